This design comes from an exercise in tuning for small area on the open sky130 flow, not from production work. At most, simulation tests tie the RTL to the original design; equivalence was not proved. The runs stand in the order in which they began. Some may have run side by side, so a run need not build on the results above it, and the first need not be the original design. The series may have gaps, and a smaller design here may also do less where the tests do not look. For run 6, only the layout was checked, not whether the RTL still works. No activity file was given, so power comes from the tool's default toggle rates. The flow treats the clock pin as an ideal source, which a real chip does not have.

### flow/constraint.sdc
create_clock -name core_clock -period 5.0 [get_ports {clk}]
set_input_delay 1.0000 -clock core_clock [delete_from_list [all_inputs] [get_ports {clk}]]
set_output_delay 1.0000 -clock core_clock [all_outputs]
set_load 0.01 [all_outputs]
### flow/config.mk
export PLATFORM = sky130hd
export DESIGN_NAME = cardinal_ring
export DESIGN_NICKNAME = cardinal_ring
export VERILOG_FILES = /design/flow/design.v
export SDC_FILE = /design/flow/constraint.sdc
export NUM_CORES = 4
export LEC_CHECK = 0
export CAP_MARGIN = 20
export CORE_MARGIN = 2
export CORE_UTILIZATION = 45
export PLACE_DENSITY = 0.6
export SLEW_MARGIN = 20
### flow/design.v
module cardinal_router (cwsi, cwri, cwdi, ccwsi, ccwri, ccwdi, pesi, peri, pedi,
               cwso, cwro, cwdo, ccwso, ccwro, ccwdo, peso, pero, pedo,
               polarity, clk, reset);
    input cwsi, cwro, ccwsi, ccwro, pesi, pero, clk, reset, polarity;
    input [60:0] cwdi, ccwdi;        
    input [63:0] pedi;
    output cwri, cwso, ccwri, ccwso, peri, peso;
    output [60:0] cwdo, ccwdo;       
    output [63:0] pedo;
    reg [60:0] cwi_e, cwi_w, ccwi_e, ccwi_w;    
    reg [62:0] pei_e, pei_w;                    
    reg cwi_fe, cwi_fw, ccwi_fe, ccwi_fw, pei_fe, pei_fw;
    reg [60:0] cwo_o, cwo_w, ccwo_o, ccwo_w;    
    reg [60:0] peo_o, peo_w;                    
    reg cwo_fo, cwo_fw, ccwo_fo, ccwo_fw, peo_fo, peo_fw;
    reg cwo_g, ccwo_g, peo_g;
    wire cwo_ri  = ~cwo_fw;
    wire ccwo_ri = ~ccwo_fw;
    wire peo_ri  = ~peo_fw;
    wire cwi_so_cw   = cwi_fe & cwo_ri & cwi_e[48];
    wire cwi_so_pe   = cwi_fe & peo_ri & ~cwi_e[48];
    wire ccwi_so_ccw = ccwi_fe & ccwo_ri & ccwi_e[48];
    wire ccwi_so_pe  = ccwi_fe & peo_ri & ~ccwi_e[48];
    wire pei_so_cw   = pei_fe & cwo_ri & ~pei_e[62];
    wire pei_so_ccw  = pei_fe & ccwo_ri & pei_e[62];
    wire cwo_g1 = cwi_so_cw & ~(pei_so_cw & cwo_g);
    wire cwo_g2 = pei_so_cw & ~(cwi_so_cw & ~cwo_g);
    wire cwo_si = cwi_so_cw | pei_so_cw;
    wire ccwo_g1 = ccwi_so_ccw & ~(pei_so_ccw & ccwo_g);
    wire ccwo_g2 = pei_so_ccw & ~(ccwi_so_ccw & ~ccwo_g);
    wire ccwo_si = ccwi_so_ccw | pei_so_ccw;
    wire peo_g1 = cwi_so_pe & ~(ccwi_so_pe & peo_g);
    wire peo_g2 = ccwi_so_pe & ~(cwi_so_pe & ~peo_g);
    wire peo_si = cwi_so_pe | ccwi_so_pe;
    assign cwri  = ~cwi_fw;
    assign ccwri = ~ccwi_fw;
    assign peri  = ~pei_fw;
    assign cwso  = cwo_fo & cwro;
    assign ccwso = ccwo_fo & ccwro;
    assign peso  = peo_fo & pero;
    wire pe_take = pesi & (pedi[63] ^ polarity);
    wire [60:0] cwo_l1  = {cwi_e[60:55], 1'b0, cwi_e[54:49], cwi_e[47:0]};
    wire [60:0] cwo_l2  = {pei_e[61:56], pei_e[55:49], pei_e[47:0]};
    wire [60:0] ccwo_l1 = {ccwi_e[60:55], 1'b0, ccwi_e[54:49], ccwi_e[47:0]};
    wire [60:0] ccwo_l2 = cwo_l2;
    wire [60:0] peo_l1  = {1'b0, cwi_e[60:55], cwi_e[54:49], cwi_e[47:0]};
    wire [60:0] peo_l2  = {1'b1, ccwi_e[60:55], ccwi_e[54:49], ccwi_e[47:0]};
    reg cwi_fwn, ccwi_fwn, pei_fwn;
    function [60:0] sel3;
        input s1; input [60:0] a;
        input s2; input [60:0] b;
        input s3; input [60:0] c;
        sel3 = ({61{s1}} & a) | ({61{s2}} & b) | ({61{s3}} & c);
    endfunction
    always @(posedge clk) begin
        cwi_e  <= ({61{cwi_fw}} & cwi_w) | ({61{cwi_fwn}} & cwdi);
        cwi_w  <= cwi_e;
        ccwi_e <= ({61{ccwi_fw}} & ccwi_w) | ({61{ccwi_fwn}} & ccwdi);
        ccwi_w <= ccwi_e;
        pei_e  <= ({63{pei_fw}} & pei_w) | ({63{pei_fwn}} & pedi[62:0]);
        pei_w  <= pei_e;
        cwo_o  <= sel3(cwo_g1, cwo_l1, cwo_g2, cwo_l2, cwo_fw, cwo_w);
        cwo_w  <= cwo_o;
        ccwo_o <= sel3(ccwo_g1, ccwo_l1, ccwo_g2, ccwo_l2, ccwo_fw, ccwo_w);
        ccwo_w <= ccwo_o;
        peo_o  <= sel3(peo_g1, peo_l1, peo_g2, peo_l2, peo_fw, peo_w);
        peo_w  <= peo_o;
    end
    wire cwi_fw_nx  = cwi_fe & ~(cwo_g1 | peo_g1);
    wire ccwi_fw_nx = ccwi_fe & ~(ccwo_g1 | peo_g2);
    wire pei_fw_nx  = pei_fe & ~(cwo_g2 | ccwo_g2);
    wire cwo_fw_nx  = cwo_fo & ~cwro;
    wire ccwo_fw_nx = ccwo_fo & ~ccwro;
    wire peo_fw_nx  = peo_fo & ~pero;
    always @(posedge clk) begin
        if (reset) begin
            cwi_fwn <= 1; ccwi_fwn <= 1; pei_fwn <= 1;
        end else begin
            cwi_fwn <= ~cwi_fw_nx;
            ccwi_fwn <= ~ccwi_fw_nx;
            pei_fwn <= ~pei_fw_nx;
        end
    end
    always @(posedge clk) begin
        if (reset) begin
            cwi_fe <= 0; cwi_fw <= 0;
            ccwi_fe <= 0; ccwi_fw <= 0;
            pei_fe <= 0; pei_fw <= 0;
            cwo_fo <= 0; cwo_fw <= 0;
            ccwo_fo <= 0; ccwo_fw <= 0;
            peo_fo <= 0; peo_fw <= 0;
            cwo_g <= 0; ccwo_g <= 0; peo_g <= 0;
        end else begin
            cwi_fe  <= cwi_fw | cwsi;
            cwi_fw  <= cwi_fw_nx;
            ccwi_fe <= ccwi_fw | ccwsi;
            ccwi_fw <= ccwi_fw_nx;
            pei_fe  <= pei_fw | pe_take;
            pei_fw  <= pei_fw_nx;
            cwo_fo  <= cwo_fw | cwo_si;
            cwo_fw  <= cwo_fw_nx;
            ccwo_fo <= ccwo_fw | ccwo_si;
            ccwo_fw <= ccwo_fw_nx;
            peo_fo  <= peo_fw | peo_si;
            peo_fw  <= peo_fw_nx;
            cwo_g  <= cwo_g  ^ (cwi_so_cw & pei_so_cw);
            ccwo_g <= ccwo_g ^ (ccwi_so_ccw & pei_so_ccw);
            peo_g  <= peo_g  ^ (cwi_so_pe & ccwi_so_pe);
        end
    end
    assign pedo = {~polarity, peo_o[60:54], 2'b00, peo_o[53:0]};
    assign cwdo  = cwo_o;
    assign ccwdo = ccwo_o;
endmodule
module cardinal_ring (node0_pesi, node0_peri, node0_pedi, node0_peso, node0_pero, node0_pedo, node0_polarity,
                  node1_pesi, node1_peri, node1_pedi, node1_peso, node1_pero, node1_pedo, node1_polarity,
                  node2_pesi, node2_peri, node2_pedi, node2_peso, node2_pero, node2_pedo, node2_polarity,
                  node3_pesi, node3_peri, node3_pedi, node3_peso, node3_pero, node3_pedo, node3_polarity,
                  clk, reset);
    input clk, reset;
    input node0_pesi, node0_pero;
    input [63:0] node0_pedi;
    output node0_peri, node0_peso, node0_polarity;
    output [63:0] node0_pedo;
    input node1_pesi, node1_pero;
    input [63:0] node1_pedi;
    output node1_peri, node1_peso, node1_polarity;
    output [63:0] node1_pedo;
    input node2_pesi, node2_pero;
    input [63:0] node2_pedi;
    output node2_peri, node2_peso, node2_polarity;
    output [63:0] node2_pedo;
    input node3_pesi, node3_pero;
    input [63:0] node3_pedi;
    output node3_peri, node3_peso, node3_polarity;
    output [63:0] node3_pedo;
    reg polarity;
    always @(posedge clk) begin
        if (reset) polarity <= 0;
        else polarity <= ~polarity;
    end
    assign node0_polarity = polarity;
    assign node1_polarity = polarity;
    assign node2_polarity = polarity;
    assign node3_polarity = polarity;
    wire cwso_0, cwso_1, cwso_2, cwso_3;
    wire ccwso_0, ccwso_1, ccwso_2, ccwso_3;
    wire cwri_0, cwri_1, cwri_2, cwri_3;
    wire ccwri_0, ccwri_1, ccwri_2, ccwri_3;
    wire [60:0] cwdo_0, cwdo_1, cwdo_2, cwdo_3;
    wire [60:0] ccwdo_0, ccwdo_1, ccwdo_2, ccwdo_3;
    cardinal_router router_0 (cwso_3, cwri_0, cwdo_3, ccwso_1, ccwri_0, ccwdo_1, node0_pesi, node0_peri, node0_pedi,
                          cwso_0, cwri_1, cwdo_0, ccwso_0, ccwri_3, ccwdo_0, node0_peso, node0_pero, node0_pedo,
                          polarity, clk, reset);
    cardinal_router router_1 (cwso_0, cwri_1, cwdo_0, ccwso_2, ccwri_1, ccwdo_2, node1_pesi, node1_peri, node1_pedi,
                          cwso_1, cwri_2, cwdo_1, ccwso_1, ccwri_0, ccwdo_1, node1_peso, node1_pero, node1_pedo,
                          polarity, clk, reset);
    cardinal_router router_2 (cwso_1, cwri_2, cwdo_1, ccwso_3, ccwri_2, ccwdo_3, node2_pesi, node2_peri, node2_pedi,
                          cwso_2, cwri_3, cwdo_2, ccwso_2, ccwri_1, ccwdo_2, node2_peso, node2_pero, node2_pedo,
                          polarity, clk, reset);
    cardinal_router router_3 (cwso_2, cwri_3, cwdo_2, ccwso_0, ccwri_3, ccwdo_0, node3_pesi, node3_peri, node3_pedi,
                          cwso_3, cwri_0, cwdo_3, ccwso_3, ccwri_2, ccwdo_3, node3_peso, node3_pero, node3_pedo,
                          polarity, clk, reset);
endmodule
### flow/run.sh
#!/bin/bash
# synth_recipe.tcl (not shown) runs the flow's synth.tcl, then flattens the netlist and writes it again
# the make line also repeats each setting of config.mk as NAME=value (left out here)
make -C /OpenROAD-flow-scripts/flow DESIGN_CONFIG=/design/flow/config.mk WORK_HOME=/design/flow/orfs CLKGATE_MAP_FILE= SYNTH_SCRIPT=/design/flow/synth_recipe.tcl finish
==> metrics.md, run 1 <==
| Metric | Value |
|---|---|
| Status | `timing/DRC/antenna clean` |
| Area Growth Syn to Fin | `21.20%` |
| Chip height | `430.8 um` |
| Crit start category | `register` |
| Fin cells | `8936` |
| Initial antenna violation count | `24` |
| Worst-Margin Slew | `1250 ps` |
| #FFs+latches synth | `3009` |
| Synth Warn # | `2` |
| CTS clk-pin slew, worst paths | `60 ps` |
| Initial drt markers | `4664` |
| Max VDD drop | `0.2539 mV` |
| Top_reg_cell synth | `dfxtp_1` |
| Critical path's top delay family | `flip-flops` |
| Crit path time final | `3328 ps` |
| Post-Syn Area | `81970 um2` |
| Synth cell count leaders | `3009 x dfxtp_1, 744 x a22o_1, 724 x and2_1` |
| Worst Path Buf+Inv | `2` |
| Post-cts resize count | `0` |
| Relative slew slack | `0.1670` |
| CTS Sinks | `3009` |
| # placed instances | `8393` |
| Most frequent cell after synthesis | `dfxtp_1` |
| Critical Path AT | `2330 ps` |
| Reg2reg start | `router_1.ccwi_fe$_SDFF_PP0_` |
| Area contributors post-synth | `dfxtp_1 73%, a221o_1 8.8%, a22o_1 7.9%` |
| ANT nets after route | `0` |
| Clock buffer depth | `4` |
| Pin count of the biggest net entering global routing | `67` |
| Final Hold Vio Count | `0` |
| DRC Markers | `0` |
| Slew Limit Fails | `0` |
| Vias per Instance | `5.706` |
| Die ar. | `185600 um2` |
| Port buffer count | `521` |
| Initial core utilization | `0.4530` |
| CP startpoint | `polarity$_SDFF_PP0_` |
| Vias | `50990` |
| Horiz. Die Dim | `430.8 um` |
| Max frequency | `0.3005 GHz` |
| Drt first pass iters | `6` |
| CP max FO | `10` |
| Final setup violating endpoints | `0` |
| Post-synth EDFFs | `0` |
| Detailed Place HPWL | `161200 um` |
| Max-cap violation count | `0` |
| Cts-stage hold buffer count | `0` |
| FP Rows | `156` |
| Total negative setup slack | `0 ps` |
| Critical path capture point type | `output port` |
| Htree depth | `5` |
| Hold_sp | `router_0.cwo_o[49]$_DFF_P_` |
| DRT Wirelength | `274500 um` |
| Seq/Total Area, Yosys | `0.7349` |
| CTS buffer count | `307` |
| P_leak | `39.88 nW` |
| Core ar. | `180900 um2` |
| CTS tree | `yes` |
| First-pass GRT wire length | `384900 um` |
| Crit-path max cell delay | `720 ps` |
| Nets@finish | `6598` |
| GR Overflow Total | `0` |
| Unrepaired setup endpoints after global routing | `no` |
| Tcrit/Tclk final | `0.6656` |
| Fraction of registers with async set or reset after synthesis | `0` |
| Setup Buffers After CTS | `0` |
| Worst path cell trace | `inv_1 > clkdlybuf4s50_1` |
| GPL Wtd Cong | `0.8280` |
| WP data required | `4000 ps` |
| Crit-path slowest cell | `dfxtp_1` |
| PwrDens | `500.0 nW/um2` |
| Synthesized instance count | `5830` |
| Vias in the first global route | `50700` |
| Gr usage total | `0.2890` |
| Worst skew pair latency | `930 ps` |
| Clock skew | `59.21 ps` |
| CTS root buf | `clkbuf_16` |
| Wire per inst | `30.72 um` |
| Yosys top cell by area | `dfxtp_1` |
| Count of different cell masters after synthesis | `35` |
| # fillers | `14690` |
| I/O Pins | `534` |
| Mean Syn Cell Area | `14.06 um2` |
| Setup CP Type | `reg -> out` |
| Top cell type's share of synthesized area | `0.7349` |
| Min-delay worst type | `reg -> reg` |
| Share of cells above drive strength 1 | `0.09583` |
==> sequential cells by signal, indices dropped and copies added (netlist names), 62 cells and up <==
name and flops:
router_2.pei_e 62, router_2.pei_w 62, router_3.pei_w 62, router_1.pei_w 62
router_0.pei_e 62, router_1.pei_e 62, router_0.pei_w 62, router_3.pei_e 62
==> where the power goes <==
part	switching (mW)	total (mW)	leakage [nW]	internal, mW
Sequential	0.634	25.4	24.5	24.8
Clock	9.24	23.2	5.04	14.0
Combinational	0.495	1.02	10.3	0.524
Total	10.4	49.7	39.9	39.3
==> stage by stage <==
| stage | hold WS, ps | util | setup slack, ps | instance area [um2] | power, mW |
|---|---|---|---|---|---|
| after floorplan | 331.7 | - | 2854 | 82000 | 26.17 |
| after global placement | 334.3 | 0.4923 | 1834 | 89080 | 26.93 |
| after detailed placement | 335.5 | 0.4924 | 1852 | 89100 | 26.95 |
| after CTS | 317.1 | 0.5489 | 1512 | 99320 | 49.91 |
| after global routing | 314.1 | 0.5489 | 1488 | 99330 | 51.04 |
| final | 313.9 | 0.5491 | 1672 | 99350 | 49.68 |
==> kinds of logic (layout without fill, tap and decap cells) <==
kind of cell | after synthesis | count (layout) | synth area share
DFF | 3009 | 3009 | 0.7349
buffers and inverters | 431 | 1147 | 0.02552
other | 1 | 21 | 0.00004575
AOI/OAI and AO/OA | 1532 | 1532 | 0.1740
xor gates and xnor gates | 4 | 4 | 0.0004273
and+or+nand+nor | 853 | 853 | 0.06519
==> cells in the final DEF (no fill, tap or decap), types with 36 or more instances in the layout <==
master              n
and2_1            724
a21oi_1            36
clkdlybuf4s50_1   520
clkbuf_8           62
a22o_1            744
dfxtp_1          2973
clkbuf_16         313
buf_4              79
a221o_1           720
clkinv_2           53
clkbuf_1           54
==> metal layers <==
layer  global-route usage  up-vias  wire, um
li1                     -    22330         -
met1               0.3855    25900    118100
met2               0.4695     2204    126900
met3              0.04582      550     18180
met4               0.1161        4     11300
met5                    0        -        29
==> path summary, 6_finish.rpt <==
check	to	cells past startpoint	slack, ps
hold reg to reg	router_0.cwo_w[49]$_DFF_P_	0	310
setup / recovery	node2_pedo[63]	2	1670
hold / removal	router_0.cwo_w[49]$_DFF_P_	0	310
setup reg to reg	router_1.ccwo_o[4]$_DFF_P_	4	1960
==> area by class of cell <==
type / count / area (um2) / area share
clock inverter: 101 / 1329 / 0.01337
tap: 2370 / 2965 / 0.02985
multi-input combinational: 2397 / 19840 / 0.1997
clock buffer: 429 / 8889 / 0.08947
inverter: 13 / 48.80 / 0.0004912
antenna: 13 / 32.53 / 0.0003274
timing repair buffer: 604 / 5878 / 0.05917
sequential: 3009 / 60370 / 0.6076
==> inputs of run 2 (changes only) <==
--- a/flow/design.v
+++ b/flow/design.v
@@ -1,3 +1,9 @@
+module buffer_right (s1, a, s2, b, s3, c, y);
+    input s1, s2, s3;
+    input [60:0] a, b, c;
+    output [60:0] y;
+    assign y = ({61{s1}} & a) | ({61{s2}} & b) | ({61{s3}} & c);
+endmodule
 module cardinal_router (cwsi, cwri, cwdi, ccwsi, ccwri, ccwdi, pesi, peri, pedi,
                cwso, cwro, cwdo, ccwso, ccwro, ccwdo, peso, pero, pedo,
                polarity, clk, reset);
@@ -46,12 +52,10 @@
     wire [60:0] peo_l1  = {1'b0, cwi_e[60:55], cwi_e[54:49], cwi_e[47:0]};
     wire [60:0] peo_l2  = {1'b1, ccwi_e[60:55], ccwi_e[54:49], ccwi_e[47:0]};
     reg cwi_fwn, ccwi_fwn, pei_fwn;
-    function [60:0] sel3;
-        input s1; input [60:0] a;
-        input s2; input [60:0] b;
-        input s3; input [60:0] c;
-        sel3 = ({61{s1}} & a) | ({61{s2}} & b) | ({61{s3}} & c);
-    endfunction
+    wire [60:0] cwo_d, ccwo_d, peo_d;
+    buffer_right cwo_sel (cwo_g1, cwo_l1, cwo_g2, cwo_l2, cwo_fw, cwo_w, cwo_d);
+    buffer_right ccwo_sel (ccwo_g1, ccwo_l1, ccwo_g2, ccwo_l2, ccwo_fw, ccwo_w, ccwo_d);
+    buffer_right peo_sel (peo_g1, peo_l1, peo_g2, peo_l2, peo_fw, peo_w, peo_d);
     always @(posedge clk) begin
         cwi_e  <= ({61{cwi_fw}} & cwi_w) | ({61{cwi_fwn}} & cwdi);
         cwi_w  <= cwi_e;
@@ -59,11 +63,11 @@
         ccwi_w <= ccwi_e;
         pei_e  <= ({63{pei_fw}} & pei_w) | ({63{pei_fwn}} & pedi[62:0]);
         pei_w  <= pei_e;
-        cwo_o  <= sel3(cwo_g1, cwo_l1, cwo_g2, cwo_l2, cwo_fw, cwo_w);
+        cwo_o  <= cwo_d;
         cwo_w  <= cwo_o;
-        ccwo_o <= sel3(ccwo_g1, ccwo_l1, ccwo_g2, ccwo_l2, ccwo_fw, ccwo_w);
+        ccwo_o <= ccwo_d;
         ccwo_w <= ccwo_o;
-        peo_o  <= sel3(peo_g1, peo_l1, peo_g2, peo_l2, peo_fw, peo_w);
+        peo_o  <= peo_d;
         peo_w  <= peo_o;
     end
     wire cwi_fw_nx  = cwi_fe & ~(cwo_g1 | peo_g1);
--- a/flow/config.mk
+++ b/flow/config.mk
@@ -5,8 +5,10 @@
 export SDC_FILE = /design/flow/constraint.sdc
 export NUM_CORES = 4
 export LEC_CHECK = 0
-export CAP_MARGIN = 20
+export CAP_MARGIN = 0
 export CORE_MARGIN = 2
 export CORE_UTILIZATION = 45
+export CTS_BUF_LIST = sky130_fd_sc_hd__clkbuf_8
 export PLACE_DENSITY = 0.6
-export SLEW_MARGIN = 20
+export SLEW_MARGIN = 0
+export SYNTH_HIERARCHICAL = 1
==> run 2 against run 1 <==
  * Combinational power is essentially flat
  * Area after synthesis shrank 0.93%
  * Cell count grew 3.2%
  * Clock skew grew 0.95 ps
  * Count of clock-buffer cells in the layout grew 152
  * Clock power shrank 13%
  * Hold slack gained 5.9 ps
  * Synthesized cell count grew 0.67%
  * Via count grew 2.3%
  * Non-clock buffer count shrank 6
  * Die area shrank 0.92%
  * Critical path type unchanged
  * Largest cell class unchanged
  * Largest power group unchanged
  * Highest routed layer is now met4
==> metrics.md, run 2 <==
| Metric | Value |
|---|---|
| Seq/Total Area, Yosys | `0.7418 (+0.006906)` |
| Worst-Margin Slew | `1230 ps (-19.77 ps)` |
| Initial core utilization | `0.4542 (+0.001127)` |
| Comb pwr share | `0.023 (+0.002)` |
| Synth Warn # | `8 (+6)` |
| P_leak | `43.56 nW (+9.2%)` |
| Vias | `52150 (+2.3%)` |
| CP max FO | `13 (+3)` |
| Crit path time final | `3613 ps (+285.6 ps)` |
| Vias per Instance | `5.657 (-0.86%)` |
| Net Switching | `10.42 mW (+0.45%)` |
| Placed instance area | `87350 um2 (-2.0%)` |
| Net Sw Frac | `0.2238 (+0.01496)` |
| Yosys top cell by area | `dfxtp_1` |
| FF+latch area | `60370 um2 (about the same)` |
| Crit start category | `register` |
| CTS buffer count | `460 (+50%)` |
| Tcrit/Tclk final | `0.7227 (+0.05712)` |
| Max VDD drop | `0.2579 mV (+1.6%)` |
| Core ar. | `178800 um2 (-1.2%)` |
| Area contributors post-synth | `dfxtp_1 74%, a222oi_1 9.0%, a22o_1 7.9%` |
| Top_reg_cell synth | `dfxtp_1` |
| Detailed Place HPWL | `159600 um (-1.0%)` |
| Hold EP | `router_2.cwo_w[32]$_DFF_P_` |
| Clock buffer depth | `4 (unchanged)` |
| End of the worst register-to-register path | `router_0.ccwo_o[45]$_DFF_P_` |
| FP Rows | `155 (-0.64%)` |
| # placed instances | `8399 (+0.071%)` |
| Initial drt markers | `8657 (+86%)` |
| Seq pwr share | `0.547 (+0.035)` |
| Critical path's top delay family | `flip-flops` |
| Post-Syn Area | `81210 um2 (-0.93%)` |
| Post-place setup slack | `1868 ps (+16.59 ps)` |
| Post-route setup slack | `1387 ps (-285.6 ps)` |
| Port buffer count | `521 (unchanged)` |
| Design Area, Final | `96560 um2 (-2.8%)` |
| Setup CP Type | `reg -> out` |
| Setup Buffers After CTS | `0 (unchanged)` |
| Status | `timing/DRC/antenna clean` |
| Drt first pass iters | `13 (+7)` |
| Chip height | `428.8 um (-0.46%)` |
| Clock skew | `60.17 ps (+0.9516 ps)` |
| Max-cap violation count | `0 (unchanged)` |
| Final setup violating endpoints | `0 (unchanged)` |
| Share of cells above drive strength 1 | `0.1171 (+0.02131)` |
| Cts-stage hold buffer count | `0 (unchanged)` |
| Gr usage total | `0.2854 (-0.003560)` |
| Top cell type's share of synthesized area | `0.7418 (+0.006906)` |
| Hold WS | `319.8 ps (+5.916 ps)` |
| Critical Path AT | `2610 ps (+280 ps)` |
| Clk network pwr share | `0.431 (-0.036)` |
| Slew Limit Fails | `0 (unchanged)` |
| Post-cts resize count | `0 (unchanged)` |
| Hold Path Depth | `0 (unchanged)` |
| Pin count of the biggest net entering global routing | `64 (-4.5%)` |
| Max frequency | `0.2768 GHz (-7.9%)` |
| Reg2reg start | `router_0.ccwo_fw$_SDFF_PP0_` |
| Worst path cell trace | `clkdlybuf4s50_1` |
| Multi-input gate area | `15390 um2 (-22%)` |
| # fillers | `15050 (+2.4%)` |
| Worst reg2reg path depth | `5 (+1)` |
| ANT nets after route | `0 (unchanged)` |
| Htree depth | `5 (unchanged)` |
| WP data required | `4000 ps (about the same)` |
| DRC Markers | `0 (unchanged)` |
| Min-delay worst type | `reg -> reg` |
| Wire per inst | `29.47 um (-4.1%)` |
| Most frequent cell after synthesis | `dfxtp_1` |
| Die ar. | `183900 um2 (-0.92%)` |
| Worst Path Buf+Inv | `1 (-1)` |
| Commonest non-fill, non-tap cell in the layout | `dfxtp_1` |
| CTS root buf | `clkbuf_8` |
| Final core utilization | `0.5400 (-0.009058)` |
| PwrDens | `482.2 nW/um2 (-3.6%)` |
| First-pass GRT wire length | `380500 um (-1.1%)` |
| Synthesized instance count | `5869 (+0.67%)` |
| Area Growth Syn to Fin | `18.90%` |
| Power Total | `46.57 mW (-6.3%)` |
| Final Hold Vio Count | `0 (unchanged)` |
| CTS tree | `yes` |
| Crit-path slowest cell | `dfxtp_1` |
| DRT Wirelength | `271700 um (-1.0%)` |
| Critical path capture point type | `output port` |
| Mean Syn Cell Area | `13.84 um2 (-1.6%)` |
| R2r setup slk | `2120 ps (+160 ps)` |
| Count of different cell masters after synthesis | `34 (-2.9%)` |
| P_int | `36.15 mW (-8.0%)` |
| #FFs+latches synth | `3009 (unchanged)` |
| Post-synth EDFFs | `0 (unchanged)` |
| Total negative setup slack | `0 ps (unchanged)` |
| Initial antenna violation count | `23 (-4.2%)` |
| Vias in the first global route | `52030 (+2.6%)` |
| CTS clk-pin slew, worst paths | `60 ps (about the same)` |
| Synth cell count leaders | `3009 x dfxtp_1, 752 x inv_1, 736 x a22o_1` |
| Most frequent cells in the layout | `2973 x dfxtp_1, 906 x inv_1, 736 x a22o_1, 732 x a222oi_1, 581 x clkbuf_8` |
| GR Overflow Total | `0 (unchanged)` |
| Unrepaired setup endpoints after global routing | `no` |
| Horiz. Die Dim | `428.8 um (-0.46%)` |
| Hold_sp | `router_2.cwo_o[32]$_DFF_P_` |
| Fraction of registers with async set or reset after synthesis | `0 (unchanged)` |
| Nets@finish | `6772 (+2.6%)` |
| GPL Wtd Cong | `0.8266 (-0.17%)` |
| Crit-path max cell delay | `850 ps (+130 ps)` |
| Worst skew pair latency | `1110 ps (+180 ps)` |
| Relative slew slack | `0.1801 (+0.01318)` |
| I/O Pins | `534 (unchanged)` |
| CTS Sinks | `3009 (unchanged)` |
| Fin cells | `9219 (+3.2%)` |
run 2: changes by cell type after synthesis, moves of 11 or more:
cell,delta
clkbuf_1,-83
a221o_1,-720
inv_1,+739
and2_1,-712
buf_6,+126
nor2_1,-11
buf_2,-13
a222oi_1,+732
run 2: power by group through the flow:
stage | sequential (mW) | combinational [mW] | clock (mW)
after detailed placement | 25.9 | 1.04 | 0
after global routing | 25.5 | 1.11 | 21.4
after CTS | 25.4 | 1.05 | 20.3
after floorplan | 25.6 | 0.611 | 0
final | 25.5 | 1.05 | 20.1
after global placement | 25.9 | 1.02 | 0
run 2: cell families (layout without fill, tap and decap cells):
| family | Yosys count | count (layout) | synth area share |
|---|---|---|---|
| buffers and inverters | 1195 | 2165 | 0.07238 |
| AND/OR/NAND/NOR | 121 | 121 | 0.01009 |
| other | 8 | 33 | 0.0003698 |
| XOR/XNOR | 4 | 4 | 0.0004314 |
| flip-flops | 3009 | 3009 | 0.7418 |
| AO/OA/AOI/OAI | 1532 | 1532 | 0.1750 |
run 2: area by class of cell:
| cell class | instances | share of cell area |
|---|---|---|
| multi-input cells | 1681 | 0.1594 |
| flip-flops and latches | 3009 | 0.6252 |
| diodes | 9 | 0.0002332 |
| clock inverters | 230 | 0.01239 |
| well taps | 2355 | 0.03052 |
| clock buffers | 581 | 0.08281 |
| inverters | 756 | 0.02939 |
| repair buffers | 598 | 0.06007 |
run 2: worst max-delay path by stage:
stage                     cells after the start  slack, ps                 from        endpoint
after global placement                        3       1860           node2_pero      node2_peso
after CTS                                     1       1200  polarity$_SDFF_PP0_  node1_polarity
after global routing                          1       1210  polarity$_SDFF_PP0_  node1_polarity
after detailed placement                      3       1870           node3_pero      node3_peso
final                                         1       1390  polarity$_SDFF_PP0_  node1_polarity
after floorplan                               1       2850           node0_pero      node0_peso
run 2: layer usage:
layer	vias up	wire length [um]	GRT usage
li1	22790	-	-
met1	25780	114000	0.3820
met2	3022	119300	0.4334
met3	561	24460	0.06057
met4	0	13900	0.1518
met5	-	0	0
run 2: Yosys stat by module, one instance, submodules excluded:
module | cell area [um2] | flops+latches | cells
buffer_right | 1031 | 0 | 143
cardinal_ring | 46.29 | 1 | 5
cardinal_router | 17200 | 752 | 1037
==> inputs of run 3 (changes only) <==
--- a/flow/config.mk
+++ b/flow/config.mk
@@ -7,8 +7,8 @@
 export LEC_CHECK = 0
 export CAP_MARGIN = 0
 export CORE_MARGIN = 2
-export CORE_UTILIZATION = 45
-export CTS_BUF_LIST = sky130_fd_sc_hd__clkbuf_8
-export PLACE_DENSITY = 0.6
+export CORE_UTILIZATION = 60
+export CTS_BUF_LIST = sky130_fd_sc_hd__clkbuf_4
+export PLACE_DENSITY = 0.7
 export SLEW_MARGIN = 0
 export SYNTH_HIERARCHICAL = 1
==> run 3 against run 2 <==
  * Highest routed layer is now met5
  * Clock skew rose by 19 ps
  * Die area fell by 25%
  * Via count rose by 6.1%
  * Fmax fell by 4.9%
  * Wire length fell by 2.6%
  * Combinational power barely moved
  * Count of clock-buffer cells in the layout rose by 444
  * Critical path depth rose by 1
==> metrics.md, run 3 <==
| Metric | Value |
|---|---|
| Area Growth Syn to Fin | `17.31%` |
| Initial core utilization | `0.6062 (+0.1520)` |
| Detailed Place HPWL | `147600 um (-7.5%)` |
| I/O Pins | `534 (unchanged)` |
| Vias | `55330 (+6.1%)` |
| Most frequent cells in the layout | `2973 x dfxtp_1, 1025 x clkbuf_4, 752 x inv_1, 736 x a22o_1, 732 x a222oi_1` |
| Max VDD drop | `0.2148 mV (-17%)` |
| CTS clk-pin slew, worst paths | `70 ps (about the same)` |
| Setup Buffers After CTS | `0 (unchanged)` |
| Mean Syn Cell Area | `13.84 um2 (unchanged)` |
| Clock skew | `79.14 ps (+18.97 ps)` |
| Crit-path slowest cell | `dfxtp_4` |
| GR Overflow Total | `0 (unchanged)` |
| Crit-path max cell delay | `880 ps (+30 ps)` |
| Pin count of the biggest net entering global routing | `63 (-1.6%)` |
| CTS tree | `yes` |
| Max-cap violation count | `0 (unchanged)` |
| CTS Sinks | `3009 (unchanged)` |
| Vias per Instance | `6.147 (+8.7%)` |
| FP Rows | `134 (-14%)` |
| Worst-Margin Slew | `1374 ps (+143.9 ps)` |
| First-pass GRT wire length | `371300 um (-2.4%)` |
| Setup CP Type | `reg -> out` |
| Horiz. Die Dim | `371.9 um (-13%)` |
| Synth Warn # | `8 (unchanged)` |
| Post-cts resize count | `0 (unchanged)` |
| Most frequent cell after synthesis | `dfxtp_1` |
| Relative slew slack | `0.08423 (-0.09590)` |
| Max frequency | `0.2632 GHz (-4.9%)` |
| Synthesized instance count | `5869 (unchanged)` |
| WP data required | `4000 ps (about the same)` |
| Post-place setup slack | `1852 ps (-16.18 ps)` |
| Fin cells | `9002 (-2.4%)` |
| Critical Path AT | `2800 ps (+190 ps)` |
| Slew Limit Fails | `0 (unchanged)` |
| P_leak | `43.37 nW (-0.45%)` |
| Crit start category | `register` |
| Post-route setup slack | `1201 ps (-185.8 ps)` |
| Worst skew pair latency | `1380 ps (+270 ps)` |
| #FFs+latches synth | `3009 (unchanged)` |
| Initial antenna violation count | `10 (-57%)` |
| Commonest non-fill, non-tap cell in the layout | `dfxtp_1` |
| Cts-stage hold buffer count | `0 (unchanged)` |
| Clock buffer depth | `4 (unchanged)` |
| PwrDens | `479.3 nW/um2 (-0.60%)` |
| Die ar. | `138300 um2 (-25%)` |
| CTS buffer count | `701 (+52%)` |
| CP max FO | `34 (+21)` |
| Top cell type's share of synthesized area | `0.7418 (unchanged)` |
| Post-Syn Area | `81210 um2 (unchanged)` |
| Gr usage total | `0.3722 (+0.08680)` |
| Post-synth EDFFs | `0 (unchanged)` |
| Seq/Total Area, Yosys | `0.7418 (unchanged)` |
| Tcrit/Tclk final | `0.7598 (+0.03715)` |
| Drt first pass iters | `13 (unchanged)` |
| Area contributors post-synth | `dfxtp_1 74%, a222oi_1 9.0%, a22o_1 7.9%` |
| DRT Wirelength | `264600 um (-2.6%)` |
| Status | `timing/DRC/antenna clean` |
| Htree depth | `6 (+1)` |
| Top_reg_cell synth | `dfxtp_1` |
| Count of different cell masters after synthesis | `34 (unchanged)` |
| Nets@finish | `7013 (+3.6%)` |
| Fraction of registers with async set or reset after synthesis | `0 (unchanged)` |
| # placed instances | `7812 (-7.0%)` |
| Crit path time final | `3799 ps (+185.8 ps)` |
| Total negative setup slack | `0 ps (unchanged)` |
| Core ar. | `134000 um2 (-25%)` |
| Final Hold Vio Count | `0 (unchanged)` |
| Port buffer count | `521 (unchanged)` |
| DRC Markers | `0 (unchanged)` |
| Yosys top cell by area | `dfxtp_1` |
| Initial drt markers | `10150 (+17%)` |
| Critical path capture point type | `output port` |
| GPL Wtd Cong | `0.8259 (about the same)` |
| Wire per inst | `29.40 um (-0.25%)` |
| Unrepaired setup endpoints after global routing | `no` |
| Worst path cell trace | `inv_1 > clkdlybuf4s50_1` |
| Vias in the first global route | `54710 (+5.1%)` |
| CTS root buf | `clkbuf_4` |
| Final setup violating endpoints | `0 (unchanged)` |
| ANT nets after route | `0 (unchanged)` |
| Chip height | `371.9 um (-13%)` |
| Final core utilization | `0.7112 (+0.1712)` |
| Synth cell count leaders | `3009 x dfxtp_1, 752 x inv_1, 736 x a22o_1` |
| Share of cells above drive strength 1 | `0.1683 (+0.05119)` |
| Min-delay worst type | `in -> reg` |
-- run 3: cell counts after synthesis --
No cell type changed its count.
-- run 3: worst paths after layout --
| kind | start | endpoint | slack, ps | depth (start not counted) |
|---|---|---|---|---|
| setup reg to reg | router_2.ccwi_fe$_SDFF_PP0_ | router_2.ccwo_o[46]$_DFF_P_ | 2040 | 5 |
| hold / removal | node3_pero | router_3.peo_fw$_SDFF_PP0_ | 240 | 2 |
| setup / recovery | router_1.pei_fw$_SDFF_PP0_ | node1_peri | 1200 | 2 |
| hold reg to reg | router_2.ccwo_o[39]$_DFF_P_ | router_2.ccwo_w[39]$_DFF_P_ | 300 | 0 |
-- run 3: report_power, final --
part / internal, mW / total (mW) / switching, mW
registers: 24.8 / 25.4 / 0.634
clock network: 9.93 / 19.2 / 9.23
logic: 0.523 / 1.07 / 0.545
-- run 3: cell type report --
type | instances | area, um2
sequential | 3009 | 60370
fill | 9272 | 38690
multi-input combinational | 1681 | 15390
clock buffer | 1025 | 7695
timing repair buffer | 598 | 5801
inverter | 756 | 2838
tap | 1768 | 2212
clock inverter | 161 | 953.4
antenna | 4 | 10.01
-- run 3: metrics by stage --
stage / hold WS, ps / instance area (um2) / power [mW]
global placement: 334.6 / 86610 / 26.93
CTS: 136.5 / 95260 / 45.75
finish: 242.5 / 95270 / 45.67
detailed placement: 335.6 / 86610 / 26.96
floorplan: 331.7 / 81270 / 26.24
global route: 186.3 / 95270 / 47.21
-- run 3: cells by family (layout without fill, tap and decap cells) --
group | count (synthesis) | count (layout) | synth area share
AOI/OAI and AO/OA | 1532 | 1532 | 0.1750
and+or+nand+nor | 121 | 121 | 0.01009
other | 8 | 28 | 0.0003698
xor gates and xnor gates | 4 | 4 | 0.0004314
buffers and inverters | 1195 | 2540 | 0.07238
DFF | 3009 | 3009 | 0.7418
-- run 3: critical path: cells and delay by family, from the launching register on --
family	cells	cell delay [ps]
buf+inv	2	610
flops	1	880
-- run 3: Yosys stat by module (local to each module, per instance) --
module	cells	flops+latches	cell area, um2	times used
cardinal_router	1037	752	17200	4
buffer_right	143	0	1031	12
cardinal_ring	5	1	46.29	1
-- run 3: metal layers --
layer | vias up | global-route usage | routed length, um
met3 | 673 | 0.1026 | 33060
met4 | 6 | 0.1811 | 11610
met2 | 4038 | 0.5596 | 116200
li1 | 23550 | - | -
met1 | 27070 | 0.4977 | 103800
met5 | - | 0 | 34
==> inputs of run 4 (changes only) <==
==> flow/flow/run.sh (new file) <==
#!/bin/bash
# Layout flow: the standard flow (standard.sh) with three changes:
#  - port buffers use the smallest buffer (sky130_fd_sc_hd__buf_1),
#  - clock tree synthesis inserts no dummy loads and uses the buffers and
#    cluster sizes set in opts.sh,
#  - any further ORFS variables set in opts.sh.
# The standard synthesis runs unchanged. Each tool's full output is in
# the ORFS logs under orfs/logs; make's own output goes to flow.log here.
set -euo pipefail
HERE="$(cd "$(dirname "${BASH_SOURCE[0]}")" && pwd)"
WORK="$(pwd)"
export BUFFER_PORTS_ARGS="-buffer_cell sky130_fd_sc_hd__buf_1"
CTS_BUFS="sky130_fd_sc_hd__clkbuf_8"
CTS_EXTRA=""
if [[ -f "$HERE/opts.sh" ]]; then source "$HERE/opts.sh"; fi
export CTS_ARGS="-sink_clustering_enable -repair_clock_nets -dont_use_dummy_load -buf_list {$CTS_BUFS} $CTS_EXTRA"
bash "$WORK/standard.sh" > "$WORK/flow.log" 2>&1 || { tail -50 "$WORK/flow.log"; exit 1; }
tail -5 "$WORK/flow.log"
==> flow/flow/opts.sh (new file) <==
CTS_BUFS="sky130_fd_sc_hd__clkbuf_8"
==> flow/standard.sh (new file) <==
#!/bin/bash
# synth_recipe.tcl (not shown) runs the flow's synth.tcl, then flattens the netlist and writes it again
# the make line also repeats each setting of config.mk as NAME=value (left out here)
make -C /OpenROAD-flow-scripts/flow DESIGN_CONFIG=/design/flow/config.mk WORK_HOME=/design/flow/orfs CLKGATE_MAP_FILE= SYNTH_SCRIPT=/design/flow/synth_recipe.tcl "${@:-finish}"
--- a/flow/config.mk
+++ b/flow/config.mk
@@ -8,7 +8,6 @@
 export CAP_MARGIN = 0
 export CORE_MARGIN = 2
 export CORE_UTILIZATION = 60
-export CTS_BUF_LIST = sky130_fd_sc_hd__clkbuf_4
 export PLACE_DENSITY = 0.7
 export SLEW_MARGIN = 0
 export SYNTH_HIERARCHICAL = 1
removed: flow/run.sh
==> run 4 against run 3 <==
  * Synthesized cell count unchanged
  * Clock power decreased by 18%
  * Global-route usage decreased by 0.63 points
  * First-iteration DRC count is 3.8% lower
  * Sequential share of layout area grew 4.1 points
  * Power shrank 7.7%
  * Critical path depth is the same
  * Count of clock-buffer cells in the layout decreased by 586
  * Clock skew rose by 45 ps
  * Critical endpoint is now node3_pedo[63]
  * Largest cell class unchanged
==> metrics.md, run 4 <==
| Metric | Value |
|---|---|
| Hold_sp | `node2_pedi[36]` |
| CP max FO | `13 (-62%)` |
| Crit path time final | `3242 ps (-557.5 ps)` |
| Pin count of the biggest net entering global routing | `63 (unchanged)` |
| GR Overflow Total | `0 (unchanged)` |
| Chip height | `371.9 um (unchanged)` |
| Relative slew slack | `0.2057 (+0.1215)` |
| Clock buffer depth | `4 (unchanged)` |
| WP data required | `4000 ps (about the same)` |
| Top cell type's share of synthesized area | `0.7418 (unchanged)` |
| Synth Warn # | `8 (unchanged)` |
| Worst-Margin Slew | `1191 ps (-182.3 ps)` |
| Top_reg_cell synth | `dfxtp_1` |
| Post-cts resize count | `0 (unchanged)` |
| CTS clk-pin slew, worst paths | `60 ps (about the same)` |
| Core ar. | `134000 um2 (unchanged)` |
| Setup CP Type | `reg -> out` |
| Mean Syn Cell Area | `13.84 um2 (unchanged)` |
| Initial antenna violation count | `12 (+2)` |
| Synth cell count leaders | `3009 x dfxtp_1, 752 x inv_1, 736 x a22o_1` |
| Drt first pass iters | `11 (-2)` |
| Wire per inst | `31.51 um (+7.2%)` |
| Die ar. | `138300 um2 (unchanged)` |
| Post-Syn Area | `81210 um2 (unchanged)` |
| Vias per Instance | `6.416 (+4.4%)` |
| Commonest non-fill, non-tap cell in the layout | `dfxtp_1` |
| Vias in the first global route | `51750 (-5.4%)` |
| PwrDens | `471.6 nW/um2 (-1.6%)` |
| CTS buffer count | `439 (-37%)` |
| Share of cells above drive strength 1 | `0.09038 (-0.07795)` |
| Yosys top cell by area | `dfxtp_1` |
| Fraction of registers with async set or reset after synthesis | `0 (unchanged)` |
| R2r setup slk | `2060 ps (+20 ps)` |
| Final setup violating endpoints | `0 (unchanged)` |
| Vias | `53000 (-4.2%)` |
| Nets@finish | `6752 (-3.7%)` |
| Most frequent cells in the layout | `2973 x dfxtp_1, 752 x inv_1, 736 x a22o_1, 732 x a222oi_1, 520 x buf_1` |
| Synthesized instance count | `5869 (unchanged)` |
| Initial core utilization | `0.6062 (unchanged)` |
| Post-synth EDFFs | `0 (unchanged)` |
| First-pass GRT wire length | `363300 um (-2.2%)` |
| #FFs+latches synth | `3009 (unchanged)` |
| Tcrit/Tclk final | `0.6483 (-0.1115)` |
| Horiz. Die Dim | `371.9 um (unchanged)` |
| Max-cap violation count | `0 (unchanged)` |
| Seq/Total Area, Yosys | `0.7418 (unchanged)` |
| Hold EP | `router_2.pei_e[36]$_DFF_P_` |
| Slew Limit Fails | `0 (unchanged)` |
| Hold WS | `110.3 ps (-132.2 ps)` |
| Clock skew | `124.4 ps (+45.25 ps)` |
| Min-delay worst type | `in -> reg` |
| Area contributors post-synth | `dfxtp_1 74%, a222oi_1 9.0%, a22o_1 7.9%` |
| Htree depth | `5 (-1)` |
| Status | `timing/DRC/antenna clean` |
| I/O Pins | `534 (unchanged)` |
| Final Hold Vio Count | `0 (unchanged)` |
| ANT nets after route | `0 (unchanged)` |
| GPL Wtd Cong | `0.8316 (+0.69%)` |
| Max VDD drop | `0.2971 mV (+38%)` |
| Area Growth Syn to Fin | `10.11%` |
| DRC Markers | `0 (unchanged)` |
| Critical Path AT | `2240 ps (-560 ps)` |
| Reg2reg start | `router_3.cwo_fw$_SDFF_PP0_` |
| CP startpoint | `polarity$_SDFF_PP0_` |
| Gr usage total | `0.3659 (-0.006306)` |
| DRT Wirelength | `260300 um (-1.6%)` |
| P_leak | `40.07 nW (-7.6%)` |
| CTS root buf | `clkbuf_8` |
| Cts-stage hold buffer count | `0 (unchanged)` |
| Critical path capture point type | `output port` |
| Max frequency | `0.3085 GHz (+17%)` |
| Hold Path Depth | `2 (unchanged)` |
| Total negative setup slack | `0 ps (unchanged)` |
| CTS Sinks | `3009 (unchanged)` |
| Crit start category | `register` |
| Most frequent cell after synthesis | `dfxtp_1` |
| Detailed Place HPWL | `147000 um (-0.41%)` |
| CTS tree | `yes` |
| Port buffer count | `521 (unchanged)` |
| Unrepaired setup endpoints after global routing | `no` |
| FP Rows | `134 (unchanged)` |
| Count of different cell masters after synthesis | `34 (unchanged)` |
| End of the worst register-to-register path | `router_3.cwo_o[7]$_DFF_P_` |
| Worst skew pair latency | `1100 ps (-280 ps)` |
| Setup Buffers After CTS | `0 (unchanged)` |
| Initial drt markers | `9762 (-3.8%)` |
| Worst reg2reg path depth | `5 (unchanged)` |
[run 4: worst max path at each step]
stage,end,cells after the start
2_1_floorplan,node0_peso,1
3_3_place_gp,router_3.cwo_o[3]$_DFF_P_,5
3_5_place_dp,router_3.cwo_o[7]$_DFF_P_,5
4_1_cts,node2_pedo[63],2
5_1_grt,node2_pedo[63],2
6_report,node3_pedo[63],2
[run 4: area by class of cell]
class	instances	area, um2
Antenna cell	9	22.52
Clock buffer	439	6042
Fill cell	9804	44540
Inverter	756	2838
Multi-Input combinational cell	1681	15390
Sequential cell	3009	60370
Tap cell	1768	2212
Timing Repair Buffer	599	2542
[run 4: worst max-delay path, cell delays in order, from the launching register on]
cell and delay (ps):
dfxtp_1 920, inv_1 90, buf_1 160
[run 4: routing by layer]
metal | wire (um) | up-vias | GRT usage
met3 | 30200 | 637 | 0.09392
met2 | 115000 | 3798 | 0.5548
met4 | 11040 | 12 | 0.1690
met5 | 76 | - | 0
li1 | - | 22380 | -
met1 | 104000 | 26170 | 0.4933
[run 4: where the power goes]
part,switching (mW),internal (mW)
combinational,0.543,0.373
clock,8.06,7.72
sequential,0.638,24.8
total,9.24,32.9
[run 4: cells by family (layout without fill, tap and decap cells)]
logic type	Yosys count	after routing	share of synthesized area
AOI/OAI and AO/OA	1532	1532	0.1750
xor gates and xnor gates	4	4	0.0004314
buffers and inverters	1195	1794	0.07238
DFF	3009	3009	0.7418
other	8	33	0.0003698
and+or+nand+nor	121	121	0.01009
[run 4: Yosys stat by module (local to each module, per instance)]
module,times used,cells
cardinal_router,4,1037
buffer_right,12,143
cardinal_ring,1,5
[run 4: per-stage QoR]
stage               area, um2  utilization  instances  worst slack (ps)  total power [mW]
global placement        83350       0.6222       7813              2324             26.78
CTS                     89400       0.6673       8252              1723             42.19
global route            89400       0.6674       8255              1655             43.34
detailed placement      83350       0.6222       7813              2247             26.81
finish                  89420       0.6675       8261              1758             42.17
floorplan               81270            -       5885              2854             26.24
==> inputs of run 5 (changes only) <==
==> flow/flow/opts.sh (replaced) <==
CTS_BUFS="sky130_fd_sc_hd__clkbuf_16"; CTS_EXTRA="-sink_clustering_size 30 -sink_clustering_max_diameter 80"
==> run 5 against run 4 <==
  * Critical path depth grew 3
  * Register-to-register slack lost 50 ps
  * Non-clock buffer count is the same
  * Count of clock-buffer cells in the layout shrank 326
  * Critical endpoint is now router_3.cwo_o[12]$_DFF_P_
  * Cell count shrank 4.0%
  * Largest power group unchanged
  * Core utilization shrank 2.4 points
  * Combinational power is essentially flat
  * Sequential power is essentially flat
  * Still clean
  * Wire length shrank 2.2%
  * Clock skew shrank 56 ps
  * Critical path type is now reg -> reg
  * Via count shrank 3.5%
  * First-iteration DRC count shrank 3.3%
==> metrics.md, run 5 <==
| Metric | Value |
|---|---|
| Max-cap violation count | `0 (unchanged)` |
| Die ar. | `138300 um2 (unchanged)` |
| Post-cts resize count | `0 (unchanged)` |
| FP Rows | `134 (unchanged)` |
| Crit-path max cell delay | `830 ps (-90 ps)` |
| Seq/Total Area, Yosys | `0.7418 (unchanged)` |
| CTS tree | `yes` |
| Max VDD drop | `0.3361 mV (+13%)` |
| Area Growth Syn to Fin | `6.138%` |
| Clock buffer depth | `3 (-1)` |
| GPL Wtd Cong | `0.8316 (unchanged)` |
| Hold Path Depth | `0 (-2)` |
| Hold WS | `315.2 ps (+204.9 ps)` |
| Count of different cell masters after synthesis | `34 (unchanged)` |
| R2r setup slk | `2010 ps (-50 ps)` |
| Critical Path AT | `3670 ps (+1430 ps)` |
| Slew Limit Fails | `0 (unchanged)` |
| ANT nets after route | `0 (unchanged)` |
| Initial core utilization | `0.6062 (unchanged)` |
| Crit start category | `register` |
| Reg2reg start | `router_3.cwo_fw$_SDFF_PP0_` |
| Fraction of registers with async set or reset after synthesis | `0 (unchanged)` |
| Top_reg_cell synth | `dfxtp_1` |
| Total negative setup slack | `0 ps (unchanged)` |
| Power Total | `37.25 mW (-12%)` |
| Drt first pass iters | `9 (-2)` |
| Setup CP Type | `reg -> reg` |
| Yosys top cell by area | `dfxtp_1` |
| First-pass GRT wire length | `353300 um (-2.7%)` |
| Final Hold Vio Count | `0 (unchanged)` |
| Placed instance area | `83350 um2 (unchanged)` |
| # placed instances | `7813 (unchanged)` |
| Cts-stage hold buffer count | `0 (unchanged)` |
| Final core utilization | `0.6434 (-0.02407)` |
| Hold EP | `router_3.pei_w[35]$_DFF_P_` |
| Min-delay worst type | `reg -> reg` |
| End of the worst register-to-register path | `router_3.cwo_o[12]$_DFF_P_` |
| Chip height | `371.9 um (unchanged)` |
| Clock skew | `68.86 ps (-55.53 ps)` |
| Commonest non-fill, non-tap cell in the layout | `dfxtp_1` |
| Fin cells | `7931 (-4.0%)` |
| Vias per Instance | `6.447 (+0.49%)` |
| Tcrit/Tclk final | `0.5970 (-0.05132)` |
| Pin count of the biggest net entering global routing | `63 (unchanged)` |
| GR Overflow Total | `0 (unchanged)` |
| Horiz. Die Dim | `371.9 um (unchanged)` |
| Mean Syn Cell Area | `13.84 um2 (unchanged)` |
| Vias | `51130 (-3.5%)` |
| Synth Warn # | `8 (unchanged)` |
| Worst reg2reg path depth | `5 (unchanged)` |
| Initial drt markers | `9438 (-3.3%)` |
| Htree depth | `3 (-2)` |
| Setup Buffers After CTS | `0 (unchanged)` |
| #FFs+latches synth | `3009 (unchanged)` |
| Final setup violating endpoints | `0 (unchanged)` |
| Status | `timing/DRC/antenna clean` |
| Share of cells above drive strength 1 | `0.04222 (-0.04815)` |
| Synthesized instance count | `5869 (unchanged)` |
| Design Area, Final | `86190 um2 (-3.6%)` |
| CP max FO | `38 (+25)` |
| Relative slew slack | `0.2232 (+0.01749)` |
| CTS buffer count | `113 (-74%)` |
| Top cell type's share of synthesized area | `0.7418 (unchanged)` |
| Worst-Margin Slew | `1165 ps (-26.24 ps)` |
| WP data required | `5680 ps (+1680 ps)` |
| CTS root buf | `clkbuf_16` |
| Worst path cell trace | `nand3b_1 > o21ba_4 > buf_4 > a222oi_1 > inv_1` |
| Critical path capture point type | `register` |
| Area contributors post-synth | `dfxtp_1 74%, a222oi_1 9.0%, a22o_1 7.9%` |
| CTS clk-pin slew, worst paths | `110 ps (+50 ps)` |
| Post-Syn Area | `81210 um2 (unchanged)` |
| PwrDens | `432.1 nW/um2 (-8.4%)` |
| Crit-path slowest cell | `buf_4` |
| Initial antenna violation count | `10 (-2)` |
| Post-synth EDFFs | `0 (unchanged)` |
| Wire per inst | `32.10 um (+1.9%)` |
| Gr usage total | `0.3565 (-0.009422)` |
| Post-route setup slack | `2015 ps (+256.6 ps)` |
| CTS Sinks | `3009 (unchanged)` |
| Detailed Place HPWL | `147000 um (unchanged)` |
| P_leak | `38.30 nW (-4.4%)` |
| DRC Markers | `0 (unchanged)` |
| Worst skew pair latency | `770 ps (-330 ps)` |
| Vias in the first global route | `48790 (-5.7%)` |
| Hold_sp | `router_3.pei_e[35]$_DFF_P_` |
| Core ar. | `134000 um2 (unchanged)` |
| Most frequent cell after synthesis | `dfxtp_1` |
| Port buffer count | `521 (unchanged)` |
| Max frequency | `0.3350 GHz (+8.6%)` |
| Crit path time final | `2985 ps (-256.6 ps)` |
| Nets@finish | `6426 (-4.8%)` |
| Synth cell count leaders | `3009 x dfxtp_1, 752 x inv_1, 736 x a22o_1` |
| DRT Wirelength | `254600 um (-2.2%)` |
| Post-place setup slack | `2247 ps (unchanged)` |
| I/O Pins | `534 (unchanged)` |
| Unrepaired setup endpoints after global routing | `no` |
| Most frequent cells in the layout | `2973 x dfxtp_1, 752 x inv_1, 736 x a22o_1, 732 x a222oi_1, 520 x buf_1` |
==> run 5: cell counts after synthesis <==
No cell type changed its count.
==> run 5: where the power goes <==
part | switching (mW) | internal [mW] | leakage, nW | total, mW
Sequential | 0.636 | 24.8 | 24.5 | 25.4
Clock | 6.84 | 4.06 | 1.39 | 10.9
Combinational | 0.541 | 0.373 | 12.4 | 0.914
Total | 8.02 | 29.2 | 38.3 | 37.2
==> run 5: how the worst max path moves through the flow <==
| stage | startpoint | endpoint | cells past startpoint |
|---|---|---|---|
| 6_report | router_3.cwo_fw$_SDFF_PP0_ | router_3.cwo_o[12]$_DFF_P_ | 5 |
| 5_1_grt | polarity$_SDFF_PP0_ | node2_pedo[63] | 2 |
| 4_1_cts | polarity$_SDFF_PP0_ | node2_pedo[63] | 2 |
| 3_5_place_dp | router_3.cwo_fw$_SDFF_PP0_ | router_3.cwo_o[7]$_DFF_P_ | 5 |
| 3_3_place_gp | router_3.cwo_fw$_SDFF_PP0_ | router_3.cwo_o[3]$_DFF_P_ | 5 |
| 2_1_floorplan | node0_pero | node0_peso | 1 |
==> run 5: worst max-delay path: cells and delay by family (launching register included) <==
family | cells | cell delay [ps]
AOI/OAI and AO/OA | 2 | 990
buffers and inverters | 2 | 950
DFF | 1 | 600
and+or+nand+nor | 1 | 310
==> run 5: layer usage <==
layer	part of all wire	track usage	routed length, um
met4	0.042	0.1396	10730
met3	0.12	0.07589	29780
met1	0.40	0.4905	101000
met2	0.44	0.5525	113000
met5	0.00027	0	69
==> run 5: Yosys stat by module (local to each module, per instance) <==
module | cells | times used
cardinal_router | 1037 | 4
buffer_right | 143 | 12
cardinal_ring | 5 | 1
==> run 5: cell families after synthesis <==
group	after synthesis	share of synthesized area
flip-flops	3009	0.7418
AO/OA/AOI/OAI	1532	0.1750
buffers and inverters	1195	0.07238
AND/OR/NAND/NOR	121	0.01009
other	8	0.0003698
XOR/XNOR	4	0.0004314
==> run 5: final cells by class <==
| type | instances | area (um2) |
|---|---|---|
| well taps | 1768 | 2212 |
| inverters | 756 | 2838 |
| diodes | 5 | 12.51 |
| multi-input cells | 1681 | 15390 |
| repair buffers | 599 | 2542 |
| fillers | 10150 | 47770 |
| clock buffers | 113 | 2828 |
| flip-flops and latches | 3009 | 60370 |
==> inputs of run 6 (changes only) <==
--- a/flow/design.v
+++ b/flow/design.v
@@ -1,8 +1,8 @@
-module buffer_right (s1, a, s2, b, s3, c, y);
+module buffer_right #(parameter W = 61) (s1, a, s2, b, s3, c, y);
     input s1, s2, s3;
-    input [60:0] a, b, c;
-    output [60:0] y;
-    assign y = ({61{s1}} & a) | ({61{s2}} & b) | ({61{s3}} & c);
+    input [W-1:0] a, b, c;
+    output [W-1:0] y;
+    assign y = ({W{s1}} & a) | ({W{s2}} & b) | ({W{s3}} & c);
 endmodule
 module cardinal_router (cwsi, cwri, cwdi, ccwsi, ccwri, ccwdi, pesi, peri, pedi,
                cwso, cwro, cwdo, ccwso, ccwro, ccwdo, peso, pero, pedo,
@@ -53,9 +53,17 @@
     wire [60:0] peo_l2  = {1'b1, ccwi_e[60:55], ccwi_e[54:49], ccwi_e[47:0]};
     reg cwi_fwn, ccwi_fwn, pei_fwn;
     wire [60:0] cwo_d, ccwo_d, peo_d;
-    buffer_right cwo_sel (cwo_g1, cwo_l1, cwo_g2, cwo_l2, cwo_fw, cwo_w, cwo_d);
-    buffer_right ccwo_sel (ccwo_g1, ccwo_l1, ccwo_g2, ccwo_l2, ccwo_fw, ccwo_w, ccwo_d);
-    buffer_right peo_sel (peo_g1, peo_l1, peo_g2, peo_l2, peo_fw, peo_w, peo_d);
+    buffer_right #(60) cwo_sel (cwo_g1, {cwo_l1[60:55], cwo_l1[53:0]},
+        cwo_g2, {cwo_l2[60:55], cwo_l2[53:0]},
+        cwo_fw, {cwo_w[60:55], cwo_w[53:0]}, {cwo_d[60:55], cwo_d[53:0]});
+    assign cwo_d[54] = (cwo_g2 & cwo_l2[54]) | (cwo_fw & cwo_w[54]);
+    buffer_right #(60) ccwo_sel (ccwo_g1, {ccwo_l1[60:55], ccwo_l1[53:0]},
+        ccwo_g2, {ccwo_l2[60:55], ccwo_l2[53:0]},
+        ccwo_fw, {ccwo_w[60:55], ccwo_w[53:0]}, {ccwo_d[60:55], ccwo_d[53:0]});
+    assign ccwo_d[54] = (ccwo_g2 & ccwo_l2[54]) | (ccwo_fw & ccwo_w[54]);
+    buffer_right #(60) peo_sel (peo_g1, peo_l1[59:0], peo_g2, peo_l2[59:0],
+        peo_fw, peo_w[59:0], peo_d[59:0]);
+    assign peo_d[60] = peo_g2 | (peo_fw & peo_w[60]);
     always @(posedge clk) begin
         cwi_e  <= ({61{cwi_fw}} & cwi_w) | ({61{cwi_fwn}} & cwdi);
         cwi_w  <= cwi_e;
==> flow/flow/opts.sh (replaced) <==
CTS_BUFS="sky130_fd_sc_hd__clkbuf_16"; CTS_EXTRA="-sink_clustering_size 36 -sink_clustering_max_diameter 60"
==> run 6 against run 5 <==
  * Flip-flop and latch count did not move
  * Via count fell by 1.1%
  * Sequential power barely moved
  * Non-clock buffer count fell by 5
  * Synthesized cell count fell by 0.27%
  * Register-to-register slack got worse by 200 ps
  * Count of clock-buffer cells in the layout rose by 26
  * Global-route usage fell by 1.2 points
  * Worst setup slack got worse by 200 ps
==> metrics.md, run 6 <==
| Metric | Value |
|---|---|
| Status | `timing/DRC/antenna clean` |
| Crit-path max cell delay | `1020 ps (+190 ps)` |
| Worst-Margin Slew | `1290 ps (+124.5 ps)` |
| Slew Limit Fails | `0 (unchanged)` |
| Most frequent cells in the layout | `2973 x dfxtp_1, 744 x a22o_1, 740 x inv_1, 720 x a222oi_1, 520 x buf_1` |
| Die ar. | `138300 um2 (about the same)` |
| ANT nets after route | `0 (unchanged)` |
| GPL Wtd Cong | `0.8352 (+0.43%)` |
| Multi-input gate area | `15330 um2 (-0.36%)` |
| CTS root buf | `clkbuf_16` |
| Worst path cell trace | `nand2_1 > a311oi_4 > buf_4 > a222oi_1 > inv_1` |
| CTS buffer count | `139 (+23%)` |
| Vias | `50600 (-1.1%)` |
| CP max FO | `49 (+29%)` |
| Synth cell count leaders | `3009 x dfxtp_1, 744 x a22o_1, 740 x inv_1` |
| Crit path time final | `3189 ps (+204.5 ps)` |
| CTS clk-pin slew, worst paths | `100 ps (about the same)` |
| # fillers | `10140 (-0.099%)` |
| GR Overflow Total | `0 (unchanged)` |
| DRT Wirelength | `244800 um (-3.8%)` |
| Chip height | `371.8 um (about the same)` |
| Cts-stage hold buffer count | `0 (unchanged)` |
| Final setup violating endpoints | `0 (unchanged)` |
| CTS Sinks | `3009 (unchanged)` |
| Critical Path AT | `3880 ps (+210 ps)` |
| Detailed Place HPWL | `142000 um (-3.4%)` |
| Synth Warn # | `8 (unchanged)` |
| Most frequent cell after synthesis | `dfxtp_1` |
| Seq/Total Area, Yosys | `0.7421 (about the same)` |
| Setup Buffers After CTS | `0 (unchanged)` |
| Gr usage total | `0.3442 (-0.01237)` |
| Initial antenna violation count | `5 (-5)` |
| Clock skew | `74.79 ps (+5.928 ps)` |
| Tcrit/Tclk final | `0.6379 (+0.04089)` |
| Post-route setup slack | `1811 ps (-204.5 ps)` |
| Count of different cell masters after synthesis | `35 (+2.9%)` |
| Pin count of the biggest net entering global routing | `64 (+1.6%)` |
| #FFs+latches synth | `3009 (unchanged)` |
| FP Rows | `134 (unchanged)` |
| Horiz. Die Dim | `371.8 um (about the same)` |
| Fraction of registers with async set or reset after synthesis | `0 (unchanged)` |
| P_leak | `38.49 nW (+0.49%)` |
| Crit start category | `register` |
| Vias in the first global route | `48530 (-0.54%)` |
| Wire per inst | `30.91 um (-3.7%)` |
| Synthesized instance count | `5853 (-0.27%)` |
| WP data required | `5690 ps (about the same)` |
| Max-cap violation count | `0 (unchanged)` |
| Worst skew pair latency | `810 ps (+40 ps)` |
| Critical path capture point type | `register` |
| Area Growth Syn to Fin | `6.785%` |
| Total negative setup slack | `0 ps (unchanged)` |
| Max VDD drop | `0.2980 mV (-11%)` |
| Initial drt markers | `9100 (-3.6%)` |
| Top_reg_cell synth | `dfxtp_1` |
| Share of cells above drive strength 1 | `0.04568 (+0.003462)` |
| Relative slew slack | `0.1375 (-0.08575)` |
| FF+latch area | `60370 um2 (unchanged)` |
| Htree depth | `4 (+1)` |
| Post-Syn Area | `81170 um2 (about the same)` |
| Setup CP Type | `reg -> reg` |
| Post-synth EDFFs | `0 (unchanged)` |
| First-pass GRT wire length | `343400 um (-2.8%)` |
| Area contributors post-synth | `dfxtp_1 74%, a222oi_1 8.9%, a22o_1 8.0%` |
| Final Hold Vio Count | `0 (unchanged)` |
| Drt first pass iters | `12 (+3)` |
| Clock buffer depth | `3 (unchanged)` |
| Min-delay worst type | `reg -> reg` |
| CTS tree | `yes` |
| PwrDens | `441.6 nW/um2 (+2.2%)` |
| Unrepaired setup endpoints after global routing | `no` |
| Mean Syn Cell Area | `13.87 um2 (+0.23%)` |
| Post-cts resize count | `0 (unchanged)` |
| Core ar. | `133800 um2 (-0.13%)` |
| Commonest non-fill, non-tap cell in the layout | `dfxtp_1` |
| Port buffer count | `521 (unchanged)` |
| Yosys top cell by area | `dfxtp_1` |
| Nets@finish | `6419 (-0.11%)` |
| DRC Markers | `0 (unchanged)` |
| Top cell type's share of synthesized area | `0.7421 (about the same)` |
| Crit-path slowest cell | `a311oi_4` |
| Initial core utilization | `0.6067 (about the same)` |
| Vias per Instance | `6.388 (-0.91%)` |
| Post-place setup slack | `2009 ps (-238.5 ps)` |
| Max frequency | `0.3135 GHz (-6.4%)` |
| I/O Pins | `534 (unchanged)` |
run 6: logic make-up (layout without fill, tap and decap cells):
family                 after synthesis  count (layout)  synth area share
other                                4               9         0.0001849
AND/OR/NAND/NOR                    121             121           0.01016
buffers and inverters             1179            1473           0.07241
XOR/XNOR                             4               4         0.0004315
flip-flops                        3009            3009            0.7421
AO/OA/AOI/OAI                     1536            1536            0.1747
run 6: final timing paths:
| kind | from | end | slack [ps] | depth (start not counted) |
|---|---|---|---|---|
| setup / recovery | router_1.ccwi_fe$_SDFF_PP0_ | router_1.ccwo_o[1]$_DFF_P_ | 1810 | 5 |
| hold / removal | router_2.cwo_o[41]$_DFF_P_ | router_2.cwo_w[41]$_DFF_P_ | 290 | 0 |
| setup reg to reg | router_1.ccwi_fe$_SDFF_PP0_ | router_1.ccwo_o[1]$_DFF_P_ | 1810 | 5 |
| hold reg to reg | router_2.cwo_o[41]$_DFF_P_ | router_2.cwo_w[41]$_DFF_P_ | 290 | 0 |
run 6: modules after synthesis, one instance, submodules excluded, excerpt:
| module | flops+latches | copies in the design |
|---|---|---|
| cardinal_router | 752 | 4 |
| cardinal_ring | 1 | 1 |
run 6: layer usage:
metal / vias up / routed length [um] / GRT usage
li1: 21710 / - / -
met1: 25100 / 99810 / 0.4815
met2: 3247 / 107100 / 0.5196
met3: 534 / 27240 / 0.07043
met4: 4 / 10610 / 0.1499
met5: - / 32 / 0
run 6: per-stage QoR:
step	cell area, um2	utilization	power (mW)	hold WS [ps]	cells
after global placement	83200	0.6219	26.74	334.0	7780
after CTS	86680	0.6479	38.29	294.1	7919
after detailed placement	83200	0.6219	26.78	335.1	7780
final	86680	0.6479	38.28	293.6	7920
after global routing	86680	0.6479	39.29	294.0	7919
after floorplan	81190	-	26.24	331.7	5857
run 6: power by group:
group | total (mW) | internal [mW] | switching [mW] | leakage, nW
Sequential | 25.4 | 24.8 | 0.632 | 24.5
Combinational | 0.882 | 0.373 | 0.509 | 12.2
Clock | 12.0 | 4.99 | 6.99 | 1.71
run 6: layout make-up:
class / instances / share of cell area
tap: 1768 / 0.02552
sequential: 3009 / 0.6965
multi-input combinational: 1669 / 0.1769
inverter: 740 / 0.03204
timing repair buffer: 594 / 0.02890
antenna: 1 / 0.00002887
clock buffer: 139 / 0.04013
run 6: critical path: cells and delay by family, from the launching register on:
kind	cells	cell delay, ps
simple gates	1	190
compound gates	2	1300
flops	1	420
buf+inv	2	1140
==> inputs of run 7 (changes only) <==
--- a/flow/design.v
+++ b/flow/design.v
@@ -1,8 +1,20 @@
-module buffer_right #(parameter W = 61) (s1, a, s2, b, s3, c, y);
-    input s1, s2, s3;
+module left_sel #(parameter W = 61) (s, a, c, y);
+    input s;
+    input [W-1:0] a, c;
+    output [W-1:0] y;
+    assign y = ~(({W{s}} & a) | c);
+endmodule
+module hold_gate #(parameter W = 61) (a, kn, y);
+    input [W-1:0] a;
+    input kn;
+    output [W-1:0] y;
+    assign y = ~(a | {W{kn}});
+endmodule
+module sel_inv #(parameter W = 60) (s1, a, s2, b, c, y);
+    input s1, s2;
     input [W-1:0] a, b, c;
     output [W-1:0] y;
-    assign y = ({W{s1}} & a) | ({W{s2}} & b) | ({W{s3}} & c);
+    assign y = ~(({W{s1}} & a) | ({W{s2}} & b) | c);
 endmodule
 module cardinal_router (cwsi, cwri, cwdi, ccwsi, ccwri, ccwdi, pesi, peri, pedi,
                cwso, cwro, cwdo, ccwso, ccwro, ccwdo, peso, pero, pedo,
@@ -15,7 +27,8 @@
     output [63:0] pedo;
     reg [60:0] cwi_e, cwi_w, ccwi_e, ccwi_w;    
     reg [62:0] pei_e, pei_w;                    
-    reg cwi_fe, cwi_fw, ccwi_fe, ccwi_fw, pei_fe, pei_fw;
+    reg cwi_fe, ccwi_fe, pei_fe;                
+    reg cwi_en, ccwi_en, pei_en;                
     reg [60:0] cwo_o, cwo_w, ccwo_o, ccwo_w;    
     reg [60:0] peo_o, peo_w;                    
     reg cwo_fo, cwo_fw, ccwo_fo, ccwo_fw, peo_fo, peo_fw;
@@ -23,12 +36,15 @@
     wire cwo_ri  = ~cwo_fw;
     wire ccwo_ri = ~ccwo_fw;
     wire peo_ri  = ~peo_fw;
-    wire cwi_so_cw   = cwi_fe & cwo_ri & cwi_e[48];
-    wire cwi_so_pe   = cwi_fe & peo_ri & ~cwi_e[48];
-    wire ccwi_so_ccw = ccwi_fe & ccwo_ri & ccwi_e[48];
-    wire ccwi_so_pe  = ccwi_fe & peo_ri & ~ccwi_e[48];
-    wire pei_so_cw   = pei_fe & cwo_ri & ~pei_e[62];
-    wire pei_so_ccw  = pei_fe & ccwo_ri & pei_e[62];
+    wire cwi_fwd  = ~cwi_e[48];
+    wire ccwi_fwd = ~ccwi_e[48];
+    wire pei_ccw  = ~pei_e[62];
+    wire cwi_so_cw   = cwi_fe & cwo_ri & cwi_fwd;
+    wire cwi_so_pe   = cwi_fe & peo_ri & ~cwi_fwd;
+    wire ccwi_so_ccw = ccwi_fe & ccwo_ri & ccwi_fwd;
+    wire ccwi_so_pe  = ccwi_fe & peo_ri & ~ccwi_fwd;
+    wire pei_so_cw   = pei_fe & cwo_ri & ~pei_ccw;
+    wire pei_so_ccw  = pei_fe & ccwo_ri & pei_ccw;
     wire cwo_g1 = cwi_so_cw & ~(pei_so_cw & cwo_g);
     wire cwo_g2 = pei_so_cw & ~(cwi_so_cw & ~cwo_g);
     wire cwo_si = cwi_so_cw | pei_so_cw;
@@ -38,77 +54,75 @@
     wire peo_g1 = cwi_so_pe & ~(ccwi_so_pe & peo_g);
     wire peo_g2 = ccwi_so_pe & ~(cwi_so_pe & ~peo_g);
     wire peo_si = cwi_so_pe | ccwi_so_pe;
-    assign cwri  = ~cwi_fw;
-    assign ccwri = ~ccwi_fw;
-    assign peri  = ~pei_fw;
+    assign cwri  = cwi_en;
+    assign ccwri = ccwi_en;
+    assign peri  = pei_en;
     assign cwso  = cwo_fo & cwro;
     assign ccwso = ccwo_fo & ccwro;
     assign peso  = peo_fo & pero;
     wire pe_take = pesi & (pedi[63] ^ polarity);
-    wire [60:0] cwo_l1  = {cwi_e[60:55], 1'b0, cwi_e[54:49], cwi_e[47:0]};
-    wire [60:0] cwo_l2  = {pei_e[61:56], pei_e[55:49], pei_e[47:0]};
-    wire [60:0] ccwo_l1 = {ccwi_e[60:55], 1'b0, ccwi_e[54:49], ccwi_e[47:0]};
-    wire [60:0] ccwo_l2 = cwo_l2;
-    wire [60:0] peo_l1  = {1'b0, cwi_e[60:55], cwi_e[54:49], cwi_e[47:0]};
-    wire [60:0] peo_l2  = {1'b1, ccwi_e[60:55], ccwi_e[54:49], ccwi_e[47:0]};
-    reg cwi_fwn, ccwi_fwn, pei_fwn;
-    wire [60:0] cwo_d, ccwo_d, peo_d;
-    buffer_right #(60) cwo_sel (cwo_g1, {cwo_l1[60:55], cwo_l1[53:0]},
-        cwo_g2, {cwo_l2[60:55], cwo_l2[53:0]},
-        cwo_fw, {cwo_w[60:55], cwo_w[53:0]}, {cwo_d[60:55], cwo_d[53:0]});
-    assign cwo_d[54] = (cwo_g2 & cwo_l2[54]) | (cwo_fw & cwo_w[54]);
-    buffer_right #(60) ccwo_sel (ccwo_g1, {ccwo_l1[60:55], ccwo_l1[53:0]},
-        ccwo_g2, {ccwo_l2[60:55], ccwo_l2[53:0]},
-        ccwo_fw, {ccwo_w[60:55], ccwo_w[53:0]}, {ccwo_d[60:55], ccwo_d[53:0]});
-    assign ccwo_d[54] = (ccwo_g2 & ccwo_l2[54]) | (ccwo_fw & ccwo_w[54]);
-    buffer_right #(60) peo_sel (peo_g1, peo_l1[59:0], peo_g2, peo_l2[59:0],
-        peo_fw, peo_w[59:0], peo_d[59:0]);
-    assign peo_d[60] = peo_g2 | (peo_fw & peo_w[60]);
-    always @(posedge clk) begin
-        cwi_e  <= ({61{cwi_fw}} & cwi_w) | ({61{cwi_fwn}} & cwdi);
-        cwi_w  <= cwi_e;
-        ccwi_e <= ({61{ccwi_fw}} & ccwi_w) | ({61{ccwi_fwn}} & ccwdi);
-        ccwi_w <= ccwi_e;
-        pei_e  <= ({63{pei_fw}} & pei_w) | ({63{pei_fwn}} & pedi[62:0]);
-        pei_w  <= pei_e;
-        cwo_o  <= cwo_d;
-        cwo_w  <= cwo_o;
-        ccwo_o <= ccwo_d;
-        ccwo_w <= ccwo_o;
-        peo_o  <= peo_d;
-        peo_w  <= peo_o;
-    end
     wire cwi_fw_nx  = cwi_fe & ~(cwo_g1 | peo_g1);
     wire ccwi_fw_nx = ccwi_fe & ~(ccwo_g1 | peo_g2);
     wire pei_fw_nx  = pei_fe & ~(cwo_g2 | ccwo_g2);
     wire cwo_fw_nx  = cwo_fo & ~cwro;
     wire ccwo_fw_nx = ccwo_fo & ~ccwro;
     wire peo_fw_nx  = peo_fo & ~pero;
+    wire [60:0] cwi_d, ccwi_d, cwi_k, ccwi_k;
+    wire [62:0] pei_d, pei_k;
+    left_sel #(61) cwi_sel (cwi_en, cwdi, cwi_w, cwi_d);
+    left_sel #(61) ccwi_sel (ccwi_en, ccwdi, ccwi_w, ccwi_d);
+    left_sel #(63) pei_sel (pei_en, pedi[62:0], pei_w, pei_d);
+    hold_gate #(61) cwi_hold (cwi_e, ~cwi_fw_nx | reset, cwi_k);
+    hold_gate #(61) ccwi_hold (ccwi_e, ~ccwi_fw_nx | reset, ccwi_k);
+    hold_gate #(63) pei_hold (pei_e, ~pei_fw_nx | reset, pei_k);
+    wire [59:0] cwo_l1  = {cwi_e[60:55], cwi_e[54:49], cwi_e[47:0]};
+    wire [59:0] cwo_l2  = {pei_e[61:56], pei_e[54:49], pei_e[47:0]};
+    wire [59:0] ccwo_l1 = {ccwi_e[60:55], ccwi_e[54:49], ccwi_e[47:0]};
+    wire [59:0] peo_l1  = {cwi_e[60:55], cwi_e[54:49], cwi_e[47:0]};
+    wire [59:0] peo_l2  = {ccwi_e[60:55], ccwi_e[54:49], ccwi_e[47:0]};
+    wire [60:0] cwo_d, ccwo_d, peo_d, cwo_k, ccwo_k, peo_k;
+    sel_inv #(60) cwo_sel (cwo_g1, cwo_l1, cwo_g2, cwo_l2,
+        {cwo_w[60:55], cwo_w[53:0]}, {cwo_d[60:55], cwo_d[53:0]});
+    assign cwo_d[54] = ~(cwo_g1 | (cwo_g2 & pei_e[55]) | cwo_w[54]);
+    sel_inv #(60) ccwo_sel (ccwo_g1, ccwo_l1, ccwo_g2, cwo_l2,
+        {ccwo_w[60:55], ccwo_w[53:0]}, {ccwo_d[60:55], ccwo_d[53:0]});
+    assign ccwo_d[54] = ~(ccwo_g1 | (ccwo_g2 & pei_e[55]) | ccwo_w[54]);
+    sel_inv #(60) peo_sel (peo_g1, peo_l1, peo_g2, peo_l2,
+        peo_w[59:0], peo_d[59:0]);
+    assign peo_d[60] = ~(peo_g1 | peo_w[60]);
+    hold_gate #(61) cwo_hold (cwo_o, ~cwo_fw_nx, cwo_k);
+    hold_gate #(61) ccwo_hold (ccwo_o, ~ccwo_fw_nx, ccwo_k);
+    hold_gate #(61) peo_hold (peo_o, ~peo_fw_nx, peo_k);
     always @(posedge clk) begin
-        if (reset) begin
-            cwi_fwn <= 1; ccwi_fwn <= 1; pei_fwn <= 1;
-        end else begin
-            cwi_fwn <= ~cwi_fw_nx;
-            ccwi_fwn <= ~ccwi_fw_nx;
-            pei_fwn <= ~pei_fw_nx;
-        end
+        cwi_e  <= cwi_d;
+        cwi_w  <= cwi_k;
+        ccwi_e <= ccwi_d;
+        ccwi_w <= ccwi_k;
+        pei_e  <= pei_d;
+        pei_w  <= pei_k;
+        cwo_o  <= cwo_d;
+        cwo_w  <= cwo_k;
+        ccwo_o <= ccwo_d;
+        ccwo_w <= ccwo_k;
+        peo_o  <= peo_d;
+        peo_w  <= peo_k;
     end
     always @(posedge clk) begin
         if (reset) begin
-            cwi_fe <= 0; cwi_fw <= 0;
-            ccwi_fe <= 0; ccwi_fw <= 0;
-            pei_fe <= 0; pei_fw <= 0;
+            cwi_fe <= 0; cwi_en <= 1;
+            ccwi_fe <= 0; ccwi_en <= 1;
+            pei_fe <= 0; pei_en <= 1;
             cwo_fo <= 0; cwo_fw <= 0;
             ccwo_fo <= 0; ccwo_fw <= 0;
             peo_fo <= 0; peo_fw <= 0;
             cwo_g <= 0; ccwo_g <= 0; peo_g <= 0;
         end else begin
-            cwi_fe  <= cwi_fw | cwsi;
-            cwi_fw  <= cwi_fw_nx;
-            ccwi_fe <= ccwi_fw | ccwsi;
-            ccwi_fw <= ccwi_fw_nx;
-            pei_fe  <= pei_fw | pe_take;
-            pei_fw  <= pei_fw_nx;
+            cwi_fe  <= ~cwi_en | cwsi;
+            cwi_en  <= ~cwi_fw_nx;
+            ccwi_fe <= ~ccwi_en | ccwsi;
+            ccwi_en <= ~ccwi_fw_nx;
+            pei_fe  <= ~pei_en | pe_take;
+            pei_en  <= ~pei_fw_nx;
             cwo_fo  <= cwo_fw | cwo_si;
             cwo_fw  <= cwo_fw_nx;
             ccwo_fo <= ccwo_fw | ccwo_si;
==> flow/flow/run.sh (replaced) <==
#!/bin/bash
# Layout flow: the standard flow (standard.sh, standard synthesis
# unchanged) with these changes, set in opts.sh:
#  - port buffers use the smallest buffer (sky130_fd_sc_hd__buf_1),
#  - clock tree synthesis inserts no dummy loads and uses the buffers and
#    sink cluster sizes given in opts.sh,
#  - other ORFS variables exported by opts.sh: PRE_FLOORPLAN_TCL runs
#    downsize.tcl, which sets the synthesized data-path gates to their
#    smallest drive strength before floorplanning (later repair steps
#    upsize or buffer where needed), and RECOVER_POWER downsizes gates with
#    timing slack after global routing.
# Each tool's full output is in the ORFS logs under orfs/logs; make's own
# output goes to flow.log in the work folder.
set -euo pipefail
HERE="$(cd "$(dirname "${BASH_SOURCE[0]}")" && pwd)"
WORK="$(pwd)"
export BUFFER_PORTS_ARGS="-buffer_cell sky130_fd_sc_hd__buf_1"
CTS_BUFS="sky130_fd_sc_hd__clkbuf_16"
CTS_EXTRA=""
if [[ -f "$HERE/opts.sh" ]]; then source "$HERE/opts.sh"; fi
export CTS_ARGS="-sink_clustering_enable -repair_clock_nets -dont_use_dummy_load -buf_list {$CTS_BUFS} $CTS_EXTRA"
bash "$WORK/standard.sh" > "$WORK/flow.log" 2>&1 || { tail -50 "$WORK/flow.log"; exit 1; }
tail -5 "$WORK/flow.log"
==> flow/flow/downsize.tcl (new file) <==
# Downsize the synthesized data-path gates to their smallest drive
# strength; later repair steps upsize or buffer where slew, capacitance or
# timing need it.
set ds_count 0
foreach inst [get_cells *] {
  set master [get_property $inst ref_name]
  if {[regexp {^(sky130_fd_sc_hd__(a221oi|a222oi|a21oi|a22o|a22oi|nor2|nand2|o21ai|inv))_([2-9]|1[0-9])$} $master -> base]} {
    if {[llength [get_lib_cells ${base}_1]] > 0} {
      replace_cell $inst ${base}_1
      incr ds_count
    }
  }
}
puts "downsize: replaced $ds_count instances"
==> flow/flow/opts.sh (replaced) <==
CTS_BUFS="sky130_fd_sc_hd__clkbuf_16"
CTS_EXTRA="-sink_clustering_size 30 -sink_clustering_max_diameter 80"
export RECOVER_POWER=100
export PRE_FLOORPLAN_TCL="$HERE/downsize.tcl"
==> run 7 against run 6 <==
  * The layout now fails its checks (max-capacitance violations, max-slew violations)
  * Area after synthesis is 1.1% higher
  * Register-to-register slack worse by 1000 ps
  * Critical path depth is 2 lower
  * Core utilization is 2.3 points lower
  * Cell area is 2.3% lower
  * Non-clock buffer count is 27 higher
  * Synthesized cell count is 13% higher
  * Cell count is 9.5% higher
  * Die area is 1.1% higher
  * Critical endpoint is now router_3.ccwo_w[56]$_DFF_P_
  * Largest cell class unchanged
  * Largest power group unchanged
==> metrics.md, run 7 <==
| Metric | Value |
|---|---|
| Vias per Instance | `6.220 (-2.6%)` |
| Htree depth | `3 (-1)` |
| FF+latch area | `60000 um2 (-0.62%)` |
| Most frequent cells in the layout | `2997 x dfxtp_1, 1485 x nor2_1, 776 x a21oi_1, 720 x a221oi_1, 491 x buf_1` |
| Max frequency | `0.2389 GHz (-24%)` |
| Crit start category | `register` |
| Initial drt markers | `7531 (-17%)` |
| Tcrit/Tclk final | `0.8370 (+0.1991)` |
| Worst skew pair latency | `770 ps (-40 ps)` |
| Crit path time final | `4185 ps (+995.6 ps)` |
| Wire per inst | `29.91 um (-3.2%)` |
| WP data required | `5630 ps (-60 ps)` |
| Port buffer count | `521 (unchanged)` |
| CTS Sinks | `2997 (-0.40%)` |
| Nets@finish | `7156 (+11%)` |
| FP Rows | `135 (+0.75%)` |
| Pin count of the biggest net entering global routing | `63 (-1.6%)` |
| Crit-path max cell delay | `2890 ps (+1870 ps)` |
| Die ar. | `139800 um2 (+1.1%)` |
| Min-delay worst type | `reg -> reg` |
| Synthesized instance count | `6585 (+13%)` |
| Vias | `53950 (+6.6%)` |
| Max VDD drop | `0.2837 mV (-4.8%)` |
| DRT Wirelength | `259500 um (+6.0%)` |
| PwrDens | `438.6 nW/um2 (-0.69%)` |
| Initial antenna violation count | `12 (+7)` |
| DRC Markers | `0 (unchanged)` |
| Gr usage total | `0.3581 (+0.01393)` |
| Cts-stage hold buffer count | `0 (unchanged)` |
| Chip height | `373.9 um (+0.55%)` |
| Clock buffer depth | `3 (unchanged)` |
| Core ar. | `135600 um2 (+1.4%)` |
| Setup Buffers After CTS | `0 (unchanged)` |
| Fail Reasons | `max-capacitance violations, max-slew violations` |
| Final setup violating endpoints | `0 (unchanged)` |
| Clock skew | `56.91 ps (-17.88 ps)` |
| Relative slew slack | `-1.691 (-1.828)` |
| P_leak | `31.10 nW (-19%)` |
| Mean Syn Cell Area | `12.46 um2 (-10%)` |
| GR Overflow Total | `0 (unchanged)` |
| CTS buffer count | `113 (-19%)` |
| I/O Pins | `534 (unchanged)` |
| Critical Path AT | `4810 ps (+930 ps)` |
| Slew Limit Fails | `1496 (+1496)` |
| Final Hold Vio Count | `0 (unchanged)` |
| Crit-path slowest cell | `nand2b_1` |
| Setup CP Type | `reg -> reg` |
| Critical path capture point type | `register` |
| ANT nets after route | `0 (unchanged)` |
| # placed instances | `8556 (+10%)` |
| Unrepaired setup endpoints after global routing | `no` |
| Post-Syn Area | `82070 um2 (+1.1%)` |
| Initial core utilization | `0.6051 (-0.001602)` |
| Fin cells | `8673 (+9.5%)` |
| Post-cts resize count | `0 (unchanged)` |
| Max-cap violation count | `40 (+40)` |
| Drt first pass iters | `7 (-5)` |
| CTS clk-pin slew, worst paths | `100 ps (about the same)` |
| # fillers | `10880 (+7.3%)` |
| Share of cells above drive strength 1 | `0.03107 (-0.01462)` |
| Status | `complete, but fails checks` |
| Commonest non-fill, non-tap cell in the layout | `dfxtp_1` |
| Horiz. Die Dim | `373.9 um (+0.55%)` |
| Multi-input gate area | `17010 um2 (+11%)` |
| Worst-Margin Slew | `4036 ps (+2747 ps)` |
| CP max FO | `45 (-8.2%)` |
| Detailed Place HPWL | `151900 um (+7.0%)` |
| Synth Warn # | `8 (unchanged)` |
| R2r setup slk | `810 ps (-1000 ps)` |
| First-pass GRT wire length | `363400 um (+5.8%)` |
| Total negative setup slack | `0 ps (unchanged)` |
| Area Growth Syn to Fin | `3.230%` |
| CTS tree | `yes` |
| GPL Wtd Cong | `0.8593 (+2.9%)` |
| CTS root buf | `clkbuf_16` |
| Worst path cell trace | `nand2b_1 > clkbuf_1 > nor2_1` |
| Vias in the first global route | `51640 (+6.4%)` |
[run 7: worst max-delay path: cells and delay by family, from the launching register on]
kind	cells	cell delay [ps]
simple gates	2	3030
buf+inv	1	680
flops	1	330
[run 7: metrics by stage]
step / setup WS (ps) / hold WS (ps) / utilization / cell area (um2) / power [mW]
finish: 815.0 / 315.0 / 0.6247 / 84730 / 37.16
global route: 923.0 / 336.0 / 0.6246 / 84720 / 38.10
CTS: 1893 / 314.7 / 0.6283 / 85220 / 37.12
detailed placement: 1598 / 367.9 / 0.6075 / 82390 / 26.71
global placement: 1659 / 365.9 / 0.6075 / 82390 / 26.69
floorplan: 2854 / 365.0 / - / 82090 / 26.13
[run 7: power by group]
| group | switching, mW | internal, mW |
|---|---|---|
| combinational | 0.680 | 0.348 |
| sequential | 0.650 | 24.6 |
| clock | 6.86 | 4.06 |
| total | 8.19 | 29.0 |
[run 7: final timing paths]
| kind | from | end | cells after the start |
|---|---|---|---|
| worst max register to register | router_2.ccwi_en$_SDFF_PP1_ | router_3.ccwo_w[56]$_DFF_P_ | 3 |
| worst min register to register | router_3.ccwi_w[57]$_DFF_P_ | router_3.ccwi_e[57]$_DFF_P_ | 1 |
| worst max-delay path | router_2.ccwi_en$_SDFF_PP1_ | router_3.ccwo_w[56]$_DFF_P_ | 3 |
| worst min-delay path | router_3.ccwi_w[57]$_DFF_P_ | router_3.ccwi_e[57]$_DFF_P_ | 1 |
[run 7: layout make-up]
cell class	instances	share of cell area
flip-flops and latches	2997	0.7081
multi-input cells	3133	0.2008
clock buffers	113	0.03337
repair buffers	621	0.03020
well taps	1781	0.02630
inverters	24	0.001063
diodes	4	0.0001181
[run 7: metal layers]
| layer | track usage | routed length (um) | vias up |
|---|---|---|---|
| li1 | - | - | 23210 |
| met1 | 0.5016 | 104600 | 26690 |
| met2 | 0.5337 | 111600 | 3462 |
| met3 | 0.08950 | 31140 | 582 |
| met4 | 0.1418 | 12020 | 8 |
| met5 | 0 | 50 | - |
==> inputs of run 8 (changes only) <==
--- a/flow/flow/run.sh
+++ b/flow/flow/run.sh
@@ -7,8 +7,7 @@
 #  - other ORFS variables exported by opts.sh: PRE_FLOORPLAN_TCL runs
 #    downsize.tcl, which sets the synthesized data-path gates to their
 #    smallest drive strength before floorplanning (later repair steps
-#    upsize or buffer where needed), and RECOVER_POWER downsizes gates with
-#    timing slack after global routing.
+#    upsize or buffer where needed).
 # Each tool's full output is in the ORFS logs under orfs/logs; make's own
 # output goes to flow.log in the work folder.
 set -euo pipefail
==> flow/flow/opts.sh (replaced) <==
CTS_BUFS="sky130_fd_sc_hd__clkbuf_16"
CTS_EXTRA="-sink_clustering_size 30 -sink_clustering_max_diameter 80"
export PRE_FLOORPLAN_TCL="$HERE/downsize.tcl"
==> run 8 against run 7 <==
  * Cell count unchanged
  * Critical endpoint is now router_0.peo_o[17]$_DFF_P_
  * Largest power group unchanged
  * Fmax rose by 26%
  * Core utilization is 0.37 points higher
  * Now clean on timing, DRC and antenna
  * Critical path depth rose by 2
  * Clock skew up 0.82 ps
  * Synthesized cell count stayed put
  * First-iteration DRC count down 0.12%
==> metrics.md, run 8 <==
| Metric | Value |
|---|---|
| Status | `timing/DRC/antenna clean` |
| Worst Path Buf+Inv | `2 (+1)` |
| Mean Syn Cell Area | `12.46 um2 (unchanged)` |
| WP data required | `5600 ps (-30 ps)` |
| Detailed Place HPWL | `151900 um (unchanged)` |
| Min-delay worst type | `reg -> reg` |
| CTS Sinks | `2997 (unchanged)` |
| Area Growth Syn to Fin | `3.846%` |
| Drt first pass iters | `6 (-1)` |
| Critical Path AT | `3920 ps (-890 ps)` |
| # fillers | `10780 (-0.93%)` |
| Hold EP | `router_3.ccwi_e[57]$_DFF_P_` |
| Slew Limit Fails | `0 (-100%)` |
| Hold Path Depth | `1 (unchanged)` |
| Max-cap violation count | `0 (-100%)` |
| P_int | `28.97 mW (about the same)` |
| Net Sw Frac | `0.2205 (about the same)` |
| Commonest non-fill, non-tap cell in the layout | `dfxtp_1` |
| Post-cts resize count | `0 (unchanged)` |
| Core ar. | `135600 um2 (unchanged)` |
| Initial core utilization | `0.6051 (unchanged)` |
| Worst path cell trace | `nand2_1 > a311oi_4 > buf_4 > buf_4 > a221oi_1` |
| P_leak | `31.33 nW (+0.74%)` |
| Post-place setup slack | `1598 ps (unchanged)` |
| Unrepaired setup endpoints after global routing | `no` |
| GR Overflow Total | `0 (unchanged)` |
| Port buffer count | `521 (unchanged)` |
| Wire per inst | `29.96 um (+0.17%)` |
| End of the worst register-to-register path | `router_0.peo_o[17]$_DFF_P_` |
| Chip height | `373.9 um (unchanged)` |
| Worst-Margin Slew | `1244 ps (-2792 ps)` |
| I/O Pins | `534 (unchanged)` |
| Max frequency | `0.3007 GHz (+26%)` |
| Critical path's top delay family | `buffers and inverters` |
| Die ar. | `139800 um2 (unchanged)` |
| CTS root buf | `clkbuf_16` |
| FP Rows | `135 (unchanged)` |
| Final Hold Vio Count | `0 (unchanged)` |
| Crit path time final | `3325 ps (-859.8 ps)` |
| Horiz. Die Dim | `373.9 um (unchanged)` |
| CTS buffer count | `113 (unchanged)` |
| Max VDD drop | `0.2829 mV (-0.30%)` |
| ANT nets after route | `0 (unchanged)` |
| Vias | `54120 (+0.31%)` |
| Vias per Instance | `6.240 (+0.31%)` |
| Total negative setup slack | `0 ps (unchanged)` |
| Comb pwr share | `0.028 (about the same)` |
| Pin count of the biggest net entering global routing | `63 (unchanged)` |
| Setup CP Type | `reg -> reg` |
| Crit-path slowest cell | `a311oi_4` |
| Initial drt markers | `7522 (-0.12%)` |
| Final setup violating endpoints | `0 (unchanged)` |
| Clock buffer depth | `3 (unchanged)` |
| PwrDens | `436.0 nW/um2 (-0.58%)` |
| CTS tree | `yes` |
| Most frequent cells in the layout | `2985 x dfxtp_1, 1485 x nor2_1, 776 x a21oi_1, 720 x a221oi_1, 520 x buf_1` |
| Setup Buffers After CTS | `0 (unchanged)` |
| Tcrit/Tclk final | `0.6650 (-0.1720)` |
| GPL Wtd Cong | `0.8593 (unchanged)` |
| DRT Wirelength | `259900 um (+0.17%)` |
| Vias in the first global route | `51640 (unchanged)` |
| Cell mode on critical path | `buf_4` |
| Worst skew pair latency | `770 ps (about the same)` |
| DRC Markers | `0 (unchanged)` |
| Nets@finish | `7156 (unchanged)` |
| CP max FO | `29 (-36%)` |
| Clock skew | `57.73 ps (+0.8216 ps)` |
| Post-route setup slack | `1675 ps (+859.8 ps)` |
| Critical path capture point type | `register` |
| Synth Warn # | `8 (unchanged)` |
| Post-Syn Area | `82070 um2 (unchanged)` |
| Reg2reg start | `router_0.ccwi_fe$_SDFF_PP0_` |
| Gr usage total | `0.3581 (unchanged)` |
| Synthesized instance count | `6585 (unchanged)` |
| Crit start category | `register` |
| Cts-stage hold buffer count | `0 (unchanged)` |
| R2r setup slk | `1670 ps (+860 ps)` |
| Crit-path max cell delay | `840 ps (-2050 ps)` |
| Net Switching | `8.194 mW (about the same)` |
| Hold_sp | `router_3.ccwi_w[57]$_DFF_P_` |
| Clk network pwr share | `0.294 (about the same)` |
| Share of cells above drive strength 1 | `0.04036 (+0.009292)` |
| Seq pwr share | `0.678 (about the same)` |
| Initial antenna violation count | `12 (unchanged)` |
| Htree depth | `3 (unchanged)` |
| First-pass GRT wire length | `363400 um (unchanged)` |
| CTS clk-pin slew, worst paths | `100 ps (about the same)` |
| Relative slew slack | `0.1705 (+1.861)` |
| Worst reg2reg path depth | `5 (+2)` |
## run 8: layout make-up
type                    instances  area (um2)  area share
diodes                          4       10.01   0.0001174
clock buffers                 113        2828     0.03318
inverters                      24       90.09    0.001057
multi-input cells            3133       17330      0.2033
flip-flops and latches       2997       60030      0.7043
well taps                    1781        2228     0.02615
repair buffers                621        2720     0.03191
## run 8: routing by layer
layer  global-route usage  share of wire
met1               0.5016           0.41
met2               0.5337           0.43
met3              0.08950           0.12
met4               0.1418          0.044
met5                    0        0.00032
## run 8: worst max path at each step
stage | start | to | slack [ps] | cells after the start
4_1_cts | router_0.ccwi_fe$_SDFF_PP0_ | router_0.peo_o[57]$_DFF_P_ | 1890 | 5
3_3_place_gp | reset | router_1.ccwi_w[18]$_DFF_P_ | 1660 | 5
2_1_floorplan | node0_pero | node0_peso | 2850 | 1
6_report | router_0.ccwi_fe$_SDFF_PP0_ | router_0.peo_o[17]$_DFF_P_ | 1670 | 5
3_5_place_dp | reset | router_1.ccwi_w[12]$_DFF_P_ | 1600 | 5
5_1_grt | router_0.ccwi_fe$_SDFF_PP0_ | router_0.peo_o[15]$_DFF_P_ | 1750 | 5
## run 8: stage by stage
step	hold slack, ps	total power, mW	utilization	cells	cell area (um2)
3_5_place_dp	367.9	26.71	0.6075	8556	82390
5_1_grt	336.0	38.12	0.6283	8669	85220
2_1_floorplan	365.0	26.13	-	6589	82090
3_3_place_gp	365.9	26.69	0.6075	8556	82390
6_report	315.6	37.16	0.6284	8673	85230
4_1_cts	314.7	37.12	0.6283	8669	85220
## run 8: power groups by stage
stage                     clock (mW)  combinational (mW)  sequential (mW)
after floorplan                    0               0.709             25.4
after global placement             0               0.970             25.7
after detailed placement           0               0.995             25.7
after CTS                       10.9                1.01             25.2
after global routing            11.8                1.09             25.3
final                           10.9                1.04             25.2
## run 8: worst register-to-register path: cells and delay by family (launching register included)
| kind | cells | cell delay, ps |
|---|---|---|
| buffers and inverters | 2 | 1320 |
| AOI/OAI and AO/OA | 2 | 1070 |
| DFF | 1 | 590 |
| and+or+nand+nor | 1 | 210 |
==> inputs of run 9 (changes only) <==
--- a/flow/config.mk
+++ b/flow/config.mk
@@ -7,7 +7,7 @@
 export LEC_CHECK = 0
 export CAP_MARGIN = 0
 export CORE_MARGIN = 2
-export CORE_UTILIZATION = 60
-export PLACE_DENSITY = 0.7
+export CORE_UTILIZATION = 72
+export PLACE_DENSITY = 0.82
 export SLEW_MARGIN = 0
 export SYNTH_HIERARCHICAL = 1
==> run 9 against run 8 <==
  * Fmax increased by 1.1%
  * Clock skew decreased by 14 ps
  * Count of clock-buffer cells in the layout decreased by 3
  * Sequential power about the same
  * Power decreased by 0.56%
  * Sequential share of layout area increased by 0.42 points
  * Hold slack improved by 51 ps
  * First-iteration DRC count increased by 9.4%
  * Cell area decreased by 0.59%
  * Worst setup slack improved by 37 ps
  * Flip-flop and latch count unchanged
==> metrics.md, run 9 <==
| Metric | Value |
|---|---|
| Clock buffer depth | `3 (unchanged)` |
| Vias | `55700 (+2.9%)` |
| DR WL met3 | `35380 um (+15%)` |
| Initial drt markers | `8228 (+9.4%)` |
| Worst skew pair latency | `750 ps (-20 ps)` |
| Total negative setup slack | `0 ps (unchanged)` |
| Drt first pass iters | `8 (+2)` |
| Crit-path max cell delay | `970 ps (+130 ps)` |
| Setup CP Type | `reg -> reg` |
| GR Overflow Total | `0 (unchanged)` |
| Hold Path Depth | `1 (unchanged)` |
| Unrepaired setup endpoints after global routing | `no` |
| ANT nets after route | `0 (unchanged)` |
| Pin count of the biggest net entering global routing | `65 (+3.2%)` |
| Worst Path Buf+Inv | `2 (unchanged)` |
| Placed instance area | `81970 um2 (-0.51%)` |
| FP Rows | `123 (-8.9%)` |
| Final core utilization | `0.7511 (+0.1227)` |
| Post-place setup slack | `1646 ps (+48.06 ps)` |
| Final Hold Vio Count | `0 (unchanged)` |
| Initial core utilization | `0.7276 (+0.1225)` |
| First-pass GRT wire length | `359800 um (-1.0%)` |
| Post-Syn Area | `82070 um2 (unchanged)` |
| Seq pwr share | `0.683 (+0.005)` |
| Design Area, Final | `84730 um2 (-0.59%)` |
| GPL Wtd Cong | `0.8738 (+1.7%)` |
| # fillers | `7346 (-32%)` |
| Area Growth Syn to Fin | `3.238%` |
| Met2 wire length | `109800 um (-1.8%)` |
| Worst reg2reg path depth | `5 (unchanged)` |
| Most frequent cells in the layout | `2985 x dfxtp_1, 1485 x nor2_1, 776 x a21oi_1, 720 x a221oi_1, 520 x buf_1` |
| Final setup violating endpoints | `0 (unchanged)` |
| Synthesized instance count | `6585 (unchanged)` |
| Critical Path AT | `3900 ps (-20 ps)` |
| Cts-stage hold buffer count | `0 (unchanged)` |
| I/O Pins | `534 (unchanged)` |
| Tcrit/Tclk final | `0.6576 (-0.007410)` |
| Vias per Instance | `6.650 (+6.6%)` |
| Status | `timing/DRC/antenna clean` |
| Horiz. Die Dim | `341.6 um (-8.6%)` |
| Crit start category | `register` |
| PwrDens | `436.2 nW/um2 (about the same)` |
| Clock skew | `43.98 ps (-13.75 ps)` |
| CTS clk-pin slew, worst paths | `110 ps (about the same)` |
| Net Switching | `8.086 mW (-1.3%)` |
| CTS root buf | `clkbuf_16` |
| Core ar. | `112800 um2 (-17%)` |
| Nets@finish | `7140 (-0.22%)` |
| DRT Wirelength | `255900 um (-1.5%)` |
| Post-cts resize count | `0 (unchanged)` |
| Uppermost layer routed | `met5` |
| Relative slew slack | `0.09651 (-0.07398)` |
| P_leak | `31.25 nW (-0.26%)` |
| R2r setup slk | `1710 ps (+40 ps)` |
| P_int | `28.87 mW (-0.34%)` |
| Gr usage total | `0.4224 (+0.06435)` |
| Detailed Place HPWL | `146100 um (-3.8%)` |
| Mean Syn Cell Area | `12.46 um2 (unchanged)` |
| DRC Markers | `0 (unchanged)` |
| Hold EP | `router_0.cwo_o[48]$_DFF_P_` |
| Met1 wire length | `93350 um (-12%)` |
| CTS tree | `yes` |
| Net Sw Frac | `0.2188 (-0.001682)` |
| Worst path cell trace | `inv_1 > a311oi_4 > or4b_4 > buf_4 > nor2_1` |
| Share of cells above drive strength 1 | `0.03813 (-0.002234)` |
| Reg2reg start | `router_1.pei_e[62]$_DFF_P_` |
| Synth Warn # | `8 (unchanged)` |
| End of the worst register-to-register path | `router_1.ccwi_w[28]$_DFF_P_` |
| Max frequency | `0.3041 GHz (+1.1%)` |
| CTS Sinks | `2997 (unchanged)` |
| Max-cap violation count | `0 (unchanged)` |
| Critical path's top delay family | `simple AND/OR/NAND/NOR gates` |
| Comb pwr share | `0.028 (about the same)` |
| Critical path capture point type | `register` |
| Vias in the first global route | `54050 (+4.7%)` |
| Crit path time final | `3288 ps (-37.05 ps)` |
| Max VDD drop | `0.3030 mV (+7.1%)` |
| CP max FO | `44 (+52%)` |
| Commonest non-fill, non-tap cell in the layout | `dfxtp_1` |
| CP startpoint | `router_1.pei_e[62]$_DFF_P_` |
| WP data required | `5620 ps (+20 ps)` |
| Port buffer count | `521 (unchanged)` |
| Min-delay worst type | `reg -> reg` |
| Slew Limit Fails | `0 (unchanged)` |
| CTS buffer count | `110 (-2.7%)` |
| Post-route setup slack | `1712 ps (+37.05 ps)` |
| FF+latch area | `60030 um2 (about the same)` |
| Hold_sp | `router_0.cwo_w[48]$_DFF_P_` |
| Chip height | `341.6 um (-8.6%)` |
| Clk network pwr share | `0.289 (-0.005)` |
| Htree depth | `3 (unchanged)` |
| Crit-path slowest cell | `or4b_4` |
| Die ar. | `116700 um2 (-16%)` |
| Setup Buffers After CTS | `0 (unchanged)` |
| Worst-Margin Slew | `1355 ps (+111.0 ps)` |
| Multi-input gate area | `17330 um2 (unchanged)` |
| Wire per inst | `30.56 um (+2.0%)` |
| Initial antenna violation count | `3 (-9)` |
==> run 9: metrics by stage <==
stage	std cells	hold WS [ps]	total power, mW
after floorplan	6589	365.0	26.13
after global placement	8262	366.4	26.63
after detailed placement	8262	368.0	26.69
after CTS	8372	377.0	36.79
after global routing	8372	385.4	37.80
final	8375	366.9	36.96
==> run 9: layout make-up <==
class,count,share of cell area
timing repair buffer,608,0.03125
sequential,2997,0.7085
tap,1500,0.02215
antenna,3,0.00008860
clock buffer,110,0.03249
inverter,24,0.001063
multi-input combinational,3133,0.2045
==> run 9: power by group through the flow <==
| stage | Combinational (mW) | Clock [mW] | Sequential [mW] |
|---|---|---|---|
| 2_1_floorplan | 0.709 | 0 | 25.4 |
| 3_3_place_gp | 0.928 | 0 | 25.7 |
| 3_5_place_dp | 0.970 | 0 | 25.7 |
| 4_1_cts | 0.982 | 10.6 | 25.2 |
| 5_1_grt | 1.06 | 11.5 | 25.3 |
| 6_report | 1.03 | 10.7 | 25.2 |
==> run 9: worst max-delay path by stage <==
stage                                        endpoint  cells past startpoint
after floorplan                            node0_peso                      1
after global placement     router_0.pei_w[24]$_DFF_P_                      4
after detailed placement    router_0.pei_w[2]$_DFF_P_                      4
after CTS                 router_1.ccwi_w[28]$_DFF_P_                      5
after global routing      router_1.ccwi_w[28]$_DFF_P_                      5
final                     router_1.ccwi_w[28]$_DFF_P_                      5
==> run 9: metal layers <==
| layer | GRT usage | vias to the layer above |
|---|---|---|
| li1 | - | 23200 |
| met1 | 0.5606 | 26950 |
| met2 | 0.6294 | 4568 |
| met3 | 0.1111 | 980 |
| met4 | 0.2445 | 2 |
| met5 | 0 | - |
==> inputs of run 10 (changes only) <==
==> flow/flow/opts.sh (replaced) <==
CTS_BUFS="sky130_fd_sc_hd__clkbuf_16"
CTS_EXTRA="-sink_clustering_size 30 -sink_clustering_max_diameter 120"
export PRE_FLOORPLAN_TCL="$HERE/downsize.tcl"
--- a/flow/config.mk
+++ b/flow/config.mk
@@ -7,7 +7,7 @@
 export LEC_CHECK = 0
 export CAP_MARGIN = 0
 export CORE_MARGIN = 2
-export CORE_UTILIZATION = 72
-export PLACE_DENSITY = 0.82
+export CORE_UTILIZATION = 80
+export PLACE_DENSITY = 0.88
 export SLEW_MARGIN = 0
 export SYNTH_HIERARCHICAL = 1
==> run 10 against run 9 <==
  * Still clean on timing, DRC and antenna
  * Worst setup slack better by 36 ps
  * Count of clock-buffer cells in the layout down 1
  * Sequential power hardly changed
  * Core utilization grew 8.0 points
  * Flip-flop and latch count did not move
  * Combinational power about the same
  * Synthesized cell count unchanged
  * Cell count fell by 1.6%
  * Power up 0.10%
  * Hold slack improved by 2.0 ps
  * Non-clock buffer count did not move
  * Clock skew decreased by 12 ps
  * Critical endpoint is now router_0.pei_w[61]$_DFF_P_
==> metrics.md, run 10 <==
| Metric | Value |
|---|---|
| Status | `timing/DRC/antenna clean` |
| Net Switching | `8.155 mW (+0.85%)` |
| Critical Path AT | `3830 ps (-70 ps)` |
| Nets@finish | `7139 (-0.014%)` |
| Clock buffer depth | `3 (unchanged)` |
| Post-place setup slack | `1747 ps (+101.6 ps)` |
| Worst path cell trace | `o2111a_2 > or4b_4 > nor2_1` |
| CTS clk-pin slew, worst paths | `110 ps (about the same)` |
| Horiz. Die Dim | `324.3 um (-5.1%)` |
| Area Growth Syn to Fin | `2.985%` |
| ANT nets after route | `0 (unchanged)` |
| Clock skew | `32.14 ps (-11.84 ps)` |
| Initial antenna violation count | `6 (+3)` |
| P_leak | `31.21 nW (-0.12%)` |
| Max frequency | `0.3075 GHz (+1.1%)` |
| Critical path's top delay family | `compound AO/OA/AOI/OAI gates` |
| Final setup violating endpoints | `0 (unchanged)` |
| FF+latch area | `60020 um2 (about the same)` |
| Htree depth | `3 (unchanged)` |
| Initial drt markers | `9851 (+20%)` |
| First-pass GRT wire length | `368100 um (+2.3%)` |
| Core ar. | `101700 um2 (-9.8%)` |
| Gr usage total | `0.4750 (+0.05260)` |
| Relative slew slack | `0.07666 (-0.01985)` |
| Total negative setup slack | `0 ps (unchanged)` |
| Post-route setup slack | `1748 ps (+36.17 ps)` |
| Worst Path Buf+Inv | `0 (-2)` |
| Comb pwr share | `0.029 (about the same)` |
| Slew Limit Fails | `0 (unchanged)` |
| Mean Syn Cell Area | `12.46 um2 (unchanged)` |
| Clk network pwr share | `0.289 (about the same)` |
| Setup Buffers After CTS | `0 (unchanged)` |
| R2r setup slk | `1750 ps (+40 ps)` |
| Crit-path max cell delay | `1210 ps (+240 ps)` |
| Unrepaired setup endpoints after global routing | `no` |
| DRC Markers | `0 (unchanged)` |
| Vias per Instance | `6.979 (+4.9%)` |
| Vias | `57540 (+3.3%)` |
| Commonest non-fill, non-tap cell in the layout | `dfxtp_1` |
| Seq pwr share | `0.682 (about the same)` |
| Crit-path slowest cell | `o2111a_2` |
| Max-cap violation count | `0 (unchanged)` |
| CTS Sinks | `2997 (unchanged)` |
| Vias in the first global route | `56650 (+4.8%)` |
| Most frequent cells in the layout | `2985 x dfxtp_1, 1485 x nor2_1, 776 x a21oi_1, 720 x a221oi_1, 520 x buf_1` |
| Post-Syn Area | `82070 um2 (unchanged)` |
| Synth Warn # | `8 (unchanged)` |
| Crit start category | `register` |
| CTS tree | `yes` |
| Max VDD drop | `0.3473 mV (+15%)` |
| Critical path capture point type | `register` |
| WP data required | `5580 ps (-40 ps)` |
| Multi-input gate area | `17310 um2 (about the same)` |
| Setup CP Type | `reg -> reg` |
| Chip height | `324.3 um (-5.1%)` |
| I/O Pins | `534 (unchanged)` |
| Worst skew pair latency | `760 ps (about the same)` |
| Synthesized instance count | `6585 (unchanged)` |
| Share of cells above drive strength 1 | `0.03799 (-0.0001400)` |
| Min-delay worst type | `reg -> reg` |
| CTS root buf | `clkbuf_16` |
| Final Hold Vio Count | `0 (unchanged)` |
| Net Sw Frac | `0.2204 (+0.001630)` |
| Port buffer count | `521 (unchanged)` |
| Initial core utilization | `0.8067 (+0.07913)` |
| GPL Wtd Cong | `0.8943 (+2.3%)` |
| Post-cts resize count | `0 (unchanged)` |
| Drt first pass iters | `10 (+2)` |
| DRT Wirelength | `258900 um (+1.2%)` |
| Cts-stage hold buffer count | `0 (unchanged)` |
| Tcrit/Tclk final | `0.6504 (-0.007234)` |
| # fillers | `5344 (-27%)` |
| P_int | `28.84 mW (-0.10%)` |
| Pin count of the biggest net entering global routing | `65 (unchanged)` |
| CP max FO | `62 (+41%)` |
| Wire per inst | `31.40 um (+2.8%)` |
| FP Rows | `117 (-4.9%)` |
| CTS buffer count | `109 (-0.91%)` |
| Worst-Margin Slew | `1385 ps (+29.77 ps)` |
| Detailed Place HPWL | `146100 um (about the same)` |
| GR Overflow Total | `0 (unchanged)` |
| Crit path time final | `3252 ps (-36.17 ps)` |
| PwrDens | `437.7 nW/um2 (+0.35%)` |
| Die ar. | `105200 um2 (-9.9%)` |
## run 10: layer usage
| layer | vias to the layer above | global-route usage | wire length (um) | part of all wire |
|---|---|---|---|---|
| li1 | 23180 | - | - | - |
| met3 | 1361 | 0.1482 | 38500 | 0.15 |
| met5 | - | 0 | 27 | 0.00010 |
| met2 | 5431 | 0.6976 | 109900 | 0.42 |
| met1 | 27570 | 0.6054 | 88970 | 0.34 |
| met4 | 4 | 0.3240 | 21530 | 0.083 |
## run 10: metrics by stage
step	total power, mW	hold WS [ps]	area [um2]	std cells	util
4_1_cts	36.74	364.8	84510	8239	0.8306
2_1_floorplan	26.13	365.0	82090	6589	-
3_5_place_dp	26.69	367.9	81780	8130	0.8038
3_3_place_gp	26.62	366.3	81780	8130	0.8038
5_1_grt	37.71	371.3	84510	8239	0.8306
6_report	37.00	368.9	84520	8245	0.8308
## run 10: final timing paths
kind              cells after the start                       start                          to
setup reg to reg                      3  router_0.pei_fe$_SDFF_PP0_  router_0.pei_w[61]$_DFF_P_
setup / recovery                      3  router_0.pei_fe$_SDFF_PP0_  router_0.pei_w[61]$_DFF_P_
hold / removal                        1  router_0.pei_w[24]$_DFF_P_  router_0.pei_e[24]$_DFF_P_
hold reg to reg                       1  router_0.pei_w[24]$_DFF_P_  router_0.pei_e[24]$_DFF_P_
## run 10: cell type report
cell class,instances,area share
Sequential cell,2997,0.7101
Clock buffer,109,0.03227
Inverter,24,0.001066
Antenna cell,6,0.0001776
Tap cell,1368,0.02025
Timing Repair Buffer,608,0.03132
Multi-Input combinational cell,3133,0.2048
## run 10: power groups by stage
stage / clock (mW) / combinational (mW) / sequential, mW
6_report: 10.7 / 1.06 / 25.2
5_1_grt: 11.4 / 1.08 / 25.3
4_1_cts: 10.6 / 0.996 / 25.2
3_5_place_dp: 0 / 0.978 / 25.7
3_3_place_gp: 0 / 0.934 / 25.7
2_1_floorplan: 0 / 0.709 / 25.4
==> inputs of run 11 (changes only) <==
==> flow/flow/opts.sh (replaced) <==
CTS_BUFS="sky130_fd_sc_hd__clkbuf_16 sky130_fd_sc_hd__clkbuf_8"
CTS_EXTRA="-sink_clustering_size 30 -sink_clustering_max_diameter 100"
export PRE_FLOORPLAN_TCL="$HERE/downsize.tcl"
==> run 11 against run 10 <==
  * Still clean
  * First-iteration DRC count did not move
  * Fmax is the same
  * Combinational power hardly changed
  * Count of clock-buffer cells in the layout did not move
  * Area after synthesis unchanged
  * Sequential share of layout area is the same
  * Critical endpoint unchanged
  * Largest cell class unchanged
==> metrics.md, run 11 <==
| Metric | Value |
|---|---|
| Post-route setup slack | `1748 ps (unchanged)` |
| Die ar. | `105200 um2 (unchanged)` |
| Cts-stage hold buffer count | `0 (unchanged)` |
| Area Growth Syn to Fin | `2.985% (unchanged)` |
| GPL Wtd Cong | `0.8943 (unchanged)` |
| Most frequent cells in the layout | `2985 x dfxtp_1, 1485 x nor2_1, 776 x a21oi_1, 720 x a221oi_1, 520 x buf_1` |
| Pin count of the biggest net entering global routing | `65 (unchanged)` |
| Share of cells above drive strength 1 | `0.03799 (unchanged)` |
| Post-place setup slack | `1747 ps (unchanged)` |
| Worst path cell trace | `o2111a_2 > or4b_4 > nor2_1` |
| Met2 wire length | `109900 um (unchanged)` |
| Setup CP Type | `reg -> reg` |
| Crit-path max cell delay | `1210 ps (about the same)` |
| Critical path's top delay family | `compound AO/OA/AOI/OAI gates` |
| Crit-path slowest cell | `o2111a_2` |
| Synth Warn # | `8 (unchanged)` |
| Nets@finish | `7139 (unchanged)` |
| Commonest non-fill, non-tap cell in the layout | `dfxtp_1` |
| Min-delay worst type | `reg -> reg` |
| Initial core utilization | `0.8067 (unchanged)` |
| Chip height | `324.3 um (unchanged)` |
| Critical Path AT | `3830 ps (about the same)` |
| Unrepaired setup endpoints after global routing | `no` |
| Horiz. Die Dim | `324.3 um (unchanged)` |
| CTS buffer count | `109 (unchanged)` |
| Gr usage total | `0.4750 (unchanged)` |
| Slew Limit Fails | `0 (unchanged)` |
| CTS root buf | `clkbuf_16` |
| P_leak | `31.21 nW (unchanged)` |
| Worst skew pair latency | `760 ps (about the same)` |
| Detailed Place HPWL | `146100 um (unchanged)` |
| Max frequency | `0.3075 GHz (unchanged)` |
| Max-cap violation count | `0 (unchanged)` |
| I/O Pins | `534 (unchanged)` |
| First-pass GRT wire length | `368100 um (unchanged)` |
| Wire per inst | `31.40 um (unchanged)` |
| Post-Syn Area | `82070 um2 (unchanged)` |
| Vias in the first global route | `56650 (unchanged)` |
| Vias | `57540 (unchanged)` |
| Crit path time final | `3252 ps (unchanged)` |
| Met1 wire length | `88970 um (unchanged)` |
| PwrDens | `437.7 nW/um2 (unchanged)` |
| ANT nets after route | `0 (unchanged)` |
| CP Depth | `3 (unchanged)` |
| Mean Syn Cell Area | `12.46 um2 (unchanged)` |
| Setup Buffers After CTS | `0 (unchanged)` |
| Total negative setup slack | `0 ps (unchanged)` |
| CTS Sinks | `2997 (unchanged)` |
| Crit start category | `register` |
| WP data required | `5580 ps (about the same)` |
| # fillers | `5344 (unchanged)` |
| Initial drt markers | `9851 (unchanged)` |
| CP max FO | `62 (unchanged)` |
| Relative slew slack | `0.07666 (unchanged)` |
| Synthesized instance count | `6585 (unchanged)` |
| Final Hold Vio Count | `0 (unchanged)` |
| CP endpoint | `router_0.pei_w[61]$_DFF_P_` |
| Worst Path Buf+Inv | `0 (unchanged)` |
| GR Overflow Total | `0 (unchanged)` |
| Final setup violating endpoints | `0 (unchanged)` |
| Worst reg2reg path depth | `3 (unchanged)` |
| Clock buffer depth | `3 (unchanged)` |
| Tcrit/Tclk final | `0.6504 (unchanged)` |
| CP startpoint | `router_0.pei_fe$_SDFF_PP0_` |
| Port buffer count | `521 (unchanged)` |
| CTS tree | `yes` |
| CTS clk-pin slew, worst paths | `110 ps (about the same)` |
| FP Rows | `117 (unchanged)` |
| Uppermost layer routed | `met5` |
| Reg2reg start | `router_0.pei_fe$_SDFF_PP0_` |
| Critical path capture point type | `register` |
| DR WL met3 | `38500 um (unchanged)` |
| Status | `timing/DRC/antenna clean` |
| Drt first pass iters | `10 (unchanged)` |
| Post-cts resize count | `0 (unchanged)` |
| Clock skew | `32.14 ps (unchanged)` |
| Htree depth | `3 (unchanged)` |
| DRT Wirelength | `258900 um (unchanged)` |
| Core ar. | `101700 um2 (unchanged)` |
| R2r setup slk | `1750 ps (about the same)` |
| Initial antenna violation count | `6 (unchanged)` |
| Worst-Margin Slew | `1385 ps (unchanged)` |
| Vias per Instance | `6.979 (unchanged)` |
| End of the worst register-to-register path | `router_0.pei_w[61]$_DFF_P_` |
| Max VDD drop | `0.3473 mV (unchanged)` |
| DRC Markers | `0 (unchanged)` |
==> run 11: cell counts in the layout (fill, tap and decap cells not counted) <==
No cell type changed its count.
==> run 11: worst register-to-register path: cells and delay by family (launching register included) <==
| family | cells | cell delay [ps] |
|---|---|---|
| and+or+nand+nor | 2 | 1230 |
| AOI/OAI and AO/OA | 1 | 1210 |
| DFF | 1 | 640 |
==> run 11: worst min path at each step <==
stage | startpoint | to | slack (ps) | depth (start not counted)
finish | router_0.pei_w[24]$_DFF_P_ | router_0.pei_e[24]$_DFF_P_ | 370 | 1
global route | router_0.cwi_w[5]$_DFF_P_ | router_0.cwi_e[5]$_DFF_P_ | 370 | 1
CTS | router_0.cwi_w[5]$_DFF_P_ | router_0.cwi_e[5]$_DFF_P_ | 360 | 1
detailed placement | router_0.cwi_w[5]$_DFF_P_ | router_0.cwi_e[5]$_DFF_P_ | 370 | 1
global placement | router_3.cwi_w[4]$_DFF_P_ | router_3.cwi_e[4]$_DFF_P_ | 370 | 1
floorplan | router_0.ccwi_w[0]$_DFF_P_ | router_0.ccwi_e[0]$_DFF_P_ | 370 | 1
==> run 11: report_power, final <==
| part | internal [mW] | switching, mW |
|---|---|---|
| combinational | 0.354 | 0.704 |
| sequential | 24.6 | 0.680 |
| clock | 3.93 | 6.77 |
| total | 28.8 | 8.15 |
==> run 11: cell type report <==
| type | count | area (um2) | area share |
|---|---|---|---|
| diodes | 6 | 15.01 | 0.0001776 |
| clock buffers | 109 | 2728 | 0.03227 |
| inverters | 24 | 90.09 | 0.001066 |
| flip-flops and latches | 2997 | 60020 | 0.7101 |
| multi-input cells | 3133 | 17310 | 0.2048 |
| repair buffers | 608 | 2648 | 0.03132 |
| well taps | 1368 | 1712 | 0.02025 |
==> run 11: metrics by stage <==
step | cells | hold slack (ps) | instance area [um2] | util | total power, mW
after global routing | 8239 | 371.3 | 84510 | 0.8306 | 37.71
after CTS | 8239 | 364.8 | 84510 | 0.8306 | 36.74
final | 8245 | 368.9 | 84520 | 0.8308 | 37.00
after global placement | 8130 | 366.3 | 81780 | 0.8038 | 26.62
after detailed placement | 8130 | 367.9 | 81780 | 0.8038 | 26.69
after floorplan | 6589 | 365.0 | 82090 | - | 26.13
==> run 11: metal layers <==
metal	vias up	global-route usage
met5	-	0
met1	27570	0.6054
li1	23180	-
met4	4	0.3240
met2	5431	0.6976
met3	1361	0.1482
==> inputs of run 12 (changes only) <==
==> flow/flow/opts.sh (replaced) <==
CTS_BUFS="sky130_fd_sc_hd__clkbuf_16"
CTS_EXTRA="-sink_clustering_size 30 -sink_clustering_max_diameter 80"
export PRE_FLOORPLAN_TCL="$HERE/downsize.tcl"
==> run 12 against run 11 <==
  * Wire length unchanged
  * Sequential share of layout area unchanged
  * Fmax stayed put
  * Clock skew unchanged
  * Synthesized cell count stayed put
  * First-iteration DRC count unchanged
  * Cell count unchanged
  * Worst setup slack unchanged
  * Area after synthesis unchanged
  * Core utilization unchanged
  * Global-route usage unchanged
  * Critical endpoint unchanged
  * Cell area did not move
==> metrics.md, run 12 <==
| Metric | Value |
|---|---|
| Post-Syn Area | `82070 um2 (unchanged)` |
| Slew Limit Fails | `0 (unchanged)` |
| Worst-Margin Slew | `1385 ps (unchanged)` |
| Met3 usage | `0.1482 (unchanged)` |
| Seq pwr share | `0.682 (about the same)` |
| Min-delay worst type | `reg -> reg` |
| Comb pwr share | `0.029 (about the same)` |
| Initial antenna violation count | `6 (unchanged)` |
| Chip height | `324.3 um (unchanged)` |
| Initial drt markers | `9851 (unchanged)` |
| # placed instances | `8130 (unchanged)` |
| Tcrit/Tclk final | `0.6504 (unchanged)` |
| Die ar. | `105200 um2 (unchanged)` |
| Vias in the first global route | `56650 (unchanged)` |
| Critical Path AT | `3830 ps (about the same)` |
| Setup CP Type | `reg -> reg` |
| Setup Buffers After CTS | `0 (unchanged)` |
| CTS buffer count | `109 (unchanged)` |
| Crit path time final | `3252 ps (unchanged)` |
| Max frequency | `0.3075 GHz (unchanged)` |
| CTS root buf | `clkbuf_16` |
| Total negative setup slack | `0 ps (unchanged)` |
| I/O Pins | `534 (unchanged)` |
| Port buffer count | `521 (unchanged)` |
| PwrDens | `437.7 nW/um2 (unchanged)` |
| WP data required | `5580 ps (about the same)` |
| Relative slew slack | `0.07666 (unchanged)` |
| Unrepaired setup endpoints after global routing | `no` |
| CTS Sinks | `2997 (unchanged)` |
| Critical path capture point type | `register` |
| Mean Syn Cell Area | `12.46 um2 (unchanged)` |
| Worst skew pair latency | `760 ps (about the same)` |
| Vias per Instance | `6.979 (unchanged)` |
| DRT Wirelength | `258900 um (unchanged)` |
| Max VDD drop | `0.3473 mV (unchanged)` |
| Nets@finish | `7139 (unchanged)` |
| Crit start category | `register` |
| Commonest non-fill, non-tap cell in the layout | `dfxtp_1` |
| Clock buffer depth | `3 (unchanged)` |
| Final setup violating endpoints | `0 (unchanged)` |
| Max-cap violation count | `0 (unchanged)` |
| Most frequent cells in the layout | `2985 x dfxtp_1, 1485 x nor2_1, 776 x a21oi_1, 720 x a221oi_1, 520 x buf_1` |
| Gr busiest metal | `met2` |
| Clk network pwr share | `0.289 (about the same)` |
| Pin count of the biggest net entering global routing | `65 (unchanged)` |
| Core ar. | `101700 um2 (unchanged)` |
| Status | `timing/DRC/antenna clean` |
| FP Rows | `117 (unchanged)` |
| Area Growth Syn to Fin | `2.985% (unchanged)` |
| R2r setup slk | `1750 ps (about the same)` |
| First-pass GRT wire length | `368100 um (unchanged)` |
| GPL Wtd Cong | `0.8943 (unchanged)` |
| Synthesized instance count | `6585 (unchanged)` |
| Cts-stage hold buffer count | `0 (unchanged)` |
| CP max FO | `62 (unchanged)` |
| Synth Warn # | `8 (unchanged)` |
| Vias | `57540 (unchanged)` |
| Horiz. Die Dim | `324.3 um (unchanged)` |
| Htree depth | `3 (unchanged)` |
| Fin cells | `8245 (unchanged)` |
| Clock skew | `32.14 ps (unchanged)` |
| CTS tree | `yes` |
| Detailed Place HPWL | `146100 um (unchanged)` |
| P_leak | `31.21 nW (unchanged)` |
| M2 GR Usage | `0.6976 (unchanged)` |
| Initial core utilization | `0.8067 (unchanged)` |
| Met1 GRT Util | `0.6054 (unchanged)` |
| Post-cts resize count | `0 (unchanged)` |
| P_int | `28.84 mW (unchanged)` |
| Drt first pass iters | `10 (unchanged)` |
| Net Switching | `8.155 mW (unchanged)` |
| CTS clk-pin slew, worst paths | `110 ps (about the same)` |
| GR Overflow Total | `0 (unchanged)` |
| Final Hold Vio Count | `0 (unchanged)` |
| Net Sw Frac | `0.2204 (unchanged)` |
| ANT nets after route | `0 (unchanged)` |
| Share of cells above drive strength 1 | `0.03799 (unchanged)` |
| Gr usage total | `0.4750 (unchanged)` |
| Wire per inst | `31.40 um (unchanged)` |
| DRC Markers | `0 (unchanged)` |
-- run 12: through the flow --
stage	hold slack [ps]	total power [mW]	cell area, um2	setup WS [ps]	utilization
3_5_place_dp	367.9	26.69	81780	1747	0.8038
3_3_place_gp	366.3	26.62	81780	1835	0.8038
6_report	368.9	37.00	84520	1748	0.8308
4_1_cts	364.8	36.74	84510	1888	0.8306
2_1_floorplan	365.0	26.13	82090	2854	-
5_1_grt	371.3	37.71	84510	1791	0.8306
-- run 12: path summary, 6_finish.rpt --
path,startpoint,end,cells after the start
worst min-delay path,router_0.pei_w[24]$_DFF_P_,router_0.pei_e[24]$_DFF_P_,1
worst min register to register,router_0.pei_w[24]$_DFF_P_,router_0.pei_e[24]$_DFF_P_,1
worst max-delay path,router_0.pei_fe$_SDFF_PP0_,router_0.pei_w[61]$_DFF_P_,3
worst max register to register,router_0.pei_fe$_SDFF_PP0_,router_0.pei_w[61]$_DFF_P_,3
-- run 12: power groups by stage --
stage / clock network [mW] / registers (mW) / logic [mW]
after CTS: 10.6 / 25.2 / 0.996
after floorplan: 0 / 25.4 / 0.709
after global routing: 11.4 / 25.3 / 1.08
after global placement: 0 / 25.7 / 0.934
final: 10.7 / 25.2 / 1.06
after detailed placement: 0 / 25.7 / 0.978
-- run 12: worst max-delay path: stages (launching register included) --
cell and delay (ps):
dfxtp_1 640, o2111a_2 1210, or4b_4 1000, nor2_1 140
-- run 12: area by class of cell --
type | instances | area, um2
inverters | 24 | 90.09
multi-input cells | 3133 | 17310
flip-flops and latches | 2997 | 60020
clock buffers | 109 | 2728
fillers | 5344 | 17220
well taps | 1368 | 1712
repair buffers | 608 | 2648
diodes | 6 | 15.01
-- run 12: per-layer routing --
layer | wire (um) | vias up
met5 | 27 | -
met4 | 21530 | 4
met3 | 38500 | 1361
met2 | 109900 | 5431
met1 | 88970 | 27570
li1 | - | 23180

afterwards: timing with drivers on the ports:
No port has a modelled driver above. Below, the same layouts with a new extraction and two added sets of constraints.
Step 1, drivers: a clkbuf_16 drives clk and a buf_2 each remaining input, both assumed.
Step 2 moves the port delays by t, midway between the first and last clock arrival at a register: inputs arrive t later, outputs are due t later. That takes back most of the time a late clock gives input paths.
Three values: ideal, step 1, step 2; two values: the first two.
run	shift t [ns]	setup WS [ns]	worst setup path after step 2	clock arrival spread, ns
run 1	0.988	1.672 / 1.587 / 1.834	input to output	0.060 / 0.060
run 2	1.168	1.387 / 1.300 / 1.846	input to output	0.068 / 0.068
run 3	1.407	1.201 / 1.121 / 1.820	input to output	0.110 / 0.110
run 4	1.124	1.758 / 1.676 / 2.055	register to register	0.127 / 0.126
run 5	0.820	2.015 / 1.988 / 2.015	register to register	0.078 / 0.078
run 6	0.859	1.811 / 1.811 / 1.811	register to register	0.079 / 0.079
run 7	0.834	0.815 / 0.815 / 0.223	input to register	0.075 / 0.076
run 8	0.834	1.675 / 1.675 / 1.498	input to register	0.075 / 0.075
run 9	0.806	1.712 / 1.712 / 1.556	input to register	0.048 / 0.048
run 10	0.823	1.748 / 1.748 / 1.629	input to register	0.036 / 0.035
run 11	0.823	1.748 / 1.748 / 1.629	input to register	0.036 / 0.035
run 12	0.823	1.748 / 1.748 / 1.629	input to register	0.036 / 0.035
For run 7, which loses most, drivers alone change the setup slack by 0.000 ns; drivers and shift together by -0.592 ns.
